What follows belongs to an exercise in optimizing a design on an open flow for small area; a production flow would make more cautious choices. Where RTL was checked, it was by simulation tests only, not by an equivalence proof against the original. Order is by start time. A run may have started before the one above it ended, and the first run may already hold edits. Some runs may be left out. An edit can pass the tests and still lose a function that they never use. Function not checked in runs 1 and 2: the RTL went through the layout flow alone. The clock cells of runs 4 and 6 to 8 come from the design's own scripts or RTL, not from TritonCTS. The flow treats the clock pin as an ideal source. Dropping or thinning the clock tree relies on that and would not hold on a real chip.

==> design/flow/config.mk <==
export PLATFORM = sky130hd
export DESIGN_NAME = probe_trigger
export DESIGN_NICKNAME = probe_trigger
export VERILOG_FILES = /design/flow/design.v
export SDC_FILE = /design/flow/constraint.sdc
export NUM_CORES = 4
export LEC_CHECK = 0
export CAP_MARGIN = 20
export CORE_MARGIN = 2
export CORE_UTILIZATION = 40
export SLEW_MARGIN = 20
==> design/flow/constraint.sdc <==
create_clock -name core_clock -period 13.0 [get_ports {clk}]
set_input_delay 2.6000 -clock core_clock [delete_from_list [all_inputs] [get_ports {clk}]]
set_output_delay 2.6000 -clock core_clock [all_outputs]
set_load 0.01 [all_outputs]
==> design/flow/design.v <==
module ADC_Aqu (
	input adc_clk,
	      rst,
	      adc_dco,
	      adc_d0a,
	      adc_d0b,
	      adc_d1a,
	      adc_d1b,
	      adc_d2a,
	      adc_d2b,
	      adc_d3a,
	      adc_d3b,
	      adc_d4a,
	      adc_d4b,
	      adc_d5a,
	      adc_d5b,
	      adc_d6a,
	      adc_d6b,
	      adc_d7a,
	      adc_d7b,
    input [15:0] decimation,
	output reg [7:0] adc_data,
	output reg decim_clk
);
reg [15:0] counter;
always @(posedge adc_clk) begin
	counter <= counter + 1;
	if (counter > decimation) begin
			counter <= 0;
			adc_data[0] <= adc_dco ? adc_d0a : adc_d0b;
			adc_data[1] <= adc_dco ? adc_d1a : adc_d1b;
			adc_data[2] <= adc_dco ? adc_d2a : adc_d2b;
			adc_data[3] <= adc_dco ? adc_d3a : adc_d3b;
			adc_data[4] <= adc_dco ? adc_d4a : adc_d4b;
			adc_data[5] <= adc_dco ? adc_d5a : adc_d5b;
			adc_data[6] <= adc_dco ? adc_d6a : adc_d6b;
			adc_data[7] <= adc_dco ? adc_d7a : adc_d7b;
			decim_clk <= 1;
	end
	else decim_clk <= 0;
	if (rst) begin
		counter <= 0;
		decim_clk <= 0;
	end
end
endmodule
module Trigger (
	input clk,
	      en,
          rising,  
    input signed [7:0] data,
				 level,
	output reg trig
);
reg signed [7:0] buff [14:0];
wire signed [15:0] first, second, third;
assign first = buff[0] + buff[1] + buff[2] + buff[3] + buff[4];
assign second = buff[5] + buff[6] + buff[7] + buff[8] + buff[9];
assign third = buff[10] + buff[11] + buff[12] + buff[13] + buff[14];
always @(posedge clk) begin
	if (en) begin
	buff[0]  <= buff[1];
	buff[1]  <= buff[2];
	buff[2]  <= buff[3];
	buff[3]  <= buff[4];
	buff[4]  <= buff[5];
	buff[5]  <= buff[6];
	buff[6]  <= buff[7];
	buff[7]  <= buff[8];
	buff[8]  <= buff[9];
	buff[9]  <= buff[10];
	buff[10] <= buff[11];
	buff[11] <= buff[12];
	buff[12] <= buff[13];
	buff[13] <= buff[14];
	buff[14] <= data;
	if (rising) begin
		trig <= (first / 5) < level && (third / 5) > level;
	end else begin
		trig <= (first / 5) > level && (third / 5) < level;
	end
	end
end
endmodule
module probe_trigger (
	input  wire        clk,
	input  wire        rst,
	input  wire        adc_dco,
	input  wire [7:0]  adc_da,
	input  wire [7:0]  adc_db,
	input  wire [15:0] decimation,
	input  wire [7:0]  level,
	input  wire        rising,
	output wire [7:0]  adc_data,
	output wire        decim_strobe,
	output wire        trig
);
ADC_Aqu ADC_A(clk, rst, adc_dco,
	adc_da[0], adc_db[0], adc_da[1], adc_db[1], adc_da[2], adc_db[2], adc_da[3], adc_db[3],
	adc_da[4], adc_db[4], adc_da[5], adc_db[5], adc_da[6], adc_db[6], adc_da[7], adc_db[7],
	decimation, adc_data, decim_strobe);
Trigger trigger (clk, decim_strobe, rising, adc_data, level, trig);
endmodule
==> design/flow/run.sh <==
#!/bin/bash
# synth_recipe.tcl (not shown) runs the flow's synth.tcl, then flattens the netlist and writes it again
# the make line also repeats each setting of config.mk as NAME=value (left out here)
make -C /OpenROAD-flow-scripts/flow DESIGN_CONFIG=/design/flow/config.mk WORK_HOME=/design/flow/orfs CLKGATE_MAP_FILE= SYNTH_SCRIPT=/design/flow/synth_recipe.tcl finish
==> impl_metrics.tcl, run 1 <==
set metrics [dict create \
    yosys_most_used_dff "edfxtp_1" \
    antennaDiodeCount 0 \
    drtIter0Drc 633 \
    overflow 0 \
    dr.pass1.iters 8 \
    final_nets 1618 \
    post-route-min-period_ns 12.14 \
    ys_types 93 \
    numCtsBuffers 17 \
    num_vias 10226 \
    avgRoutedWirePerCell_um 14.9 \
    cts-root-buf "clkbuf_16" \
    cp_data_required_time_ns 13.24 \
    cts.clk_slew.worst_paths_ns 0.06 \
    yosys_register_bits 146 \
    die_w_um 183 \
    final.setup.tns_ns 0 \
    die_y_um 183 \
    fin_ws_ns 0.863 \
    num_rows 65 \
    start_util_pct 40.7 \
    slew_viol_final 0 \
    synthesis.area_sq_um 12800 \
    antenna_found_initial 0 \
    whs_ns 0.416 \
    yosysSeqAreaShare_pct 32.9 \
    async_flop_share_pct 0 \
    crit_slowest_cell "or4_4" \
    cpPeakStageDelay_ns 0.61 \
    clock_latency_ns 0.42 \
    ant_nets 0 \
    routed_via_density 5.61 \
    drc 0 \
    cp_data_arrival_time_ns 12.38 \
    synth_nets 1554 \
    final-hold-violation-count 0 \
    syn2layout_area_growth_pct 14.9 \
    hold_buffers 0 \
    place_area_sq_um 13900 \
    avgSynthCellArea_sq_um 9.55 \
    gp_congestion 0.891 \
    drive_above_1_share_pct 10.0 \
    clk_path_buf_depth 2 \
    grt_pass1_vias 9914 \
    rsz0062_at_grt "false" \
    cts_tree "built" \
    fin_area_sq_um 14700 \
    dp_hpwl_um 20400 \
    critPathMaxFanout 15 \
    grt_use_total_pct 16.6 \
    worst-setup-path-type "reg2reg" \
    grt_max_degree 53 \
    grt_first_pass_wirelength_um 46700 \
    syn_inst 1343 \
    max_freq_ghz 0.0824 \
    drt_wl_total_um 27100 \
    critPathLaunchType "flip-flop" \
    die-area_sq_um 33500 \
    worstMarginPinSlew_ns 0.918 \
    setup_viol 0 \
    post-route-period-util_pct 93.4 \
    port_buffers 53 \
    htree_levels 4 \
    drv_cap 0 \
    min_path_type "reg2reg" \
    core_area_sq_um 31600 \
    synth_warnings 3 \
    pre_cts_ws_ns 0.239 \
    worst_path_most_repeated_cell "a21oi_1" \
    finalClockSkew_ns 0.00734 \
    io_pins 54 \
    status "no timing/DRC/antenna violations" \
    synth_edf_count 129 \
    cts_sinks 146 \
    slew-limit-headroom_pct 38.8 \
    worstSetupEndpointType "flip-flop" \
]
[critical path: cells and delay by family (launching register included)]
kind	cells	cell delay (ns)
XOR/XNOR	3	0.53
AND/OR/NAND/NOR	16	3.07
buffers and inverters	1	0.21
adder cells (fa/ha/maj)	7	2.41
AO/OA/AOI/OAI	25	5.33
flip-flops	1	0.41
[worst paths after layout]
kind                                 startpoint                      endpoint  slack [ns]  cells after the start
setup reg to reg  trigger.buff[11][1]$_DFFE_PP_        trigger.trig$_DFFE_PP_        0.86                     52
setup / recovery  trigger.buff[11][1]$_DFFE_PP_        trigger.trig$_DFFE_PP_        0.86                     52
hold / removal     trigger.buff[6][2]$_DFFE_PP_  trigger.buff[5][2]$_DFFE_PP_        0.42                      0
hold reg to reg    trigger.buff[6][2]$_DFFE_PP_  trigger.buff[5][2]$_DFFE_PP_        0.42                      0
[metal layers]
metal	part of all wire, %	vias up	wire length, um	global-route usage (%)
met1	47	4845	12700	22.4
met4	0.80	0	216	3.23
met2	48	238	13100	28.3
li1	-	5121	-	-
met5	0	-	0	0
met3	4.0	22	1100	2.68
[synthesized netlist by cell type (all sizes together), types with 8 or more instances]
master | number | area share, %
nor2b | 25 | 1.2
nand3 | 35 | 1.4
buf | 8 | 0.45
o21ai | 72 | 2.8
a41oi | 16 | 1.1
o22ai | 10 | 0.59
o31ai | 12 | 0.74
and2 | 23 | 1.1
nand2 | 68 | 2.0
a211oi | 10 | 0.62
nand2b | 26 | 1.3
and3 | 11 | 0.58
a21oi | 77 | 3.0
o211ai | 14 | 0.82
mux2 | 11 | 0.97
xnor2 | 51 | 3.6
a21o | 21 | 1.2
nor4 | 16 | 0.95
nor3 | 29 | 1.2
inv | 128 | 3.7
ha | 127 | 12
dfxtp | 17 | 2.7
fa | 40 | 6.2
nor2 | 97 | 2.9
xor2 | 34 | 2.3
nand4 | 23 | 1.1
clkbuf | 35 | 1.0
a31oi | 39 | 2.0
edfxtp | 129 | 30
[cells by family after synthesis]
| family | after synthesis | synth area share [%] |
|---|---|---|
| flip-flops | 146 | 32.9 |
| buffers and inverters | 171 | 5.22 |
| multiplexers | 18 | 1.51 |
| XOR/XNOR | 85 | 5.92 |
| AO/OA/AOI/OAI | 372 | 20.4 |
| AND/OR/NAND/NOR | 381 | 15.3 |
| adder cells (fa/ha/maj) | 170 | 18.9 |
[layout by cell type, fill, tap and decap left out, drive strengths merged, types with 39 or more instances in the layout]
cell type	netlist	routed
o21ai	72	72
nor2	97	97
edfxtp	129	129
nand2	68	68
xnor2	51	51
fa	40	40
inv	128	133
clkdlybuf4s50	0	53
ha	127	127
a31oi	39	39
a21oi	77	77
[through the flow]
stage	std cells	util [%]
3_3_place_gp	1782	44.0
3_5_place_dp	1782	44.0
4_1_cts	1814	45.9
5_1_grt	1822	46.7
2_1_floorplan	1343	-
6_report	1822	46.7
[flip-flops by register name, indices dropped and copies added (netlist names)]
signal	count
trigger.trig	1
trigger.buff	120
ADC_A.counter	16
ADC_A.decim_clk	1
ADC_A.adc_data	8
[repair_timing]
action / 4_1_cts / 5_1_grt
setup buffers: 0 / 8
resized for setup: 0 / 41
setup endpoints to repair: 0 / 1
[cell type report]
class,instances,area (sq um)
clock inverter,15,153
clock buffer,17,425
multi-input combinational,1026,8170
inverter,128,480
tap,402,503
timing repair buffer,88,793
fill,3022,16800
sequential,146,4220
Power of run 1 is not shown: the default activity estimate is doubtful for this run.
==> run 2: changes to the inputs <==
==> design/flow/design.v (replaced) <==
module ADC_Aqu (
	input             adc_clk,
	input             rst,
	input             adc_dco,
	input      [7:0]  adc_da,
	input      [7:0]  adc_db,
	input      [15:0] decimation,
	output reg [7:0]  adc_data,
	output reg        decim_clk
);
reg  [15:0] cnt_n;
wire [16:0] cy;      
wire [16:0] bw;      
wire        gt = ~cy[16];
wire        clr = gt | rst;
assign cy[0] = 1'b1;
assign bw[0] = 1'b1;
genvar i;
generate for (i = 0; i < 16; i = i + 1) begin : bitc
	assign cy[i+1] = (cnt_n[i] & decimation[i]) | (cnt_n[i] & cy[i]) | (decimation[i] & cy[i]);
	assign bw[i+1] = bw[i] & ~cnt_n[i];
end endgenerate
always @(posedge adc_clk) begin
	cnt_n     <= clr ? 16'hffff : cnt_n ^ bw[15:0];
	decim_clk <= gt & ~rst;
	if (gt)
		adc_data <= adc_dco ? adc_da : adc_db;
end
endmodule
module Trigger (
	input            clk,
	input            en,
	input            rising,
	input      [7:0] data,
	input      [7:0] level,
	output reg       trig
);
reg  [119:0] win;
wire [7:0]   lb = {level[7], ~level[6:0]};
wire [10:0]  q;
wire [3:0]   e1, e3;
wire         c1, c3;
wire         lz  = ~|level[6:0];
wire         kle = level[7] | lz;     
wire         nkge = level[7];         
assign e1 = {rising & kle, rising ? ~kle : nkge, 1'b0, rising};
assign e3 = {~rising & kle, rising ? nkge : ~kle, 1'b0, ~rising};
always @(posedge clk) begin
	if (en) begin
		win  <= {~data[7], data[6:0], win[119:8]};
		trig <= (c1 ^ c3) & (c3 == rising);
	end
end
wire n1, n2, n3, n4, n6, n7, n9, n10, n12, n13, n15, n16, n18, n19, n20, n21, n22, n23, n25, n26, n28, n30, n31, n33, n34, n36, n37, n39, n41, n42, n44, n45, n47, n48, n50, n51, n53, n55, n56, n58, n59, n61, n62, n64, n65, n67, n68, n70, n71, n72, n74, n75, n77, n78, n80, n81, n83, n84, n86, n87, n88, n90, n91, n93, n94, n96, n97, n99, n100, n102, n103, n104, n106, n107, n109, n110, n112, n113, n115, n116, n118, n119, n120, n122, n123, n125, n126, n128, n129, n131, n132, n134, n135, n136, n138, n139, n141, n143, n144, n146, n147, n149, n150, n151, n153, n154, n156, n158, n159, n161, n162, n164, n165, n167, n169, n170, n172, n173, n175, n176, n178, n179, n181, n183, n184, n186, n187, n189, n190, n192, n193, n195, n196, n198, n199, n200, n202, n203, n205, n206, n208, n209, n211, n212, n214, n215, n216, n218, n219, n221, n222, n224, n225, n227, n228, n230, n231, n232, n234, n235, n237, n238, n240, n241, n243, n244, n246, n247, n248, n250, n251, n253, n254, n256, n257, n259, n260, n262, n263, n264, n266, n267, n269, n271, n272, n274, n275, n277;
assign n1 = lb[0] ^ lb[2];
assign n2 = lb[0] & lb[2];
TrigFA fa5 (.a(lb[1]), .b(lb[3]), .c(n2), .s(n3), .co(n4));
TrigFA fa8 (.a(lb[2]), .b(lb[4]), .c(n4), .s(n6), .co(n7));
TrigFA fa11 (.a(lb[3]), .b(lb[5]), .c(n7), .s(n9), .co(n10));
TrigFA fa14 (.a(lb[4]), .b(lb[6]), .c(n10), .s(n12), .co(n13));
TrigFA fa17 (.a(lb[5]), .b(lb[7]), .c(n13), .s(n15), .co(n16));
assign n18 = lb[6] ^ 1'b1 ^ n16;
assign n19 = (lb[6] & 1'b1) | (lb[6] & n16) | (1'b1 & n16);
assign n20 = lb[7] ^ 1'b1 ^ n19;
assign n21 = (lb[7] & 1'b1) | (lb[7] & n19) | (1'b1 & n19);
assign q[0] = lb[0];
assign q[1] = lb[1];
assign q[2] = n1;
assign q[3] = n3;
assign q[4] = n6;
assign q[5] = n9;
assign q[6] = n12;
assign q[7] = n15;
assign q[8] = n18;
assign q[9] = n20;
assign q[10] = n21;
TrigFA fa24 (.a(win[0]), .b(win[8]), .c(win[16]), .s(n22), .co(n23));
TrigFA fa27 (.a(win[24]), .b(win[32]), .c(e1[0]), .s(n25), .co(n26));
TrigMaj mj29 (.a(n22), .b(n25), .c(q[0]), .co(n28));
TrigFA fa32 (.a(win[1]), .b(win[9]), .c(win[17]), .s(n30), .co(n31));
TrigFA fa35 (.a(win[25]), .b(win[33]), .c(n23), .s(n33), .co(n34));
TrigFA fa38 (.a(n30), .b(n26), .c(n33), .s(n36), .co(n37));
TrigMaj mj40 (.a(q[1]), .b(n28), .c(n36), .co(n39));
TrigFA fa43 (.a(win[2]), .b(win[10]), .c(win[18]), .s(n41), .co(n42));
TrigFA fa46 (.a(win[26]), .b(win[34]), .c(e1[2]), .s(n44), .co(n45));
TrigFA fa49 (.a(n31), .b(n41), .c(n34), .s(n47), .co(n48));
TrigFA fa52 (.a(n44), .b(q[2]), .c(n37), .s(n50), .co(n51));
TrigMaj mj54 (.a(n47), .b(n39), .c(n50), .co(n53));
TrigFA fa57 (.a(win[3]), .b(win[11]), .c(win[19]), .s(n55), .co(n56));
TrigFA fa60 (.a(win[27]), .b(win[35]), .c(e1[3]), .s(n58), .co(n59));
TrigFA fa63 (.a(n42), .b(n55), .c(n45), .s(n61), .co(n62));
TrigFA fa66 (.a(n58), .b(q[3]), .c(n48), .s(n64), .co(n65));
TrigFA fa69 (.a(n61), .b(n51), .c(n64), .s(n67), .co(n68));
assign n70 = n53 & n67;
TrigFA fa73 (.a(win[4]), .b(win[12]), .c(win[20]), .s(n71), .co(n72));
TrigFA fa76 (.a(win[28]), .b(win[36]), .c(n56), .s(n74), .co(n75));
TrigFA fa79 (.a(n71), .b(n59), .c(n74), .s(n77), .co(n78));
TrigFA fa82 (.a(q[4]), .b(n62), .c(n77), .s(n80), .co(n81));
TrigFA fa85 (.a(n65), .b(n80), .c(n68), .s(n83), .co(n84));
assign n86 = n70 & n83;
TrigFA fa89 (.a(win[5]), .b(win[13]), .c(win[21]), .s(n87), .co(n88));
TrigFA fa92 (.a(win[29]), .b(win[37]), .c(n72), .s(n90), .co(n91));
TrigFA fa95 (.a(n87), .b(n75), .c(n90), .s(n93), .co(n94));
TrigFA fa98 (.a(q[5]), .b(n78), .c(n93), .s(n96), .co(n97));
TrigFA fa101 (.a(n81), .b(n96), .c(n84), .s(n99), .co(n100));
assign n102 = n86 & n99;
TrigFA fa105 (.a(win[6]), .b(win[14]), .c(win[22]), .s(n103), .co(n104));
TrigFA fa108 (.a(win[30]), .b(win[38]), .c(n88), .s(n106), .co(n107));
TrigFA fa111 (.a(n103), .b(n91), .c(n106), .s(n109), .co(n110));
TrigFA fa114 (.a(q[6]), .b(n94), .c(n109), .s(n112), .co(n113));
TrigFA fa117 (.a(n97), .b(n112), .c(n100), .s(n115), .co(n116));
assign n118 = n102 & n115;
TrigFA fa121 (.a(win[7]), .b(win[15]), .c(win[23]), .s(n119), .co(n120));
TrigFA fa124 (.a(win[31]), .b(win[39]), .c(n104), .s(n122), .co(n123));
TrigFA fa127 (.a(n119), .b(n107), .c(n122), .s(n125), .co(n126));
TrigFA fa130 (.a(q[7]), .b(n110), .c(n125), .s(n128), .co(n129));
TrigFA fa133 (.a(n113), .b(n128), .c(n116), .s(n131), .co(n132));
assign n134 = n118 & n131;
TrigFA fa137 (.a(n120), .b(n123), .c(q[8]), .s(n135), .co(n136));
TrigFA fa140 (.a(n126), .b(n135), .c(n129), .s(n138), .co(n139));
TrigMaj mj142 (.a(n138), .b(n132), .c(n134), .co(n141));
TrigFA fa145 (.a(q[9]), .b(n136), .c(n139), .s(n143), .co(n144));
assign n146 = n143 & n141;
TrigMaj mj148 (.a(q[10]), .b(n144), .c(n146), .co(n147));
assign n149 = 1'b1 & n147;
TrigFA fa152 (.a(win[80]), .b(win[88]), .c(win[96]), .s(n150), .co(n151));
TrigFA fa155 (.a(win[104]), .b(win[112]), .c(e3[0]), .s(n153), .co(n154));
TrigMaj mj157 (.a(n150), .b(n153), .c(q[0]), .co(n156));
TrigFA fa160 (.a(win[81]), .b(win[89]), .c(win[97]), .s(n158), .co(n159));
TrigFA fa163 (.a(win[105]), .b(win[113]), .c(n151), .s(n161), .co(n162));
TrigFA fa166 (.a(n158), .b(n154), .c(n161), .s(n164), .co(n165));
TrigMaj mj168 (.a(q[1]), .b(n156), .c(n164), .co(n167));
TrigFA fa171 (.a(win[82]), .b(win[90]), .c(win[98]), .s(n169), .co(n170));
TrigFA fa174 (.a(win[106]), .b(win[114]), .c(e3[2]), .s(n172), .co(n173));
TrigFA fa177 (.a(n159), .b(n169), .c(n162), .s(n175), .co(n176));
TrigFA fa180 (.a(n172), .b(q[2]), .c(n165), .s(n178), .co(n179));
TrigMaj mj182 (.a(n175), .b(n167), .c(n178), .co(n181));
TrigFA fa185 (.a(win[83]), .b(win[91]), .c(win[99]), .s(n183), .co(n184));
TrigFA fa188 (.a(win[107]), .b(win[115]), .c(e3[3]), .s(n186), .co(n187));
TrigFA fa191 (.a(n170), .b(n183), .c(n173), .s(n189), .co(n190));
TrigFA fa194 (.a(n186), .b(q[3]), .c(n176), .s(n192), .co(n193));
TrigFA fa197 (.a(n189), .b(n179), .c(n192), .s(n195), .co(n196));
assign n198 = n181 & n195;
TrigFA fa201 (.a(win[84]), .b(win[92]), .c(win[100]), .s(n199), .co(n200));
TrigFA fa204 (.a(win[108]), .b(win[116]), .c(n184), .s(n202), .co(n203));
TrigFA fa207 (.a(n199), .b(n187), .c(n202), .s(n205), .co(n206));
TrigFA fa210 (.a(q[4]), .b(n190), .c(n205), .s(n208), .co(n209));
TrigFA fa213 (.a(n193), .b(n208), .c(n196), .s(n211), .co(n212));
assign n214 = n198 & n211;
TrigFA fa217 (.a(win[85]), .b(win[93]), .c(win[101]), .s(n215), .co(n216));
TrigFA fa220 (.a(win[109]), .b(win[117]), .c(n200), .s(n218), .co(n219));
TrigFA fa223 (.a(n215), .b(n203), .c(n218), .s(n221), .co(n222));
TrigFA fa226 (.a(q[5]), .b(n206), .c(n221), .s(n224), .co(n225));
TrigFA fa229 (.a(n209), .b(n224), .c(n212), .s(n227), .co(n228));
assign n230 = n214 & n227;
TrigFA fa233 (.a(win[86]), .b(win[94]), .c(win[102]), .s(n231), .co(n232));
TrigFA fa236 (.a(win[110]), .b(win[118]), .c(n216), .s(n234), .co(n235));
TrigFA fa239 (.a(n231), .b(n219), .c(n234), .s(n237), .co(n238));
TrigFA fa242 (.a(q[6]), .b(n222), .c(n237), .s(n240), .co(n241));
TrigFA fa245 (.a(n225), .b(n240), .c(n228), .s(n243), .co(n244));
assign n246 = n230 & n243;
TrigFA fa249 (.a(win[87]), .b(win[95]), .c(win[103]), .s(n247), .co(n248));
TrigFA fa252 (.a(win[111]), .b(win[119]), .c(n232), .s(n250), .co(n251));
TrigFA fa255 (.a(n247), .b(n235), .c(n250), .s(n253), .co(n254));
TrigFA fa258 (.a(q[7]), .b(n238), .c(n253), .s(n256), .co(n257));
TrigFA fa261 (.a(n241), .b(n256), .c(n244), .s(n259), .co(n260));
assign n262 = n246 & n259;
TrigFA fa265 (.a(n248), .b(n251), .c(q[8]), .s(n263), .co(n264));
TrigFA fa268 (.a(n254), .b(n263), .c(n257), .s(n266), .co(n267));
TrigMaj mj270 (.a(n266), .b(n260), .c(n262), .co(n269));
TrigFA fa273 (.a(q[9]), .b(n264), .c(n267), .s(n271), .co(n272));
assign n274 = n271 & n269;
TrigMaj mj276 (.a(q[10]), .b(n272), .c(n274), .co(n275));
assign n277 = 1'b1 & n275;
assign c1 = n149;
assign c3 = n277;
endmodule
module TrigFA (input a, input b, input c, output s, output co);
assign s  = a ^ b ^ c;
assign co = (a & b) | (a & c) | (b & c);
endmodule
module TrigMaj (input a, input b, input c, output co);
assign co = (a & b) | (a & c) | (b & c);
endmodule
module probe_trigger (
	input  wire        clk,
	input  wire        rst,
	input  wire        adc_dco,
	input  wire [7:0]  adc_da,
	input  wire [7:0]  adc_db,
	input  wire [15:0] decimation,
	input  wire [7:0]  level,
	input  wire        rising,
	output wire [7:0]  adc_data,
	output wire        decim_strobe,
	output wire        trig
);
ADC_Aqu ADC_A (
	.adc_clk(clk), .rst(rst), .adc_dco(adc_dco), .adc_da(adc_da), .adc_db(adc_db),
	.decimation(decimation), .adc_data(adc_data), .decim_clk(decim_strobe));
Trigger trigger (
	.clk(clk), .en(decim_strobe), .rising(rising), .data(adc_data), .level(level),
	.trig(trig));
endmodule
--- a/design/flow/config.mk
+++ b/design/flow/config.mk
@@ -5,7 +5,11 @@
 export SDC_FILE = /design/flow/constraint.sdc
 export NUM_CORES = 4
 export LEC_CHECK = 0
+export ABC_AREA = 1
 export CAP_MARGIN = 20
 export CORE_MARGIN = 2
-export CORE_UTILIZATION = 40
+export CORE_UTILIZATION = 65
+export CTS_BUF_LIST = sky130_fd_sc_hd__clkbuf_4
+export PLACE_DENSITY = 0.75
 export SLEW_MARGIN = 20
+export SYNTH_HIERARCHICAL = 1
==> impl_metrics.tcl, run 2 <==
set metrics [dict create \
    synth_top_family_by_area "adder cells" \
    drc 0 \
    worst_r2r_path_depth 20 \
    avgSynthCellArea_sq_um 16.1 \
    slew-limit-headroom_pct 47.7 \
    status "no timing/DRC/antenna violations" \
    synth-simple-area-share_pct 8.06 \
    drt_wl_total_um 10900 \
    die_w_um 108 \
    drtIter0Drc 183 \
    clk_path_buf_depth 2 \
    num_rows 37 \
    largest_reg_flops 120 \
    synth_compound_area_share_pct 1.36 \
    die-area_sq_um 11600 \
    slew_viol_final 0 \
    worst-setup-path-type "in2reg" \
    hold_start "ADC_A.cnt_n[0]$_SDFF_PP1_" \
    yosysSeqAreaShare_pct 60.2 \
    synthTopCellsByArea "edfxtp_1 (55%), fa_1 (23%), dfxtp_1 (4.9%)" \
    syn2layout_area_growth_pct 14.6 \
    grt_max_degree 66 \
    async_flop_share_pct 0 \
    synthAdderAreaFrac_pct 25.6 \
    synth-xor-area-share_pct 0.125 \
    yosys_register_bits 146 \
    cp_data_required_time_ns 13.30 \
    syn_inst 436 \
    grt_first_pass_wirelength_um 18300 \
    n_fill_cell 638 \
    synthesis.area_sq_um 7000 \
    hold_buffers 0 \
    avgRoutedWirePerCell_um 16.7 \
    place_area_sq_um 7680 \
    num_vias 3501 \
    die_y_um 108 \
    dr.pass1.iters 4 \
    io_pins 54 \
    min_path_type "reg2reg" \
    drv_cap 0 \
    overflow 0 \
    synth_common_cells "edfxtp_1 (129), fa_1 (79), nand2_1 (63)" \
    drive_above_1_share_pct 12.3 \
    crit_start "rising" \
    finalClockSkew_ns 0.0153 \
    postCtsSetupBuffers 0 \
    cts_resized 0 \
    ys_types 23 \
    synth_edf_count 129 \
    final_nets 646 \
    rsz0062_at_grt "false" \
    critPathLaunchType "primary input" \
    post-route-min-period_ns 7.35 \
    yosys_most_used_dff "edfxtp_1" \
    htree_levels 4 \
    numCtsBuffers 17 \
    grt_pass1_vias 3796 \
    yosysMostFrequentCell "edfxtp_1" \
    grt_use_total_pct 21.5 \
    cts_sinks 146 \
    r2r_end "trigger.trig$_DFFE_PP_" \
    gp_congestion 0.787 \
    dp_hpwl_um 7950 \
    synth_mux_area_share_pct 1.29 \
    clock_latency_ns 0.52 \
    max_freq_ghz 0.136 \
    worstSetupEndpointType "flip-flop" \
    critPathMaxFanout 6 \
    start_util_pct 67.5 \
    synth_top_cell_by_area "edfxtp_1" \
    port_buffers 53 \
    fin_area_sq_um 8020 \
    synth_warnings 8 \
    synth_nets 576 \
    routed_via_density 5.34 \
    mostFrequentLayoutCells "edfxtp_1 (129), fa_1 (79), nand2_1 (63)" \
    worstMarginPinSlew_ns 0.785 \
    antenna_found_initial 1 \
    final.setup.tns_ns 0 \
    endpoint "trigger.trig$_DFFE_PP_" \
    top_regs "trigger.win: 120 flops, ADC_A.cnt_n: 16 flops, ADC_A.adc_data: 8 flops" \
    r2r_start "trigger.win[80]$_DFFE_PP_" \
    cts.clk_slew.worst_paths_ns 0.12 \
    final-hold-violation-count 0 \
    r2r_slack_ns 7.62 \
    post-route-period-util_pct 56.5 \
    core_area_sq_um 10400 \
    cts-root-buf "clkbuf_4" \
    final_common_cell "edfxtp_1" \
    cp_data_arrival_time_ns 7.65 \
    synth_top_cell_area_share_pct 55.3 \
    cts_tree "built" \
    ant_nets 0 \
    setup_viol 0 \
    top_register "trigger.win" \
]
-- run 2: worst min path at each step --
stage | end | slack, ns | depth (start not counted)
3_5_place_dp | ADC_A.cnt_n[0]$_SDFF_PP1_ | 0.40 | 1
4_1_cts | trigger.win[59]$_DFFE_PP_ | 0.42 | 0
2_1_floorplan | ADC_A.cnt_n[0]$_SDFF_PP1_ | 0.38 | 1
3_3_place_gp | ADC_A.cnt_n[0]$_SDFF_PP1_ | 0.39 | 1
5_1_grt | trigger.win[61]$_DFFE_PP_ | 0.44 | 0
6_report | ADC_A.cnt_n[0]$_SDFF_PP1_ | 0.42 | 1
-- run 2: per-module statistics from Yosys, one instance, submodules excluded, a selection --
module | cell area [sq um] | cells inside
Trigger | 3870 | 173
ADC_Aqu | 1340 | 144
TrigFA | 20.0 | 1
TrigMaj | 21.3 | 4
-- run 2: critical path, stage by stage --
cell	delay (ns)
clkdlybuf4s50_1	0.66
inv_2	0.15
fa_1	0.42
fa_1	0.45
fa_1	0.41
fa_1	0.44
fa_1	0.39
fa_1	0.40
fa_1	0.40
fa_1	0.50
nand4_1	0.10
nor2_1	0.14
nand2_1	0.09
nand3_2	0.07
nand2_1	0.04
inv_1	0.06
nand2_1	0.06
nand3_2	0.09
o21ai_2	0.05
o21ai_1	0.07
inv_1	0.05
-- run 2: logic make-up (layout without fill, tap and decap cells) --
kind of cell | count (synthesis) | count (layout)
AOI/OAI and AO/OA | 15 | 15
adders and majority gates | 96 | 96
and+or+nand+nor | 112 | 112
xor gates and xnor gates | 1 | 1
muxes | 8 | 8
other | 0 | 1
DFF | 146 | 146
buffers and inverters | 58 | 141
-- run 2: per-layer routing --
layer | global-route usage [%] | share of wire [%]
met5 | 0 | 0
met4 | 7.42 | 1.6
met3 | 5.87 | 4.0
met2 | 36.3 | 52
met1 | 27.2 | 42
-- run 2: final cells by class --
| class | instances | area [sq um] | area share (%) |
|---|---|---|---|
| sequential | 146 | 4220 | 52.6 |
| multi-input combinational | 232 | 2550 | 31.8 |
| timing repair buffer | 54 | 538 | 6.71 |
| inverter | 55 | 206 | 2.57 |
| clock inverter | 13 | 190 | 2.37 |
| tap | 136 | 170 | 2.12 |
| clock buffer | 19 | 143 | 1.78 |
| antenna | 1 | 2.50 | 0.0312 |
-- run 2: through the flow --
step / cells / utilization (%) / hold WS (ns) / setup WS [ns]
after floorplan: 436 / - / 0.381 / 5.92
after global placement: 623 / 74.1 / 0.393 / 5.25
final: 656 / 77.3 / 0.422 / 5.65
after global routing: 656 / 77.3 / 0.437 / 5.46
after CTS: 655 / 77.3 / 0.424 / 5.73
after detailed placement: 623 / 74.1 / 0.400 / 5.12
Power of run 2 is not shown: the default activity estimate is doubtful for this run.
==> run 3: changes to the inputs <==
--- a/design/flow/design.v
+++ b/design/flow/design.v
@@ -10,22 +10,45 @@
 );
 reg  [15:0] cnt_n;
 wire [16:0] cy;      
-wire [16:0] bw;      
-wire        gt = ~cy[16];
-wire        clr = gt | rst;
-assign cy[0] = 1'b1;
-assign bw[0] = 1'b1;
+wire [16:0] bo;      
+wire [15:0] cnt_d;
+wire        gt   = ~cy[16];
+wire        nclr = cy[16] & ~rst;
+assign cy[1]    = cnt_n[0] | decimation[0];
+assign cnt_d[0] = ~(nclr & cnt_n[0]);
+assign bo[1]    = cnt_n[0];
 genvar i;
-generate for (i = 0; i < 16; i = i + 1) begin : bitc
-	assign cy[i+1] = (cnt_n[i] & decimation[i]) | (cnt_n[i] & cy[i]) | (decimation[i] & cy[i]);
-	assign bw[i+1] = bw[i] & ~cnt_n[i];
+generate for (i = 1; i < 16; i = i + 1) begin : bitc
+	CntMaj cmp (.a(cnt_n[i]), .b(decimation[i]), .c(cy[i]), .co(cy[i+1]));
+	if (i % 2) begin : odd
+		CntDB db (.k(cnt_n[i]), .nb(bo[i]), .nclr(nclr), .d(cnt_d[i]));
+		CntBB bb (.k(cnt_n[i]), .nb(bo[i]), .bwo(bo[i+1]));
+	end else begin : even
+		CntDA da (.k(cnt_n[i]), .bw(bo[i]), .nclr(nclr), .d(cnt_d[i]));
+		CntBA ba (.k(cnt_n[i]), .bw(bo[i]), .nbo(bo[i+1]));
+	end
 end endgenerate
 always @(posedge adc_clk) begin
-	cnt_n     <= clr ? 16'hffff : cnt_n ^ bw[15:0];
-	decim_clk <= gt & ~rst;
+	cnt_n     <= cnt_d;
+	decim_clk <= ~(cy[16] | rst);
 	if (gt)
 		adc_data <= adc_dco ? adc_da : adc_db;
 end
+endmodule
+module CntMaj (input a, input b, input c, output co);
+assign co = (a & b) | (a & c) | (b & c);
+endmodule
+module CntDA (input k, input bw, input nclr, output d);
+assign d = ~(nclr & ~(k ^ bw));
+endmodule
+module CntDB (input k, input nb, input nclr, output d);
+assign d = ~(nclr & (k ^ nb));
+endmodule
+module CntBA (input k, input bw, output nbo);
+assign nbo = k | ~bw;
+endmodule
+module CntBB (input k, input nb, output bwo);
+assign bwo = ~(nb | k);
 endmodule
 module Trigger (
 	input            clk,
==> design/flow/flow/run.sh (new file) <==
#!/bin/bash
set -euo pipefail
export BUFFER_PORTS_ARGS="-buffer_cell sky130_fd_sc_hd__buf_1"
export CTS_ARGS="-sink_clustering_enable -repair_clock_nets -buf_list sky130_fd_sc_hd__clkbuf_8 -dont_use_dummy_load -sink_clustering_size 25 -sink_clustering_max_diameter 80"
bash standard.sh synth > log_synth.txt 2>&1
bash standard.sh finish > log_finish.txt 2>&1
==> design/flow/standard.sh (new file) <==
#!/bin/bash
# synth_recipe.tcl (not shown) runs the flow's synth.tcl, then flattens the netlist and writes it again
# the make line also repeats each setting of config.mk as NAME=value (left out here)
make -C /OpenROAD-flow-scripts/flow DESIGN_CONFIG=/design/flow/config.mk WORK_HOME=/design/flow/orfs CLKGATE_MAP_FILE= SYNTH_SCRIPT=/design/flow/synth_recipe.tcl "${@:-finish}"
==> design/flow/config.mk (replaced) <==
export PLATFORM = sky130hd
export DESIGN_NAME = probe_trigger
export DESIGN_NICKNAME = probe_trigger
export VERILOG_FILES = /design/flow/design.v
export SDC_FILE = /design/flow/constraint.sdc
export NUM_CORES = 4
export LEC_CHECK = 0
export CAP_MARGIN = 20
export CORE_MARGIN = 2
export CORE_UTILIZATION = 65
export CTS_BUF_LIST = sky130_fd_sc_hd__clkbuf_8
export PLACE_DENSITY = 0.75
export SLEW_MARGIN = 20
export SYNTH_HIERARCHICAL = 1
removed: design/flow/run.sh
==> impl_metrics.tcl, run 3 <==
set metrics [dict create \
    synth_top_cell_by_area "edfxtp_1" \
    top_regs "trigger.win: 120 flops, ADC_A.cnt_n: 16 flops, ADC_A.adc_data: 8 flops" \
    cts.clk_slew.worst_paths_ns 0.07 \
    top_register "trigger.win" \
    grt_use_total_pct 19.2 \
    slew_viol_final 0 \
    worst-setup-path-type "in2reg" \
    min_path_type "reg2reg" \
    numCtsBuffers 17 \
    ys_types 25 \
    rsz0062_at_grt "false" \
    cpPeakStageDelay_ns 0.34 \
    crit_slowest_cell "maj3_2" \
    finalClockSkew_ns 0.0249 \
    n_fill_cell 653 \
    synthesis.area_sq_um 6710 \
    routed_via_density 5.30 \
    async_flop_share_pct 0 \
    synth_top_cell_area_share_pct 57.7 \
    worstSetupEndpointType "flip-flop" \
    synth_nets 472 \
    crit_chain "buf_1, or2_2, maj3_2, maj3_2, maj3_2, maj3_2, maj3_2, maj3_2, maj3_2, maj3_2, maj3_2, maj3_2, maj3_2, maj3_2, maj3_2, maj3_2, maj3_2, inv_1" \
    grt_max_degree 80 \
    largest_reg_flops 120 \
    overflow 0 \
    antenna_found_initial 0 \
    final_nets 544 \
    clk_path_buf_depth 2 \
    avgRoutedWirePerCell_um 17.0 \
    fin_util_pct 71.8 \
    gp_congestion 0.761 \
    yosys_register_bits 146 \
    post-route-min-period_ns 7.77 \
    drv_cap 0 \
    drt_wl_total_um 9380 \
    status "no timing/DRC/antenna violations" \
    drive_above_1_share_pct 12.7 \
    yosysMostFrequentCell "edfxtp_1" \
    syn_inst 346 \
    worstMarginPinSlew_ns 0.962 \
    drtIter0Drc 162 \
    post-route-period-util_pct 59.8 \
    final_common_cell "edfxtp_1" \
    avgSynthCellArea_sq_um 19.4 \
    drc 0 \
    crit_buf_inv 2 \
    cts_tree "built" \
    max_freq_ghz 0.129 \
    yosysSeqAreaShare_pct 62.8 \
    critPathMaxFanout 8 \
    hold_buffers 0 \
    synth_common_cells "edfxtp_1 (129), fa_1 (79), maj3_2 (25)" \
    pre_cts_ws_ns 4.73 \
    cts-root-buf "clkbuf_8" \
    die-area_sq_um 11200 \
    num_vias 2927 \
    core_area_sq_um 10200 \
    io_pins 54 \
    die_y_um 106 \
    cp_data_arrival_time_ns 7.88 \
    worst_path_most_repeated_cell "maj3_2" \
    slew-limit-headroom_pct 35.9 \
    port_buffers 53 \
    cts_sinks 146 \
    cp_data_required_time_ns 13.11 \
    cp_top_family "adder cells" \
    dp_hpwl_um 6860 \
    start_util_pct 65.9 \
    mostFrequentLayoutCells "edfxtp_1 (129), fa_1 (79), buf_1 (53)" \
    setup_viol 0 \
    synthTopCellsByArea "edfxtp_1 (58%), fa_1 (24%), dfxtp_1 (5.1%)" \
    num_rows 37 \
    final.setup.tns_ns 0 \
    htree_levels 4 \
    fin_ws_ns 5.23 \
    clock_latency_ns 0.43 \
    grt_first_pass_wirelength_um 15600 \
    critPathLaunchType "primary input" \
    cts_resized 0 \
    postCtsSetupBuffers 0 \
    dr.pass1.iters 4 \
    synth_warnings 8 \
    antennaDiodeCount 0 \
    yosys_most_used_dff "edfxtp_1" \
    syn2layout_area_growth_pct 8.98 \
    grt_pass1_vias 3228 \
    final-hold-violation-count 0 \
    synth_edf_count 129 \
    ant_nets 0 \
    die_w_um 106 \
]
==> run 3: cell count changes after synthesis, sizes merged, moves of 3 or more <==
cell,change
inv,-40
nand2,-49
xnor2,+7
nand3,-29
maj3,+25
nor2,-5
a22oi,-4
o22ai,-3
xor2,+8
ha,-14
nand2b,+8
==> run 3: final cells by class <==
cell class,count,area [sq um],area share (%)
flip-flops and latches,146,4220,57.6
multi-input cells,184,2430,33.2
clock buffers,17,234,3.20
repair buffers,54,206,2.82
well taps,136,170,2.33
inverters,15,56.3,0.769
==> run 3: metal layers <==
| layer | up-vias | global-route usage (%) | wire length (um) | part of all wire [%] |
|---|---|---|---|---|
| li1 | 1358 | - | - | - |
| met1 | 1491 | 26.9 | 4210 | 45 |
| met2 | 68 | 28.7 | 4570 | 49 |
| met3 | 10 | 6.56 | 470 | 5.0 |
| met4 | 0 | 7.14 | 129 | 1.4 |
| met5 | - | 0 | 0 | 0 |
==> run 3: Yosys stat by module, one instance, submodules excluded, a selection <==
module,flip-flops and latches,times used,area [sq um],cells inside
Trigger,121,1,3850,159
CntBA,0,7,6.26,1
TrigMaj,0,10,11.3,1
ADC_Aqu,25,1,739,39
CntDB,0,8,12.5,2
TrigFA,0,79,20.0,1
CntMaj,0,15,11.3,1
CntDA,0,7,12.5,2
CntBB,0,7,3.75,1
==> run 3: final timing paths <==
check / cells after the start / endpoint / slack (ns) / start
max: 18 / ADC_A.adc_data[1]$_DFFE_PN_ / 5.23 / decimation[0]
min reg2reg: 0 / trigger.win[37]$_DFFE_PP_ / 0.40 / trigger.win[45]$_DFFE_PP_
max reg2reg: 17 / ADC_A.adc_data[1]$_DFFE_PN_ / 7.09 / ADC_A.cnt_n[0]$_DFF_P_
min: 0 / trigger.win[37]$_DFFE_PP_ / 0.40 / trigger.win[45]$_DFFE_PP_
==> run 3: kinds of logic (layout without fill, tap and decap cells) <==
family                   Yosys count  in the layout  share of synthesized area (%)
AO/OA/AOI/OAI                      5              5                          0.447
XOR/XNOR                          16             16                           2.09
adder cells (fa/ha/maj)          107            107                           28.3
buffers and inverters             16             86                           1.01
flip-flops                       146            146                           62.8
multiplexers                       8              8                           1.79
AND/OR/NAND/NOR                   48             48                           3.60
==> run 3: through the flow <==
stage                     area [sq um]  std cells  hold WS (ns)
after floorplan                   6710        346         0.400
after global placement            7080        535         0.401
after detailed placement          7080        535         0.405
after CTS                         7320        552         0.401
after global routing              7320        552         0.417
final                             7320        552         0.398
Power of run 3 is not shown: the default activity estimate is doubtful for this run.
==> run 4: changes to the inputs <==
==> design/flow/flow/run.sh (replaced) <==
#!/bin/bash
set -euo pipefail
F=$PWD/flow
export POST_SYNTH_TCL=$F/downsize.tcl
export PRE_CTS_TCL=$F/cts.tcl
export BUFFER_PORTS_ARGS="-buffer_cell sky130_fd_sc_hd__buf_1"
bash standard.sh synth > log_synth.txt 2>&1
bash standard.sh finish > log_finish.txt 2>&1
==> design/flow/flow/cts.tcl (new file) <==
# PRE_CTS hook: a small two-level clock tree in place of TritonCTS's H-tree.
# The flip-flops are split by recursive bisection of their placement into
# 2^LEAF_LEVELS groups, each driven by a clkbuf_8 at its centroid (about
# 18 flip-flops per buffer keeps the clock-pin slew near 100 ps). The leaf
# buffers are driven by 2 root clkbuf_8 (one per half of the die), which the
# clock port drives. Every register sees the same buffer depth; detailed
# placement, parasitics estimation and the timing repair that cts.tcl runs
# next work on this tree as on TritonCTS's.
rename clock_tree_synthesis tritoncts_unused
set ::LEAF_LEVELS 3

proc cts_split {items} {
  # split a list of {obj x y} in two halves along its wider extent
  set xs [lsort -integer -index 1 $items]
  set ys [lsort -integer -index 2 $items]
  set dx [expr {[lindex $xs end 1] - [lindex $xs 0 1]}]
  set dy [expr {[lindex $ys end 2] - [lindex $ys 0 2]}]
  set s [expr {$dx >= $dy ? $xs : $ys}]
  set h [expr {[llength $s] / 2}]
  return [list [lrange $s 0 [expr {$h - 1}]] [lrange $s $h end]]
}

proc cts_centroid {items} {
  set sx 0; set sy 0
  foreach s $items { incr sx [lindex $s 1]; incr sy [lindex $s 2] }
  return [list [expr {$sx / [llength $items]}] [expr {$sy / [llength $items]}]]
}

proc cts_buffer {name driver_net loads x y} {
  # loads: list of {iterm x y}; returns the new buffer's {inst x y}
  set block [ord::get_db_block]
  set master [[ord::get_db] findMaster sky130_fd_sc_hd__clkbuf_8]
  set buf [odb::dbInst_create $block $master $name]
  set net [odb::dbNet_create $block ${name}_net]
  $net setSigType CLOCK
  foreach s $loads { set it [lindex $s 0]; $it disconnect; $it connect $net }
  [$buf findITerm A] connect $driver_net
  [$buf findITerm X] connect $net
  $buf setLocation $x $y
  $buf setPlacementStatus PLACED
  puts "cts.tcl: $name drives [llength $loads] pins at ($x, $y)"
  return [list [$buf findITerm A] $x $y]
}

proc clock_tree_synthesis {args} {
  set block [ord::get_db_block]
  set clk [$block findNet clk]
  set sinks {}
  foreach it [$clk getITerms] {
    set b [[$it getInst] getBBox]
    lappend sinks [list $it [expr {([$b xMin] + [$b xMax]) / 2}] [expr {([$b yMin] + [$b yMax]) / 2}]]
  }
  # two halves, one root each; each half split into leaf groups
  set r 0
  set l 0
  foreach half [cts_split $sinks] {
    set groups [list $half]
    for {set i 1} {$i < $::LEAF_LEVELS} {incr i} {
      set next {}
      foreach g $groups { lappend next {*}[cts_split $g] }
      set groups $next
    }
    set leaves {}
    foreach g $groups {
      lassign [cts_centroid $g] x y
      lappend leaves [list $g $x $y]
    }
    lassign [cts_centroid $leaves] rx ry
    # create the root first (driven by clk, no loads yet), then the leaves on its net
    set root [cts_buffer clkroot_$r $clk {} $rx $ry]
    set rnet [[[$block findInst clkroot_$r] findITerm X] getNet]
    foreach lf $leaves {
      lassign $lf g x y
      cts_buffer clkleaf_$l $rnet $g $x $y
      incr l
    }
    incr r
  }
  $clk setSigType CLOCK
  set_propagated_clock [all_clocks]
}
==> design/flow/flow/downsize.tcl (new file) <==
# POST_SYNTH hook: set every cell to the smallest drive strength of its
# function (same cell name up to the _N suffix). Timing has several ns of
# slack; the later repair steps upsize whatever needs it for slew or load.
set db [ord::get_db]
set block [ord::get_db_block]
set n 0
foreach inst [$block getInsts] {
  set m [[$inst getMaster] getName]
  if {![regexp {^(sky130_fd_sc_hd__[a-z0-9]+)_([0-9]+)$} $m -> base sz]} { continue }
  foreach s {0 1 2} {
    if {$s >= $sz} { break }
    set cand [$db findMaster ${base}_$s]
    if {$cand != "NULL" && $cand != ""} {
      if {[$inst swapMaster $cand]} { incr n }
      break
    }
  }
}
puts "downsize.tcl: swapped $n cells to a smaller drive strength"
==> impl_metrics.tcl, run 4 <==
set metrics [dict create \
    top_register "trigger.win" \
    cp_data_required_time_ns 13.00 \
    dp_hpwl_um 6760 \
    grt_pass1_vias 3117 \
    avgRoutedWirePerCell_um 16.4 \
    rsz0062_at_grt "false" \
    antennaDiodeCount 0 \
    dp_cells 532 \
    critPathLaunchType "primary input" \
    grt_first_pass_wirelength_um 15000 \
    final_nets 537 \
    die-area_sq_um 11000 \
    final_common_cell "edfxtp_1" \
    die_y_um 105 \
    overflow 0 \
    status "no timing/DRC/antenna violations" \
    drc 0 \
    slew-limit-headroom_pct 35.4 \
    worstMarginPinSlew_ns 0.966 \
    max_freq_ghz 0.117 \
    whs_ns 0.419 \
    io_pins 54 \
    cts.clk_slew.worst_paths_ns 0.10 \
    clock_latency_ns 0.32 \
    syn_inst 346 \
    synth_warnings 8 \
    antenna_found_initial 0 \
    hold_buffers 0 \
    die_w_um 105 \
    r2r_start "ADC_A.cnt_n[0]$_DFF_P_" \
    cp_data_arrival_time_ns 8.57 \
    num_rows 36 \
    min_path_type "reg2reg" \
    routed_via_density 5.38 \
    postCtsSetupBuffers 0 \
    fin_util_pct 72.5 \
    grt_max_degree 66 \
    largest_reg_flops 120 \
    worstSetupEndpointType "flip-flop" \
    finalClockSkew_ns 0.0135 \
    ant_nets 0 \
    port_buffers 53 \
    drt_wl_total_um 8880 \
    post-route-period-util_pct 65.9 \
    avgSynthCellArea_sq_um 19.2 \
    final_cells 542 \
    synth_nets 472 \
    grt_use_total_pct 16.9 \
    synthesis.area_sq_um 6650 \
    setup_viol 0 \
    drive_above_1_share_pct 2.93 \
    hold_start "trigger.win[63]$_DFFE_PP_" \
    slew_viol_final 0 \
    core_area_sq_um 9860 \
    top_regs "trigger.win: 120 flops, ADC_A.cnt_n: 16 flops, ADC_A.adc_data: 8 flops" \
    cts_resized 0 \
    crit_start "decimation[0]" \
    final.setup.tns_ns 0 \
    worst-setup-path-type "in2reg" \
    num_vias 2916 \
    drtIter0Drc 120 \
    gp_congestion 0.847 \
    mostFrequentLayoutCells "edfxtp_1 (129), fa_1 (79), buf_1 (53)" \
    syn2layout_area_growth_pct 7.68 \
    start_util_pct 67.4 \
    final-hold-violation-count 0 \
    dr.pass1.iters 4 \
    drv_cap 0 \
    critPathMaxFanout 8 \
    post-route-min-period_ns 8.57 \
]
-- run 4: changes by cell type in the layout (fill, tap and decap cells not counted), sizes merged --
cell and change:
clkbuf -7
-- run 4: layout make-up --
| class | instances | area (sq um) |
|---|---|---|
| well taps | 133 | 166 |
| multi-input cells | 184 | 2370 |
| plain buffers | 10 | 138 |
| inverters | 15 | 56.3 |
| repair buffers | 54 | 206 |
| flip-flops and latches | 146 | 4220 |
| fillers | 607 | 2710 |
-- run 4: routing by layer --
layer | global-route usage [%] | vias up | wire (um)
met4 | 1.52 | 0 | 99
met5 | 0 | - | 0
met2 | 27.9 | 78 | 4190
met3 | 1.93 | 9 | 422
li1 | - | 1345 | -
met1 | 25.8 | 1484 | 4160
-- run 4: critical path: stages --
cell and delay [ns]:
buf_1 0.06, or2_0 0.19, maj3_1 0.36, maj3_1 0.37
maj3_1 0.36, maj3_1 0.36, maj3_1 0.36, maj3_1 0.37
maj3_1 0.36, maj3_1 0.36, maj3_1 0.37, maj3_1 0.36
maj3_1 0.36, maj3_1 0.36, maj3_1 0.36, maj3_1 0.36
maj3_1 0.40, inv_1 0.25
-- run 4: final timing paths --
check                                                   end  slack [ns]  depth (start not counted)
worst max-delay path            ADC_A.adc_data[4]$_DFFE_PN_        4.43                         18
worst min-delay path              trigger.win[55]$_DFFE_PP_        0.42                          0
worst max register to register  ADC_A.adc_data[4]$_DFFE_PN_        6.38                         17
worst min register to register    trigger.win[55]$_DFFE_PP_        0.42                          0
-- run 4: per-stage QoR --
stage          setup WS, ns  area (sq um)
6_report               4.43          7160
2_1_floorplan          4.35          6650
5_1_grt                4.18          7160
4_1_cts                4.40          7160
3_3_place_gp           4.13          7020
3_5_place_dp           4.05          7020
Power of run 4 is not shown: the default activity estimate is doubtful for this run.
==> run 5: changes to the inputs <==
==> design/flow/run.sh (new file) <==
#!/bin/bash
# synth_recipe.tcl (not shown) runs the flow's synth.tcl, then flattens the netlist and writes it again
# the make line also repeats each setting of config.mk as NAME=value (left out here)
make -C /OpenROAD-flow-scripts/flow DESIGN_CONFIG=/design/flow/config.mk WORK_HOME=/design/flow/orfs CLKGATE_MAP_FILE= SYNTH_SCRIPT=/design/flow/synth_recipe.tcl finish
removed: design/flow/flow/run.sh
removed: design/flow/flow/cts.tcl
removed: design/flow/flow/downsize.tcl
removed: design/flow/standard.sh
==> impl_metrics.tcl, run 5 <==
set metrics [dict create \
    status "no timing/DRC/antenna violations" \
    hold_depth 0 \
    cts_tree "built" \
    cts-root-buf "clkbuf_8" \
    gr-usage-met3_pct 6.12 \
    synth_common_cells "edfxtp_1 (129), fa_1 (79), maj3_2 (25)" \
    worst_path_most_repeated_cell "maj3_2" \
    final_common_cell "edfxtp_1" \
    finalClockSkew_ns 0.00984 \
    start_util_pct 65.9 \
    yosysMostFrequentCell "edfxtp_1" \
    synth_top_cell_by_area "edfxtp_1" \
    cp_data_required_time_ns 13.13 \
    core_area_sq_um 10200 \
    post-route-min-period_ns 8.08 \
    synth-xor-area-share_pct 2.09 \
    syn2layout_area_growth_pct 15.9 \
    gp_congestion 0.746 \
    cp_num_cells 18 \
    drt_wl_total_um 9590 \
    cts_resized 0 \
    endpoint "ADC_A.adc_data[6]$_DFFE_PN_" \
    grtUsageMet1_pct 26.6 \
    grt.busiest_layer "met2" \
    synth_mux_area_share_pct 1.79 \
    whs_ns 0.416 \
    avgRoutedWirePerCell_um 16.9 \
    synth_top_family_by_area "adder cells" \
    slew_viol_final 0 \
    drive_above_1_share_pct 15.3 \
    clk_path_buf_depth 2 \
    top_regs "trigger.win: 120 flops, ADC_A.cnt_n: 16 flops, ADC_A.adc_data: 8 flops" \
    clock_latency_ns 0.45 \
    r2r_slack_ns 7.07 \
    final_nets 544 \
    yosys_most_used_dff "edfxtp_1" \
    yosysSeqAreaShare_pct 62.8 \
    top_register "trigger.win" \
    antenna_found_initial 0 \
    crit_slowest_cell "clkdlybuf4s50_1" \
    synthesis.area_sq_um 6710 \
    synth-simple-area-share_pct 3.60 \
    largest_reg_flops 120 \
    hold_buffers 0 \
    crit_buf_inv 2 \
    htree_levels 4 \
    crit_start "decimation[0]" \
    grt_pass1_vias 3281 \
    critPathMaxFanout 8 \
    drc 0 \
    grt_first_pass_wirelength_um 16100 \
    place_area_sq_um 7410 \
    final.setup.tns_ns 0 \
    postCtsSetupBuffers 0 \
    min_path_type "reg2reg" \
    final-hold-violation-count 0 \
    mostFrequentLayoutCells "edfxtp_1 (129), fa_1 (79), clkdlybuf4s50_1 (53)" \
    die_w_um 106 \
    met2_usage_pct 30.9 \
    cts.clk_slew.worst_paths_ns 0.08 \
    dr.pass1.iters 5 \
    io_pins 54 \
    die_y_um 106 \
    num_rows 37 \
    fin_area_sq_um 7780 \
    worstMarginPinSlew_ns 0.986 \
    cts_sinks 146 \
    synth_edf_count 129 \
    worst_r2r_path_depth 17 \
    port_buffers 53 \
    synth_warnings 8 \
    avgSynthCellArea_sq_um 19.4 \
    antennaDiodeCount 0 \
    worst-setup-path-type "in2reg" \
    dp_hpwl_um 7020 \
    post-route-period-util_pct 62.2 \
    num_vias 2997 \
    cp_data_arrival_time_ns 8.21 \
    grt_max_degree 69 \
    cpPeakStageDelay_ns 0.38 \
    n_fill_cell 604 \
    numCtsBuffers 17 \
    drv_cap 0 \
    ys_types 25 \
    synth_top_cell_area_share_pct 57.7 \
    r2r_end "ADC_A.adc_data[6]$_DFFE_PN_" \
    r2r_start "ADC_A.cnt_n[0]$_DFF_P_" \
    synth_nets 472 \
    setup_viol 0 \
    routed_via_density 5.29 \
    die-area_sq_um 11200 \
    grt_use_total_pct 20.0 \
    syn_inst 346 \
    overflow 0 \
    synthTopCellsByArea "edfxtp_1 (58%), fa_1 (24%), dfxtp_1 (5.1%)" \
    max_freq_ghz 0.124 \
    synth_compound_area_share_pct 0.447 \
    cp_top_family "adder cells" \
    yosys_register_bits 146 \
    crit_chain "clkdlybuf4s50_1, or2_2, maj3_2, maj3_2, maj3_2, maj3_2, maj3_2, maj3_2, maj3_2, maj3_2, maj3_2, maj3_2, maj3_2, maj3_2, maj3_2, maj3_2, maj3_2, inv_1" \
    critPathLaunchType "primary input" \
    fin_util_pct 76.4 \
    worstSetupEndpointType "flip-flop" \
    ant_nets 0 \
    drtIter0Drc 161 \
    async_flop_share_pct 0 \
    rsz0062_at_grt "false" \
    slew-limit-headroom_pct 34.1 \
    synthAdderAreaFrac_pct 28.3 \
]
-- run 5: worst min-delay path by stage --
| stage | startpoint | endpoint |
|---|---|---|
| 6_report | trigger.win[63]$_DFFE_PP_ | trigger.win[55]$_DFFE_PP_ |
| 5_1_grt | trigger.win[77]$_DFFE_PP_ | trigger.win[69]$_DFFE_PP_ |
| 2_1_floorplan | trigger.win[40]$_DFFE_PP_ | trigger.win[32]$_DFFE_PP_ |
| 3_5_place_dp | trigger.win[54]$_DFFE_PP_ | trigger.win[46]$_DFFE_PP_ |
| 3_3_place_gp | trigger.win[49]$_DFFE_PP_ | trigger.win[41]$_DFFE_PP_ |
| 4_1_cts | trigger.win[63]$_DFFE_PP_ | trigger.win[55]$_DFFE_PP_ |
-- run 5: final cells by class --
| type | count | area (sq um) | area share (%) |
|---|---|---|---|
| clock buffers | 17 | 234 | 3.01 |
| well taps | 136 | 170 | 2.19 |
| clock inverters | 15 | 133 | 1.70 |
| repair buffers | 54 | 538 | 6.91 |
| inverters | 15 | 56.3 | 0.724 |
| flip-flops and latches | 146 | 4220 | 54.2 |
| multi-input cells | 184 | 2430 | 31.3 |
-- run 5: per-module statistics from Yosys, one instance, submodules excluded, excerpt --
module | cells | flip-flops and latches | area, sq um | times used
TrigFA | 1 | 0 | 20.0 | 79
ADC_Aqu | 39 | 25 | 739 | 1
CntDA | 2 | 0 | 12.5 | 7
CntBB | 1 | 0 | 3.75 | 7
CntMaj | 1 | 0 | 11.3 | 15
CntDB | 2 | 0 | 12.5 | 8
TrigMaj | 1 | 0 | 11.3 | 10
CntBA | 1 | 0 | 6.26 | 7
Trigger | 159 | 121 | 3850 | 1
-- run 5: kinds of logic after synthesis --
group	count (synthesis)
fa+ha+maj	107
buf+inv	16
flops	146
xor+xnor	16
simple gates	48
compound gates	5
mux	8
-- run 5: worst register-to-register path, cell delays in order (launching register included) --
cell	delay, ns
dfxtp_1	0.35
or2_2	0.30
maj3_2	0.31
maj3_2	0.31
maj3_2	0.31
maj3_2	0.31
maj3_2	0.31
maj3_2	0.31
maj3_2	0.31
maj3_2	0.31
maj3_2	0.31
maj3_2	0.31
maj3_2	0.31
maj3_2	0.32
maj3_2	0.33
maj3_2	0.32
maj3_2	0.34
inv_1	0.26
-- run 5: metrics by stage --
| step | instances | worst slack (ns) |
|---|---|---|
| 4_1_cts | 567 | 4.90 |
| 2_1_floorplan | 346 | 5.03 |
| 5_1_grt | 567 | 4.80 |
| 3_3_place_gp | 535 | 4.47 |
| 6_report | 567 | 4.92 |
| 3_5_place_dp | 535 | 4.41 |
-- run 5: layer usage --
metal  routed length (um)  part of all wire, %
met5                    0                    0
met4                  222                  2.3
met3                  484                  5.0
met2                 4760                   50
met1                 4120                   43
Power of run 5 is not shown: the default activity estimate is doubtful for this run.
==> run 6: changes to the inputs <==
==> design/flow/flow/run.sh (new file) <==
#!/bin/bash
set -euo pipefail
F=$PWD/flow
export POST_SYNTH_TCL=$F/downsize.tcl
export PRE_CTS_TCL=$F/cts.tcl
export CTS_LEAVES=${CTS_LEAVES:-8} CTS_ROOTS=${CTS_ROOTS:-2}
export CTS_LEAF_CELL=sky130_fd_sc_hd__clkbuf_8 CTS_ROOT_CELL=sky130_fd_sc_hd__clkbuf_4
export BUFFER_PORTS_ARGS="-buffer_cell sky130_fd_sc_hd__buf_1"
bash standard.sh synth > log_synth.txt 2>&1
bash standard.sh finish > log_finish.txt 2>&1
==> design/flow/flow/cts.tcl (new file) <==
rename clock_tree_synthesis tritoncts_unused

proc cts_env {name default} {
  if {[info exists ::env($name)] && $::env($name) ne ""} { return $::env($name) }
  return $default
}

proc cts_split {items k} {
  # split a list of {obj x y} into k groups of near-equal size, cutting
  # each time along the wider extent
  if {$k <= 1} { return [list $items] }
  set xs [lsort -integer -index 1 $items]
  set ys [lsort -integer -index 2 $items]
  set dx [expr {[lindex $xs end 1] - [lindex $xs 0 1]}]
  set dy [expr {[lindex $ys end 2] - [lindex $ys 0 2]}]
  set s [expr {$dx >= $dy ? $xs : $ys}]
  set k1 [expr {$k / 2}]
  set k2 [expr {$k - $k1}]
  set n1 [expr {([llength $s] * $k1 + $k / 2) / $k}]
  return [concat [cts_split [lrange $s 0 [expr {$n1 - 1}]] $k1] \
                 [cts_split [lrange $s $n1 end] $k2]]
}

proc cts_centroid {items} {
  set sx 0; set sy 0
  foreach s $items { incr sx [lindex $s 1]; incr sy [lindex $s 2] }
  return [list [expr {$sx / [llength $items]}] [expr {$sy / [llength $items]}]]
}

proc cts_buffer {name cell driver_net loads x y} {
  # loads: list of {iterm x y}; returns the new buffer's input as {iterm x y}
  set block [ord::get_db_block]
  set master [[ord::get_db] findMaster $cell]
  set buf [odb::dbInst_create $block $master $name]
  set net [odb::dbNet_create $block ${name}_net]
  $net setSigType CLOCK
  foreach s $loads { set it [lindex $s 0]; $it disconnect; $it connect $net }
  if {$driver_net ne ""} { [$buf findITerm A] connect $driver_net }
  [$buf findITerm X] connect $net
  $buf setLocation $x $y
  $buf setPlacementStatus PLACED
  puts "cts.tcl: $name ($cell) drives [llength $loads] pins at ($x, $y)"
  return [list [$buf findITerm A] $x $y]
}

proc clock_tree_synthesis {args} {
  set nleaf [cts_env CTS_LEAVES 8]
  set nroot [cts_env CTS_ROOTS 2]
  set leafcell [cts_env CTS_LEAF_CELL sky130_fd_sc_hd__clkbuf_8]
  set rootcell [cts_env CTS_ROOT_CELL sky130_fd_sc_hd__clkbuf_8]
  set block [ord::get_db_block]
  set clk [$block findNet clk]
  set sinks {}
  foreach it [$clk getITerms] {
    set b [[$it getInst] getBBox]
    lappend sinks [list $it [expr {([$b xMin] + [$b xMax]) / 2}] [expr {([$b yMin] + [$b yMax]) / 2}]]
  }
  set leaves {}
  set l 0
  foreach g [cts_split $sinks $nleaf] {
    lassign [cts_centroid $g] x y
    lappend leaves [cts_buffer clkleaf_$l $leafcell "" $g $x $y]
    incr l
  }
  set r 0
  foreach g [cts_split $leaves $nroot] {
    lassign [cts_centroid $g] x y
    cts_buffer clkroot_$r $rootcell $clk $g $x $y
    incr r
  }
  $clk setSigType CLOCK
  set_propagated_clock [all_clocks]
}
==> design/flow/flow/downsize.tcl (new file) <==
# POST_SYNTH hook: set every cell to the smallest drive strength of its
# function (same cell name up to the _N suffix). Timing has several ns of
# slack; the later repair steps upsize whatever needs it for slew or load.
set db [ord::get_db]
set block [ord::get_db_block]
set n 0
foreach inst [$block getInsts] {
  set m [[$inst getMaster] getName]
  if {![regexp {^(sky130_fd_sc_hd__[a-z0-9]+)_([0-9]+)$} $m -> base sz]} { continue }
  foreach s {0 1 2} {
    if {$s >= $sz} { break }
    set cand [$db findMaster ${base}_$s]
    if {$cand != "NULL" && $cand != ""} {
      if {[$inst swapMaster $cand]} { incr n }
      break
    }
  }
}
puts "downsize.tcl: swapped $n cells to a smaller drive strength"
==> design/flow/standard.sh (new file) <==
#!/bin/bash
# synth_recipe.tcl (not shown) runs the flow's synth.tcl, then flattens the netlist and writes it again
# the make line also repeats each setting of config.mk as NAME=value (left out here)
make -C /OpenROAD-flow-scripts/flow DESIGN_CONFIG=/design/flow/config.mk WORK_HOME=/design/flow/orfs CLKGATE_MAP_FILE= SYNTH_SCRIPT=/design/flow/synth_recipe.tcl "${@:-finish}"
--- a/design/flow/config.mk
+++ b/design/flow/config.mk
@@ -7,8 +7,7 @@
 export LEC_CHECK = 0
 export CAP_MARGIN = 20
 export CORE_MARGIN = 2
-export CORE_UTILIZATION = 65
-export CTS_BUF_LIST = sky130_fd_sc_hd__clkbuf_8
-export PLACE_DENSITY = 0.75
+export CORE_UTILIZATION = 80
+export PLACE_DENSITY = 0.9
 export SLEW_MARGIN = 20
 export SYNTH_HIERARCHICAL = 1
removed: design/flow/run.sh
==> impl_metrics.tcl, run 6 <==
set metrics [dict create \
    status "no timing/DRC/antenna violations" \
    num_vias 3040 \
    cts.clk_slew.worst_paths_ns 0.11 \
    antenna_found_initial 0 \
    synth_warnings 8 \
    syn2layout_area_growth_pct 6.97 \
    worstMarginPinSlew_ns 0.990 \
    gp_congestion 0.903 \
    slew-limit-headroom_pct 33.9 \
    routed_via_density 5.91 \
    slew_viol_final 0 \
    grt_first_pass_wirelength_um 16500 \
    worstSetupEndpointType "flip-flop" \
    cp_data_arrival_time_ns 8.64 \
    die-area_sq_um 9050 \
    grt_pass1_vias 3322 \
    syn_inst 346 \
    port_buffers 53 \
    drt_wl_total_um 10400 \
    hold_buffers 0 \
    critPathLaunchType "primary input" \
    clock_latency_ns 0.38 \
    final_nets 537 \
    drive_above_1_share_pct 2.93 \
    final_common_cell "edfxtp_1" \
    drc 0 \
    synthesis.area_sq_um 6650 \
    die_y_um 95.1 \
    final-hold-violation-count 0 \
    worst-setup-path-type "in2reg" \
    overflow 0 \
    top_regs "trigger.win: 120 flops, ADC_A.cnt_n: 16 flops, ADC_A.adc_data: 8 flops" \
    largest_reg_flops 120 \
    whs_ns 0.421 \
    n_fill_cell 303 \
    avgSynthCellArea_sq_um 19.2 \
    rsz0062_at_grt "false" \
    die_w_um 95.1 \
    core_area_sq_um 8130 \
    setup_viol 0 \
    ant_nets 0 \
    dr.pass1.iters 4 \
    io_pins 54 \
    antennaDiodeCount 0 \
    grt_max_degree 69 \
    cp_data_required_time_ns 13.05 \
    drv_cap 0 \
    final.setup.tns_ns 0 \
    post-route-period-util_pct 66.1 \
    cts_resized 0 \
    finalClockSkew_ns 0.0128 \
    critPathMaxFanout 8 \
    post-route-min-period_ns 8.59 \
    drtIter0Drc 126 \
    mostFrequentLayoutCells "edfxtp_1 (129), fa_1 (79), buf_1 (53)" \
    min_path_type "reg2reg" \
    grt_use_total_pct 24.5 \
    top_register "trigger.win" \
    dp_hpwl_um 7790 \
    avgRoutedWirePerCell_um 20.3 \
    synth_nets 472 \
    postCtsSetupBuffers 0 \
    num_rows 33 \
    start_util_pct 81.7 \
    max_freq_ghz 0.116 \
]
run 6: worst max-delay path, cell delays in order:
cell and delay, ns:
buf_1 0.06, or2_0 0.19, maj3_1 0.37, maj3_1 0.36
maj3_1 0.36, maj3_1 0.36, maj3_1 0.36, maj3_1 0.37
maj3_1 0.36, maj3_1 0.36, maj3_1 0.36, maj3_1 0.37
maj3_1 0.36, maj3_1 0.37, maj3_1 0.37, maj3_1 0.37
maj3_1 0.42, inv_1 0.28
run 6: per-stage QoR:
stage | utilization, % | cell area (sq um) | cells | worst slack [ns]
after CTS | 87.4 | 7110 | 514 | 4.38
final | 87.4 | 7110 | 514 | 4.41
after floorplan | - | 6650 | 346 | 4.35
after detailed placement | 85.8 | 6980 | 504 | 3.97
after global routing | 87.4 | 7110 | 514 | 4.20
after global placement | 85.8 | 6980 | 504 | 4.10
run 6: metal layers:
metal  share of wire [%]  global-route usage [%]  up-vias
met4                 2.5                    5.68        0
met2                  52                    44.0      115
met3                 5.5                    3.00       23
met5                   0                       0        -
met1                  40                    32.8     1559
li1                    -                       -     1343
run 6: cell type report:
class                   count  area [sq um]  share of cell area [%]
flip-flops and latches    146          4220                    59.3
repair buffers             54           206                    2.90
inverters                  15          56.3                   0.792
well taps                 105           131                    1.85
multi-input cells         184          2370                    33.4
plain buffers              10           125                    1.76
run 6: path summary, 6_finish.rpt:
check	from	end	cells after the start	slack, ns
hold reg to reg	trigger.win[76]$_DFFE_PP_	trigger.win[68]$_DFFE_PP_	0	0.42
setup reg to reg	ADC_A.cnt_n[0]$_DFF_P_	ADC_A.adc_data[3]$_DFFE_PN_	17	6.30
setup / recovery	decimation[0]	ADC_A.adc_data[3]$_DFFE_PN_	18	4.41
hold / removal	trigger.win[76]$_DFFE_PP_	trigger.win[68]$_DFFE_PP_	0	0.42
Power of run 6 is not shown: the default activity estimate is doubtful for this run.
==> run 7: changes to the inputs <==
==> design/flow/flow/run.sh (replaced) <==
#!/bin/bash
set -euo pipefail
F=$PWD/flow
export POST_SYNTH_TCL=$F/downsize.tcl
export PRE_CTS_TCL=$F/cts.tcl
export CTS_LEAVES=${CTS_LEAVES:-7} CTS_ROOTS=${CTS_ROOTS:-2}
export CTS_LEAF_CELL=sky130_fd_sc_hd__clkbuf_8 CTS_ROOT_CELL=sky130_fd_sc_hd__clkbuf_4
export BUFFER_PORTS_ARGS="-buffer_cell sky130_fd_sc_hd__buf_1"
bash standard.sh synth > log_synth.txt 2>&1
bash standard.sh finish > log_finish.txt 2>&1
==> impl_metrics.tcl, run 7 <==
set metrics [dict create \
    status "no timing/DRC/antenna violations" \
    io_pins 54 \
    drt_wl_total_um 10400 \
    syn2layout_area_growth_pct 6.76 \
    synth_nets 472 \
    place_area_sq_um 6980 \
    final_nets 536 \
    min_path_type "reg2reg" \
    crit_slowest_cell "maj3_1" \
    crit_chain "buf_1, or2_0, maj3_1, maj3_1, maj3_1, maj3_1, maj3_1, maj3_1, maj3_1, maj3_1, maj3_1, maj3_1, maj3_1, maj3_1, maj3_1, maj3_1, maj3_1, inv_1" \
    synthesis.area_sq_um 6650 \
    max_freq_ghz 0.116 \
    grt_use_total_pct 24.6 \
    avgSynthCellArea_sq_um 19.2 \
    grt_pass1_vias 3311 \
    cp_data_arrival_time_ns 8.69 \
    dp_hpwl_um 7790 \
    avgRoutedWirePerCell_um 20.3 \
    dr.pass1.iters 4 \
    cp_data_required_time_ns 13.07 \
    antenna_found_initial 0 \
    synth_warnings 8 \
    die_y_um 95.1 \
    worstSetupEndpointType "flip-flop" \
    drv_cap 0 \
    hold_buffers 0 \
    antennaDiodeCount 0 \
    post-route-min-period_ns 8.62 \
    num_vias 3060 \
    worst-setup-path-type "in2reg" \
    dp_cells 504 \
    overflow 0 \
    cts.clk_slew.worst_paths_ns 0.12 \
    routed_via_density 5.96 \
    start_util_pct 81.7 \
    final_common_cell "edfxtp_1" \
    postCtsSetupBuffers 0 \
    finalClockSkew_ns 0.0486 \
    syn_inst 346 \
    cpPeakStageDelay_ns 0.42 \
    fin_area_sq_um 7090 \
    slew-limit-headroom_pct 35.5 \
    grt_max_degree 69 \
    critPathMaxFanout 8 \
    mostFrequentLayoutCells "edfxtp_1 (129), fa_1 (79), buf_1 (53)" \
    top_register "trigger.win" \
    final-hold-violation-count 0 \
    grt_first_pass_wirelength_um 16600 \
    slew_viol_final 0 \
    final.setup.tns_ns 0 \
    worst_path_most_repeated_cell "maj3_1" \
    num_rows 33 \
    port_buffers 53 \
    n_fill_cell 316 \
    ant_nets 0 \
    fin_util_pct 87.2 \
    die-area_sq_um 9050 \
    cts_resized 0 \
    drive_above_1_share_pct 2.70 \
    final_cells 513 \
    drtIter0Drc 126 \
    clock_latency_ns 0.39 \
    setup_viol 0 \
    top_regs "trigger.win: 120 flops, ADC_A.cnt_n: 16 flops, ADC_A.adc_data: 8 flops" \
    post-route-period-util_pct 66.3 \
    critPathLaunchType "primary input" \
    core_area_sq_um 8130 \
    largest_reg_flops 120 \
    rsz0062_at_grt "false" \
    worstMarginPinSlew_ns 0.966 \
    drc 0 \
    gp_congestion 0.903 \
    die_w_um 95.1 \
]
run 7: cell types whose count changed in the layout (fill, tap and decap cells not counted), sizes merged:
| cell | delta |
|---|---|
| clkbuf | -1 |
run 7: area by class of cell:
type	count	area (sq um)	share of cell area [%]
plain buffers	9	111	1.57
well taps	105	131	1.85
inverters	15	56.3	0.794
repair buffers	54	206	2.91
multi-input cells	184	2370	33.4
flip-flops and latches	146	4220	59.5
run 7: stage by stage:
stage | hold WS [ns] | worst slack (ns)
detailed placement | 0.405 | 3.97
floorplan | 0.400 | 4.35
global placement | 0.401 | 4.10
global route | 0.408 | 4.19
CTS | 0.399 | 4.36
finish | 0.397 | 4.38
run 7: per-layer routing:
metal	vias to the layer above	global-route usage [%]	part of all wire [%]
met5	-	0	0
met3	15	2.29	4.9
met2	105	44.7	53
met1	1600	34.2	41
met4	0	3.02	1.4
li1	1340	-	-
run 7: final timing paths:
check	start	to	slack, ns	depth (start not counted)
hold / removal	trigger.win[43]$_DFFE_PP_	trigger.win[35]$_DFFE_PP_	0.40	0
setup / recovery	decimation[0]	ADC_A.adc_data[0]$_DFFE_PN_	4.38	18
hold reg to reg	trigger.win[43]$_DFFE_PP_	trigger.win[35]$_DFFE_PP_	0.40	0
setup reg to reg	ADC_A.cnt_n[0]$_DFF_P_	ADC_A.adc_data[0]$_DFFE_PN_	6.26	17
run 7: critical path: cells and delay by family:
kind	cells	cell delay, ns
adder cells (fa/ha/maj)	15	5.55
buffers and inverters	2	0.33
AND/OR/NAND/NOR	1	0.19
Power of run 7 is not shown: the default activity estimate is doubtful for this run.
==> run 8: changes to the inputs <==
==> design/flow/flow/run.sh (replaced) <==
#!/bin/bash
set -euo pipefail
F=$PWD/flow
export POST_SYNTH_TCL=$F/downsize.tcl
export PRE_CTS_TCL=$F/cts.tcl
export CTS_LEAVES=8 CTS_ROOTS=2
export CTS_LEAF_CELL=sky130_fd_sc_hd__clkbuf_8 CTS_ROOT_CELL=sky130_fd_sc_hd__clkbuf_4
export BUFFER_PORTS_ARGS="-buffer_cell sky130_fd_sc_hd__buf_1"
bash standard.sh synth > log_synth.txt 2>&1
bash standard.sh finish > log_finish.txt 2>&1
==> impl_metrics.tcl, run 8 <==
set metrics [dict create \
    status "no timing/DRC/antenna violations" \
    r2r_slack_ns 6.30 \
    ant_nets 0 \
    final_cells 514 \
    hold_buffers 0 \
    grt_pass1_vias 3322 \
    postCtsSetupBuffers 0 \
    finalClockSkew_ns 0.0128 \
    final_common_cell "edfxtp_1" \
    min_path_type "reg2reg" \
    max_freq_ghz 0.116 \
    dp_cells 504 \
    avgSynthCellArea_sq_um 19.2 \
    final_nets 537 \
    top_register "trigger.win" \
    drive_above_1_share_pct 2.93 \
    synthesis.area_sq_um 6650 \
    port_buffers 53 \
    worstMarginPinSlew_ns 0.990 \
    slew-limit-headroom_pct 33.9 \
    syn2layout_area_growth_pct 6.97 \
    die-area_sq_um 9050 \
    slew_viol_final 0 \
    grt_max_degree 69 \
    drv_cap 0 \
    die_y_um 95.1 \
    worst-setup-path-type "in2reg" \
    num_rows 33 \
    die_w_um 95.1 \
    setup_viol 0 \
    antennaDiodeCount 0 \
    post-route-min-period_ns 8.59 \
    rsz0062_at_grt "false" \
    n_fill_cell 303 \
    largest_reg_flops 120 \
    cts_resized 0 \
    top_regs "trigger.win: 120 flops, ADC_A.cnt_n: 16 flops, ADC_A.adc_data: 8 flops" \
    cts.clk_slew.worst_paths_ns 0.11 \
    final.setup.tns_ns 0 \
    dp_hpwl_um 7790 \
    io_pins 54 \
    worstSetupEndpointType "flip-flop" \
    start_util_pct 81.7 \
    core_area_sq_um 8130 \
    dr.pass1.iters 4 \
    gp_congestion 0.903 \
    post-route-period-util_pct 66.1 \
    cp_data_arrival_time_ns 8.64 \
    routed_via_density 5.91 \
    critPathMaxFanout 8 \
    drc 0 \
    fin_util_pct 87.4 \
    synth_warnings 8 \
    cp_data_required_time_ns 13.05 \
    drtIter0Drc 126 \
    overflow 0 \
    grt_first_pass_wirelength_um 16500 \
    num_vias 3040 \
    antenna_found_initial 0 \
    avgRoutedWirePerCell_um 20.3 \
    synth_nets 472 \
    clock_latency_ns 0.38 \
    critPathLaunchType "primary input" \
    mostFrequentLayoutCells "edfxtp_1 (129), fa_1 (79), buf_1 (53)" \
    grt_use_total_pct 24.5 \
    drt_wl_total_um 10400 \
    syn_inst 346 \
    final-hold-violation-count 0 \
]
[run 8: metrics by stage]
step | setup slack (ns) | hold WS (ns) | cell area, sq um
finish | 4.41 | 0.421 | 7110
global route | 4.20 | 0.433 | 7110
detailed placement | 3.97 | 0.405 | 6980
floorplan | 4.35 | 0.400 | 6650
CTS | 4.38 | 0.429 | 7110
global placement | 4.10 | 0.401 | 6980
[run 8: final cells by class]
cell class / instances / area [sq um] / area share (%)
repair buffers: 54 / 206 / 2.90
multi-input cells: 184 / 2370 / 33.4
well taps: 105 / 131 / 1.85
flip-flops and latches: 146 / 4220 / 59.3
plain buffers: 10 / 125 / 1.76
inverters: 15 / 56.3 / 0.792
[run 8: critical path: stages]
cell	delay [ns]
buf_1	0.06
or2_0	0.19
maj3_1	0.37
maj3_1	0.36
maj3_1	0.36
maj3_1	0.36
maj3_1	0.36
maj3_1	0.37
maj3_1	0.36
maj3_1	0.36
maj3_1	0.36
maj3_1	0.37
maj3_1	0.36
maj3_1	0.37
maj3_1	0.37
maj3_1	0.37
maj3_1	0.42
inv_1	0.28
[run 8: path summary, 6_finish.rpt]
path | cells after the start | endpoint | start
worst max-delay path | 18 | ADC_A.adc_data[3]$_DFFE_PN_ | decimation[0]
worst min-delay path | 0 | trigger.win[68]$_DFFE_PP_ | trigger.win[76]$_DFFE_PP_
worst max register to register | 17 | ADC_A.adc_data[3]$_DFFE_PN_ | ADC_A.cnt_n[0]$_DFF_P_
worst min register to register | 0 | trigger.win[68]$_DFFE_PP_ | trigger.win[76]$_DFFE_PP_
[run 8: per-layer routing]
metal,GRT usage (%),vias up,wire [um]
met5,0,-,0
li1,-,1343,-
met3,3.00,23,571
met1,32.8,1559,4150
met4,5.68,0,258
met2,44.0,115,5450
Power of run 8 is not shown: the default activity estimate is doubtful for this run.

==> static timing again, ports no longer ideal <==
The flow's constraints put no driver on any port. The routed layouts listed below were extracted and timed again, unchanged, in two steps. Step 1: set_driving_cell puts a clkbuf_16 on clk and a buf_2 on each other input, an assumption about the parent block. Step 2, shift: input delay + t, output delay - t, t = (earliest + latest rising clock arrival at the registers) / 2. This alone moves slack from input paths to output paths. a / b / c = ideal / step 1 / step 2; a / b = the first two.
run | t, ns | setup slack, ns | worst register clock-pin slew, ns | worst data-port slew with drivers (ns) | cell pins on the clock port's net
run 1 | 0.459 | 0.863 / 0.863 / 0.863 | 0.07 / 0.07 | 0.03 | 1
run 2 | 0.550 | 5.651 / 5.661 / 5.110 | 0.12 / 0.12 | 0.04 | 1
run 3 | 0.451 | 5.231 / 5.244 / 4.794 | 0.08 / 0.08 | 0.04 | 1
run 4 | 0.352 | 4.430 / 4.451 / 4.099 | 0.11 / 0.11 | 0.03 | 2
run 5 | 0.483 | 4.915 / 4.929 / 4.446 | 0.08 / 0.08 | 0.04 | 1
run 6 | 0.407 | 4.407 / 4.426 / 4.019 | 0.11 / 0.11 | 0.05 | 2
run 7 | 0.400 | 4.381 / 4.401 / 4.000 | 0.12 / 0.12 | 0.05 | 2
run 8 | 0.407 | 4.407 / 4.426 / 4.019 | 0.11 / 0.11 | 0.05 | 2
After both steps setup and hold are still met in every run listed. For run 2, which loses most, drivers alone change the setup slack by +0.010 ns; drivers and shift together by -0.541 ns.
